This is an optimization exercise on Yosys and OpenROAD, whose aim is small area and a short achievable clock period, not a production implementation. In this exercise RTL edits were held to simulation tests only and were not proved equivalent to the original. Order is by start time. A run may have started before the one above it ended, and the first run may already hold edits. The series may have gaps, and a smaller design here may also do less where the tests do not look. Power is estimated from default activity; no workload was simulated.

===== flow/run.sh =====
#!/bin/bash
# synth_recipe.tcl (not shown) runs the flow's synth.tcl, then flattens the netlist and writes it again
# the make line also repeats each setting of config.mk as NAME=value (left out here)
make -C /OpenROAD-flow-scripts/flow DESIGN_CONFIG=/design/flow/config.mk WORK_HOME=/design/flow/orfs CLKGATE_MAP_FILE= SYNTH_SCRIPT=/design/flow/synth_recipe.tcl finish

===== flow/config.mk =====
export PLATFORM = sky130hd
export DESIGN_NAME = arm
export DESIGN_NICKNAME = arm
export VERILOG_FILES = /design/flow/design.v
export SDC_FILE = /design/flow/constraint.sdc
export NUM_CORES = 4
export LEC_CHECK = 0
export CAP_MARGIN = 20
export CORE_MARGIN = 2
export CORE_UTILIZATION = 30
export SETUP_SLACK_MARGIN = 1.0
export SLEW_MARGIN = 20

===== flow/constraint.sdc =====
create_clock -name core_clock -period 20.0 [get_ports {clk}]
set_input_delay 4.0000 -clock core_clock [delete_from_list [all_inputs] [get_ports {clk}]]
set_output_delay 4.0000 -clock core_clock [all_outputs]
set_load 0.01 [all_outputs]

===== flow/design.v =====
module adder #(parameter WIDTH = 8)
				(input logic [WIDTH-1:0] a, b,
				output logic [WIDTH-1:0] y);
	assign y = a + b;
endmodule
module mux #(parameter WIDTH = 8) (
	input logic [WIDTH-1:0] d0,d1,
	input logic s,
	output logic [WIDTH-1:0] y);
assign y = s ? d1 : d0;
endmodule
module flopr #(parameter WIDTH = 8)
				(input logic clk, reset,
				input logic [WIDTH-1:0] d,
				output logic [WIDTH-1:0] q);
	always_ff @(posedge clk, posedge reset)
		if (reset) q <= 0;
		else q <= d;
endmodule
module flopenr #(parameter WIDTH = 8)
			(input logic clk, reset, en,
			input logic [WIDTH-1:0] d,
			output logic [WIDTH-1:0] q);
	always_ff @(posedge clk, posedge reset)
		if (reset) q <= 0;
		else if (en) q <= d;
endmodule
module extend(input logic [23:0] Instr,
				input logic [1:0] ImmSrc,
				output logic [31:0] ExtImm);
	always_comb
		case(ImmSrc)
		2'b00: ExtImm = {24'b0, Instr[7:0]};
		2'b01: ExtImm = {20'b0, Instr[11:0]};
		2'b10: ExtImm = {{6{Instr[23]}}, Instr[23:0], 2'b00};
		2'b11: ExtImm = { 24'b0, Instr[11:8] , Instr[3:0]};
		default: ExtImm = 32'bx;  
	endcase
endmodule
module shifter (input logic[31:0] a,
		input logic[2:0] opcode,
		input logic carryIn,
		input logic[4:0] shift,
		output logic[31:0] a_out,
		output logic carryOut);
always @* begin
carryOut = carryIn;  
case(opcode)
	3'h0: a_out = a << shift;
	3'h1: begin
			if (shift == 5'b00000) a_out = 32'h00000000;
			else a_out = a >> shift;
		  end
	3'h3: a_out = (a >> shift) | (a << (32-shift));
	3'h2: begin
		if (shift == 5'b00000) a_out = 32'h00000000;
		else
		begin
			if (a[31]) 
				a_out = (a >> shift) | (32'hFFFFFFFF << ~shift);
			else 
				a_out = a >> shift;
		end
	end
	3'h4: begin
		a_out[31] = carryIn;
		a_out[30:0] = a[31:1];
		carryOut = a[0];
	end
	default a_out = a;
endcase
end
endmodule
module alu (input logic [31:0] a, b,
	input logic carry,
	input logic [3:0] opcode,
	output logic [31:0] c,
	output logic [3:0] flags);
logic [31:0] temp;
always @* begin
flags[0] = 1'b0;
flags[1] = 1'b0;
case(opcode)
	4'h0: begin
		temp = a & b;	
		flags[0] = 1'b0;
		flags[1] = 1'b0;
	end
	4'h1: begin
		temp = a ^ b;
		flags[0] = 1'b0;
		flags[1] = 1'b0;
	end
	4'h2: begin
		{flags[1],temp} = (a + (~b)) + 1;
		flags[0] = (~a[31] & b[31] & temp[31]) | (a[31] & ~b[31] & ~temp[31]);
	end
	4'h3: begin
		{flags[1],temp} = ((~a) + b) + 1;
		flags[0] = (a[31] & ~b[31] & temp[31]) | (~a[31] & b[31] & ~temp[31]);
	end
	4'h4: begin
		{flags[1],temp} = a + b;
		flags[0] = (a[31] & b[31] & ~temp[31]) | (~a[31] & ~b[31] & temp[31]);
	end
	4'h5: begin
		{flags[1],temp} = a + b + carry;
		flags[0] = (a[31] & b[31] & ~temp[31]) | (~a[31] & ~b[31] & temp[31]);
	end
	4'h6: begin
		{flags[1],temp} = (a + (~b) + carry);
		flags[0] = (~a[31] & b[31] & temp[31]) | (a[31] & ~b[31] & ~temp[31]);
	end
	4'h7: begin
		{flags[1], temp} = ((~a) + b + carry);
		flags[0] = (a[31] & ~b[31] & temp[31]) | (~a[31] & b[31] & ~temp[31]);
	end
	4'h8: begin
		temp = a & b;	
		flags[0] = 1'b0;
		flags[1] = 1'b0;
	end
	4'h9: begin
		temp = a ^ b;	
		flags[0] = 1'b0;
		flags[1] = 1'b0;
	end
	4'hA: begin
		{flags[1],temp} = (a + (~b)) + 1;
		flags[0] = (~a[31] & b[31] & temp[31]) | (a[31] & ~b[31] & ~temp[31]);
	end
	4'hB: begin
		{flags[1],temp} = a + b;
		flags[0] = (a[31] & b[31] & ~temp[31]) | (~a[31] & ~b[31] & temp[31]);
	end
	4'hC: begin
		temp = a | b;
		flags[0] = 1'b0;
		flags[1] = 1'b0;
	end
	4'hD: begin  
		temp = b;
		flags[0] = 1'b0;
		flags[1] = 1'b0;
	end	
	4'hE: begin 
		temp = a & (~b);
		flags[0] = 1'b0;
		flags[1] = 1'b0;
	end	
	4'hF: begin  
		 temp = ~b;
		 flags[0] = 1'b0;
	end	
	default
		temp = 32'h00000000;
endcase
if(temp == 0)
	flags[2] = 1'b1;
else
	flags[2] = 1'b0;
flags[3] = temp[31];
end
assign c = temp;
endmodule
module regfile(input logic clk, 
		input logic we3, 
		input logic [3:0] ra1, ra2,
		input logic[3:0] ra3,
		input logic [3:0] wa3, 
		input logic [31:0] wd3, r15, 
		output logic [31:0] rd1, rd2, rd3);
	logic [31:0] rf[14:0];
	always_ff @(posedge clk) 
		if (we3 && wa3 != 4'b1111) rf[wa3] <= wd3;
	assign rd1 = (ra1 == 4'b1111) ? r15 : rf[ra1]; 
	assign rd2 = (ra2 == 4'b1111) ? r15 : rf[ra2]; 
	assign rd3 = (ra3 == 4'b1111) ? r15 : rf[ra3]; 
endmodule
module byte_enabler(input logic [1:0] ALUResult,
                 input logic [1:0] enableSelect,
                 output logic [3:0] be);
always_comb
    case(enableSelect)
		2'h0:
		begin
			case(ALUResult)
				2'b00: be = 4'b0001;
      			2'b01: be = 4'b0010;
				2'b10: be = 4'b0100;
				2'b11: be = 4'b1000;
			endcase
		end
		2'h1:
		begin
			case(ALUResult[1])
				1'b0: be = 4'b0011;
      			1'b1: be = 4'b1100;
			endcase
		end
		default: be = 4'b1111;
	endcase
endmodule
module memextend(input logic [31:0] data,
                 input logic [2:0] memSelect, 
                 input logic [3:0] be,
                 output logic [31:0] dataOut);
always_comb begin
    dataOut = data;
    case(memSelect[1:0])
		2'h0:begin
      			if(memSelect[2]) begin
              if(be[0]) dataOut = {{24{data[7]}}, data[7:0]};
      				else if(be[1]) dataOut = {{24{data[15]}}, data[15:8]};
      				else if(be[2]) dataOut = {{24{data[23]}}, data[23:16]};
              else if(be[3]) dataOut = {{24{data[31]}}, data[31:24]};
      	end
      			else begin
              if(be[0]) dataOut = {24'b0, data[7:0]};
              else if(be[1]) dataOut = {24'b0, data[15:8]};
              else if(be[2]) dataOut = {24'b0, data[23:16]};
              else if(be[3]) dataOut = {24'b0, data[31:24]};
            end
      end
		2'h1:begin
      			if(memSelect[2]) begin
              if(be[1:0]) dataOut = {{16{data[15]}}, data[15:0]};
              else if(be[3:2]) dataOut = {{16{data[31]}}, data[31:16]};
      	end
      			else begin
              if(be[1:0]) dataOut = {16'b0, data[15:0]};
              else if(be[3:2]) dataOut = {16'b0, data[31:16]};
            end 
      end
		default:begin
      	dataOut = data[31:0];
    			end
	endcase
    end
endmodule
module write_data_aligner(input logic [31:0] d,
                 input logic [1:0] enableSelect,
				 input logic [3:0] byteEnable,
                 output logic [31:0] aligned);
always_comb
    case(enableSelect)
		2'h0:
		begin
			case(byteEnable)
				4'b0001: aligned = d;
				4'b0010: aligned = d << 8;
				4'b0100: aligned = d << 16;
				4'b1000: aligned = d << 24;
				default: aligned = d;
			endcase
		end
		2'h1:
		begin
			case(byteEnable)
				4'b0011: aligned = d;
				4'b1100: aligned = d << 16;
				default: aligned = d;
			endcase
		end
		default: aligned = d;
	endcase
endmodule
module decoder(input logic [1:0] Op, 
	input logic [5:0] Funct, 
	input logic [3:0] Rd,
	input logic [11:4] Instr,
	output logic [3:0] FlagW,  
	output logic PCS, RegW, MemW, 
	output logic MemtoReg, ALUSrc,
	output logic linkSelect,
	output logic [1:0] ImmSrc, RegSrc,
	output logic [3:0] ALUControl,
	output logic [2:0] shiftOp,
	output logic registerShift,
	output logic [2:0] memSelect);
	logic [10:0] controls; 
	logic Branch, ALUOp;
	logic [1:0] enableSelect;
	logic loadSigned;
	assign registerShift = Instr[4] & ~Instr[7];
	logic RegWMask; 
	logic temp_RegW;
	always_comb 
	begin
	shiftOp = 3'h5;  
	RegWMask = 1'b1;  
	loadSigned = 1'b0;  
	enableSelect = 2'h2;  
	casex(Op)
		2'b00: begin
			if (Funct[4] & ~Funct[3]) RegWMask = 1'b0;
			if (Funct[5]) begin  
				controls = 11'b00001010010; 
				shiftOp  =  3'h3;
			end
			else begin
				if (Instr[7] & Instr[4]) begin  
					if(Instr[5]) begin  
						loadSigned = Instr[6];
						enableSelect = 2'h1;
						if(Funct[0]) controls = 11'b00111110000; 
						else controls = 11'b10111101000;  
					end
					else begin  
						loadSigned = 1'b1;
						enableSelect = 2'h0;
						controls = 11'b00111110000;
					end
				end
				else begin  
					controls = 11'b00000010010;
					if ( (Instr[11:7] == 5'b0000) && (Instr[4] == 1'b0) && (Instr[6:5] == 2'b11)) shiftOp = 3'h4;
					else shiftOp = {1'b0,Instr[6:5]};
				end
			end
		end
		2'b01: 
			if(Funct[2]) begin
				if(Funct[0]) begin
					enableSelect = 2'h0;
					controls = 11'b00011110000;
				end
				else begin
					enableSelect = 2'h0;
					controls = 11'b10011101000;
				end 
			end
			else begin
				if(Funct[0]) begin
					enableSelect = 2'h2;
					controls = 11'b00011110000;
                  		end
		                else begin
					enableSelect = 2'h2;
					controls = 11'b10011101000;
				end
			end
			2'b10: begin
				if(Funct[4]) controls = 11'b01101010101;  
				else controls = 11'b01101000100;  
			end		
			default: controls = 11'b0; 
	endcase
	end
	assign memSelect = {loadSigned,enableSelect};
	assign {RegSrc, ImmSrc, ALUSrc, MemtoReg, 
		temp_RegW, MemW, Branch, ALUOp, linkSelect} = controls;
	assign RegW = temp_RegW & RegWMask;
	always_comb 
	if (ALUOp) begin  
	 	ALUControl = Funct[4:1];
		FlagW[0] = 1'b0;
		FlagW[3] = Funct[0];
		FlagW[2] = Funct[0];
		FlagW[1] = Funct[0];
		case(Funct[4:1]) 
			4'hA: FlagW = 4'b1111; 			
			4'hB: FlagW = 4'b1111; 			
			4'h9: FlagW[3:1] = 3'b111;
			4'h8: FlagW[3:1] = 3'b111; 			
		endcase
	end	
	else begin 
		ALUControl = 4'h4;  
		FlagW = 4'b0000;  
	end
	assign PCS = ((Rd == 4'b1111) & RegW) | Branch; 
endmodule
module cond_logic(input  logic       clk, reset,
				 input  logic [3:0] Cond,
				 input  logic [3:0] ALUFlags,
				 input  logic [3:0] FlagW,
				 input  logic       PCS, RegW, MemW,
				 output logic       PCSrc, RegWrite, 
									MemWrite,
				 output logic       storedCarry);
	logic [3:0] Flags;
	logic       CondEx;
	flopenr #(1)negFlag(clk, reset, FlagW[3],
						 ALUFlags[3], Flags[3]);
	flopenr #(1)zerFlag(clk, reset, FlagW[2],
						 ALUFlags[2], Flags[2]);
	flopenr #(1)carFlag(clk, reset, FlagW[1],
						 ALUFlags[1], Flags[1]);
	flopenr #(1)ovrFlag(clk, reset, FlagW[0],
						 ALUFlags[0], Flags[0]);						 
	condcheck cc(Cond, Flags, CondEx);
	assign RegWrite  = RegW  & CondEx;
	assign MemWrite  = MemW  & CondEx;
	assign PCSrc     = PCS   & CondEx;
	assign storedCarry = Flags[1];
endmodule
module condcheck(input  logic [3:0]  Cond,
				 input  logic [3:0]  Flags,
				 output logic        CondEx);
	logic neg, zero, carry, overflow, ge;
	assign {neg, zero, carry, overflow} = Flags;
	assign ge =(neg == overflow);
	always_comb
		case(Cond)
		4'b0000: CondEx = zero;                
		4'b0001: CondEx = ~zero;               
		4'b0010: CondEx = carry;               
		4'b0011: CondEx = ~carry;              
		4'b0100: CondEx = neg;             	   
		4'b0101: CondEx = ~neg;                
		4'b0110: CondEx = overflow;            
		4'b0111: CondEx = ~overflow;           
		4'b1000: CondEx = carry & ~zero;       
		4'b1001: CondEx = ~(carry & ~zero);    
		4'b1010: CondEx = ge;                  
		4'b1011: CondEx = ~ge;             	   
		4'b1100: CondEx = ~zero & ge;          
		4'b1101: CondEx = ~(~zero & ge);       
		4'b1110: CondEx = 1'b1;                
		default: CondEx = 1'b0;                
	endcase
endmodule
module controller(	input logic clk, reset,
					input logic [31:4] Instr,
					input logic [3:0] ALUFlags,
					output logic [1:0] RegSrc,
					output logic RegWrite,
					output logic [1:0] ImmSrc,
					output logic ALUSrc,
					output logic linkSelect,
					output logic [3:0] ALUControl,
					output logic MemWrite, MemtoReg,
					output logic PCSrc,
					output logic storedCarry,
					output logic [2:0] shiftOp,
					output logic registerShift,
					output logic [2:0] memSelect);
logic [3:0] FlagW;
logic PCS, RegW, MemW;
decoder decoder(.Op(Instr[27:26]), .Funct(Instr[25:20]), .Rd(Instr[15:12]), 
			.Instr(Instr[11:4]), .FlagW(FlagW), .PCS(PCS), .RegW(RegW), .MemW(MemW),
			.MemtoReg(MemtoReg), .ALUSrc(ALUSrc), .linkSelect(linkSelect),
			.ImmSrc(ImmSrc), .RegSrc(RegSrc), .ALUControl(ALUControl),
			.shiftOp(shiftOp), .registerShift(registerShift), .memSelect(memSelect));
cond_logic cond_logic(clk, reset, Instr[31:28], ALUFlags,
			FlagW, PCS, RegW, MemW,
			PCSrc, RegWrite, MemWrite, storedCarry);
endmodule
module datapath(input logic clk, reset, 
		input logic  [1:0] RegSrc, 
		input logic  RegWrite, 
		input logic  [1:0] ImmSrc, 
		input logic  ALUSrc, 
		input logic  linkSelect,
		input logic  [3:0] ALUControl, 
		input logic  MemtoReg, 
		input logic  PCSrc, 
		output logic [3:0] ALUFlags, 
		output logic [31:0] PC, 
		input logic  [31:0] Instr, 
		output logic [31:0] ALUResult, WriteData, 
		input logic  [31:0] ReadData,
		input logic  storedCarry,
		input logic [2:0] shiftOp,
		input logic registerShift,
		input logic [2:0] memSelect,
		output logic [3:0] byteEnable);
	logic [31:0] PCNext, PCPlus4, PCPlus8; 
	logic [31:0] ExtImm, SrcA, SrcB, Result, BLResult; 
	logic [3:0] RA1, RA2, BLAmuxOut;
	logic [31:0] RD3;
	logic [4:0] shiftAmt;
	logic [31:0] shiftOut;
	logic shiftCarry;
	logic[4:0] regShiftMuxOut;
	logic [3:0] be;
	logic [31:0] ExtReadData;
	logic [31:0] rd2Data;
	mux #(5) regShiftMux(.d0(Instr[11:7]), .d1(RD3[4:0]),  .s(registerShift) , .y(regShiftMuxOut)); 
	mux #(5) immShiftMux(.d0(regShiftMuxOut), .d1({Instr[11:8],1'b0}), .s(Instr[25]), .y(shiftAmt)); 
	shifter shifter(.a(SrcB), .opcode(shiftOp), .carryIn(storedCarry), .shift( shiftAmt) , .a_out(shiftOut), .carryOut(shiftCarry));
	mux #(32) pcmux(.d0(PCPlus4), .d1(Result), .s(PCSrc), .y(PCNext)); 
	flopr #(32) pcreg(.clk(clk), .reset(reset), .d(PCNext), .q(PC)); 
	adder #(32) pcadd1(.a(PC), .b(32'b100), .y(PCPlus4)); 
	adder #(32) pcadd2(.a(PCPlus4), .b(32'b100), .y(PCPlus8));
	mux #(4) ra1mux(.d0(Instr[19:16]), .d1(4'b1111), .s(RegSrc[0]), .y(RA1)); 
	mux #(4) ra2mux(.d0(Instr[3:0]), .d1(Instr[15:12]), .s(RegSrc[1]), .y(RA2)); 
	regfile rf(.clk(clk), .we3(RegWrite), .ra1(RA1), .ra2(RA2), .ra3(Instr[11:8]), 
		.wa3(BLAmuxOut), .wd3(BLResult), .r15(PCPlus8), 
		.rd1(SrcA), .rd2(rd2Data), .rd3(RD3)); 
	mux #(32) resmux(.d0(ALUResult), .d1(ExtReadData), .s(MemtoReg), .y(Result)); 
	mux #(32) bldmux(.d0(Result), .d1(PCPlus4), .s(linkSelect), .y(BLResult));  
	mux #(4) blamux(.d0(Instr[15:12]), .d1(4'b1110), .s(linkSelect), .y(BLAmuxOut));  
 	extend ext(.Instr(Instr[23:0]), .ImmSrc(ImmSrc), .ExtImm(ExtImm));
	mux #(32) srcbmux(.d0(rd2Data), .d1(ExtImm), .s(ALUSrc), .y(SrcB)); 
    alu alu(.a(SrcA), .b(shiftOut), .carry(storedCarry), .opcode(ALUControl), .c(ALUResult), .flags(ALUFlags)); 
	byte_enabler byte_enabler(.ALUResult(ALUResult[1:0]), .enableSelect(memSelect[1:0]), .be(be));
	memextend memextend(.data(ReadData), .memSelect(memSelect), .be(be), .dataOut(ExtReadData));
	write_data_aligner write_data_aligner(.d(rd2Data), .enableSelect(memSelect[1:0]), .byteEnable(be), .aligned(WriteData));
	assign byteEnable = be;
endmodule
module arm( 
	input logic clk, reset, 
	output logic [31:0] PC, 
	input logic [31:0] Instr, 
	output logic MemWrite, 
	output logic [31:0] ALUResult, 
	output logic [31:0] WriteData, 
	input logic [31:0] ReadData ,
	output logic [3:0] byteEnable);
logic [3:0] ALUFlags, ALUControl; 
logic RegWrite, linkSelect, ALUSrc, MemtoReg, PCSrc, storedCarry, registerShift; 
logic [1:0] RegSrc, ImmSrc;
logic [2:0] shiftOp,memSelect;
controller c(clk, reset, Instr[31:4], ALUFlags, RegSrc, RegWrite, ImmSrc, ALUSrc, linkSelect,
			ALUControl, MemWrite, MemtoReg, PCSrc, storedCarry,shiftOp, registerShift, memSelect); 
datapath dp(clk, reset, RegSrc, RegWrite, ImmSrc, ALUSrc, linkSelect, ALUControl, MemtoReg, 
			PCSrc, ALUFlags, PC, Instr, ALUResult, WriteData, ReadData,storedCarry,
			shiftOp, registerShift, memSelect, byteEnable); 
endmodule

==> impl_results.md, run 1 <==
- Status: no timing/DRC/antenna violations
- Initial DRC Count: 9744
- Worst-Margin Slew: 1.25 ns
- Die W: 416 um
- Most frequent cells in the layout: buf_4 (981), nand2_1 (657), edfxtp_1 (480), nor2_1 (459), a21oi_1 (437)
- Crit-path max FO: 15
- Core Region: 169000 um2
- Initial Utilization: 30.2%
- Leakage: 0.0236 uW
- Crit Path Class: primary input to output pin
- Hold Crit Class: register to register
- Gr ovfl total: 0
- Hold violation count in the final report: 0
- FF-to-FF Start: dp.pcreg.q[3]$_DFF_PP0_
- GR peak layer: met2
- EDFF count, synth: 480
- Area of the mapped netlist: 51000 um2
- CP Capture Type: output pin
- Die Y: 416 um
- Via/cell ratio: 6.71
- CTS clk-pin slew, worst paths: 0.07 ns
- Synth top area share: 28.3%
- Max-cap viol count: 0
- Grt met1 use: 51.7%
- Initial antenna violation count: 27
- IO Port Bufs: 166
- Die area: 173000 um2
- Final-report setup violation count: 0
- Max_slew headroom: 15.8%
- Root Buffer: clkbuf_16
- Post-Synth Adder-Cell Area: 3.72%
- Top FF cell, synth: edfxtp_1
- Final worst path period share: 94.2%
- Crit path launch type: primary input
- Area Growth Syn to Fin: 26.1%
- Slowest cell on the critical path: clkdlybuf4s50_1
- Cell taking the most area after synthesis: edfxtp_1
- Post-Syn Nets: 6480
- Clock tree buffer depth: 3
- Nets@finish: 7236
- Vias in the first global route: 57354
- Placed Instance Area: 61500 um2
- Hold path startpoint: c.cond_logic.negFlag.q$_DFFE_PP0P_
- Io pins: 167
- Routed wire length: 369000 um
- Clk_skew: 0.0484 ns
- Power Dens Cells: 123 nW/um2
- Fmax: 53.1 MHz
- H-tree level count: 2
- First-pass GRT wire length: 495000 um
- Antenna-violating nets left: 0
- Global Route Usage Sum: 40.7%
- Seq cells post-synth: 516
- Post-synth ARST share: 6.98%
- Final core utilization: 38.0%
- Worst reg-to-reg setup slack: 6.73 ns
- Slew Viols, Final: 0
- Reg2reg end: dp.rf.rf[0][30]$_DFFE_PP_
- Design Area, Final: 64300 um2
- FF-to-FF path depth: 39
- Compound-Gate Fraction of Synth Area: 28.7%
- Post-synth cell types: 118
- Hold path depth: 2
- Seq/Total Area, Yosys: 30.0%
- Vias: 62262
- CP peak stage delay: 1.28 ns
- GP Congestion: 1.07
- Avg Cell Area, Syn: 8.14 um2
- Number of clock sinks: 516
- Synthesis Warnings: 11
- Later-pin clock latency in the skew report: 0.66 ns
- Xor-xnor portion of the synthesized cell area: 3.43%
- Top post-synthesis cells by area: edfxtp_1 (28%), nand2_1 (4.9%), a21oi_1 (4.4%)
- Largest net degree at the start of global routing: 77
- Grt met2 use: 60.1%
- Fill count: 17337
- Largest family of logic cells by synthesized area: compound AO/OA/AOI/OAI gates
- Inst Count DP: 9149
- Row count: 151
- Drt first pass iters: 6
- Final worst path period need: 18.84 ns
- Worst EP arrival: 14.84 ns
- Critical path buffers and inverters: 9
- Top Family by Delay on Critical Path: compound AO/OA/AOI/OAI gates
- Hold Path Sink: c.cond_logic.negFlag.q$_DFFE_PP0P_
- Cell mode on critical path: buf_4
- Layout cells sized above 1: 21.6%
- GR Util met3: 9.50%
- Setup TNS: 0 ns
- Simple-gate share of the synthesized area: 21.5%
- RSZ-0062 raised after global routing: yes
- Critical path required time: 16.00 ns
- DRC Markers: 0
- Num CTS Buffers: 49
- Non-filler cells, final: 9284
- Syn Inst Count: 6264
- Most common cell after layout, fill and taps aside: buf_4
- Drt wl/cell: 39.7 um
- Post-detail-place hpwl: 282000 um
- Post-synthesis mux area share: 7.57%
- Peak supply drop: 0.0000771 V
- CTS tree: done
[worst min-delay path: stages, from the launching register on]
cell and delay (ns):
dfrtp_1 0.39, nand2_1 0.06, o21ai_0 0.06
[synthesized netlist by cell type, types with 68 or more instances]
library cell	n
o211ai_1	94
a31oi_1	137
o22ai_1	95
inv_1	170
nand4_1	81
ha_1	147
mux2_2	109
nand3_1	258
nor3_1	192
xnor2_1	146
a21oi_1	448
clkbuf_1	351
nor4_1	91
mux2i_1	200
o221ai_1	69
nand2_1	659
o21ai_0	423
a211oi_1	143
a221oi_1	68
nor2b_1	86
edfxtp_1	480
nor2_1	493
[logic make-up after synthesis]
| logic type | count (synthesis) |
|---|---|
| simple gates | 2246 |
| compound gates | 2162 |
| buf+inv | 653 |
| flops | 516 |
| mux | 337 |
| xor+xnor | 200 |
| fa+ha+maj | 150 |
[final cells by class]
cell class	instances	area, um2	share of cell area, %
Antenna cell	6	15.0	0.0234
Clock inverter	37	383	0.596
Timing Repair Buffer	1172	9460	14.7
Clock buffer	54	1240	1.94
Sequential cell	516	15300	23.8
Tap cell	2218	2780	4.32
Multi-Input combinational cell	5098	34400	53.5
Inverter	183	687	1.07
[metrics by stage]
| stage | worst slack (ns) | hold WS (ns) | total power, uW |
|---|---|---|---|
| after global routing | 0.942 | 0.576 | 8050 |
| after global placement | -0.525 | 0.515 | 6620 |
| after CTS | 0.883 | 0.552 | 7600 |
| after detailed placement | -0.259 | 0.534 | 6590 |
| final | 1.16 | 0.545 | 7880 |
| after floorplan | 1.89 | 0.467 | 3790 |
[how the worst max path moves through the flow]
stage          slack, ns  startpoint       endpoint  cells past startpoint
2_1_floorplan       1.89    Instr[9]  ALUResult[26]                     40
3_3_place_gp       -0.53   Instr[26]  ALUResult[30]                     39
3_5_place_dp       -0.26   Instr[26]  ALUResult[30]                     40
4_1_cts             0.88   Instr[27]  ALUResult[30]                     41
5_1_grt             0.94   Instr[27]  ALUResult[30]                     42
6_report            1.16    Instr[2]  ALUResult[30]                     35
[routing by layer]
metal  vias up  part of all wire [%]
met3      1151                    11
met1     30764                    38
met2      4667                    41
met4        20                   9.4
met5         -                 0.038
li1      25660                     -
[what timing repair did]
item,CTS,global route
resized for setup,48,121
hold buffers,0,0
pin swaps,5,25
cloned,1,2
setup buffers,2,31
endpoints found under the hold margin,0,0
setup endpoints to repair,23,30
[registers in the layout (all words and copies together), names as in the netlist]
register                flops
c.cond_logic.carFlag.q      1
c.cond_logic.negFlag.q      1
c.cond_logic.ovrFlag.q      1
c.cond_logic.zerFlag.q      1
dp.pcreg.q                 32
dp.rf.rf                  480
[where the power goes]
part	internal (uW)	total, uW	switching [uW]
Clock	533	984	450
Combinational	1890	5390	3500
Sequential	1400	1500	105
Total	3820	7880	4050
==> run 2, diff against run 1 <==
==> flow/design.v (replaced) <==
module arm(
	input  logic        clk, reset,
	output logic [31:0] PC,
	input  logic [31:0] Instr,
	output logic        MemWrite,
	output logic [31:0] ALUResult,
	output logic [31:0] WriteData,
	input  logic [31:0] ReadData,
	output logic [3:0]  byteEnable);
	logic [1:0] op;
	logic       isMH, isDP, isLS, isB, dpImm, dpReg;
	logic       mask, RegW, MemW, MemtoReg, link, PCS;
	logic [1:0] enSel;      
	logic       loadSigned;
	logic       fN, fZ, fC, fV;    
	assign op    = Instr[27:26];
	assign isMH  = (op == 2'b00) & ~Instr[25] & Instr[7] & Instr[4];
	assign isDP  = (op == 2'b00) & ~isMH;
	assign isLS  = (op == 2'b01);
	assign isB   = (op == 2'b10);
	assign dpImm = (op == 2'b00) & Instr[25];
	assign dpReg = isDP & ~Instr[25];
	assign mask  = ~(Instr[24] & ~Instr[23]);
	assign RegW = (isDP & mask)
	            | (isMH & mask & (~Instr[5] | Instr[20]))
	            | (isLS & Instr[20])
	            | (isB & Instr[24]);
	assign MemW = (isMH & Instr[5] & ~Instr[20]) | (isLS & ~Instr[20]);
	assign MemtoReg = (isMH & (~Instr[5] | Instr[20])) | (isLS & Instr[20]);
	assign link = isB & Instr[24];
	assign PCS  = isB | (RegW & (Instr[15:12] == 4'b1111));
	assign enSel = isMH ? {1'b0, Instr[5]} : (isLS & Instr[22]) ? 2'b00 : 2'b10;
	assign loadSigned = isMH & (~Instr[5] | Instr[6]);
	assign fN = isDP & (Instr[20] | (Instr[24:23] == 2'b10));
	assign fZ = fN;
	assign fC = fN;
	assign fV = isDP & (Instr[24:22] == 3'b101);
	logic flagN, flagZ, flagC, flagV;
	logic aluN, aluZ, aluC, aluV;
	logic CondEx;
	always_ff @(posedge clk, posedge reset)
		if (reset) begin
			flagN <= 1'b0; flagZ <= 1'b0; flagC <= 1'b0; flagV <= 1'b0;
		end else begin
			if (fN) flagN <= aluN;
			if (fZ) flagZ <= aluZ;
			if (fC) flagC <= aluC;
			if (fV) flagV <= aluV;
		end
	always_comb
		case (Instr[31:28])
		4'b0000: CondEx = flagZ;
		4'b0001: CondEx = ~flagZ;
		4'b0010: CondEx = flagC;
		4'b0011: CondEx = ~flagC;
		4'b0100: CondEx = flagN;
		4'b0101: CondEx = ~flagN;
		4'b0110: CondEx = flagV;
		4'b0111: CondEx = ~flagV;
		4'b1000: CondEx = flagC & ~flagZ;
		4'b1001: CondEx = ~(flagC & ~flagZ);
		4'b1010: CondEx = (flagN == flagV);
		4'b1011: CondEx = (flagN != flagV);
		4'b1100: CondEx = ~flagZ & (flagN == flagV);
		4'b1101: CondEx = ~(~flagZ & (flagN == flagV));
		4'b1110: CondEx = 1'b1;
		default: CondEx = 1'b0;
		endcase
	logic RegWrite, PCSrc;
	assign RegWrite = RegW & CondEx;
	assign MemWrite = MemW & CondEx;
	assign PCSrc    = PCS & CondEx;
	logic [31:3] pcInc;
	logic [31:0] PCPlus4, PCPlus8, PCNext, Result;
	always_comb
		for (int i = 3; i < 32; i++) pcInc[i] = PC[i] ^ (&(PC[31:3] | ~((29'd1 << (i - 3)) - 29'd1)));
	assign PCPlus4 = PC[2] ? {pcInc, 1'b0, PC[1:0]} : {PC[31:3], 1'b1, PC[1:0]};
	assign PCPlus8 = {pcInc, PC[2:0]};
	assign PCNext  = PCSrc ? Result : PCPlus4;
	always_ff @(posedge clk, posedge reset)
		if (reset) PC <= 32'b0;
		else       PC <= PCNext;
	logic [31:0] rf [0:14];
	logic [3:0]  wa;
	logic [31:0] wd;
	assign wa = link ? 4'd14 : Instr[15:12];
	assign wd = link ? PCPlus4 : Result;
	always_ff @(posedge clk)
		if (RegWrite && wa != 4'b1111) rf[wa] <= wd;
	logic [15:0] decN, decD, decM, decS, sel1, sel2;
	logic [31:0] rd1, rd2;
	logic [4:0]  rd3;
	always_comb begin
		decN = 16'b0; decN[Instr[19:16]] = 1'b1;
		decD = 16'b0; decD[Instr[15:12]] = 1'b1;
		decM = 16'b0; decM[Instr[3:0]]   = 1'b1;
		decS = 16'b0; decS[Instr[11:8]]  = 1'b1;
	end
	assign sel1 = isB ? 16'h8000 : decN;
	assign sel2 = MemW ? decD : decM;
	always_comb begin
		rd1 = {32{sel1[15]}} & PCPlus8;
		rd2 = {32{sel2[15]}} & PCPlus8;
		rd3 = {5{decS[15]}} & PCPlus8[4:0];
		for (int i = 0; i < 15; i++) begin
			rd1 = rd1 | ({32{sel1[i]}} & rf[i]);
			rd2 = rd2 | ({32{sel2[i]}} & rf[i]);
			rd3 = rd3 | ({5{decS[i]}} & rf[i][4:0]);
		end
	end
	logic        useImm;
	logic [31:0] imm, shIn, rot, keep, fill, srcB;
	logic [4:0]  s, amt;
	logic        kLSL, kLSR, kASR, kRRX, sNZ;
	logic [31:0] geS;   
	assign useImm = dpImm | isMH | isLS | isB;
	assign imm = dpImm ? {24'b0, Instr[7:0]} :
	             isB   ? {{6{Instr[23]}}, Instr[23:0], 2'b00} :
	             isLS  ? {20'b0, Instr[11:0]} :
	                     {24'b0, Instr[11:8], Instr[3:0]};
	assign shIn = useImm ? imm : rd2;
	assign s    = dpImm ? {Instr[11:8], 1'b0} : dpReg ? (Instr[4] ? rd3 : Instr[11:7]) : 5'd0;
	assign sNZ  = (s != 5'd0);
	assign kLSL = dpReg & (Instr[6:5] == 2'b00);
	assign kLSR = dpReg & (Instr[6:5] == 2'b01);
	assign kASR = dpReg & (Instr[6:5] == 2'b10);
	assign kRRX = dpReg & (Instr[6:5] == 2'b11) & ~Instr[4] & (Instr[11:7] == 5'd0);
	logic [4:0] negS;
	assign negS = {s[4] ^ (|s[3:0]), s[3] ^ (|s[2:0]), s[2] ^ (|s[1:0]), s[1] ^ s[0], s[0]};
	assign amt = kLSL ? negS : {4'b0, kRRX} | s;
	logic [31:0] r1, r2, r4, r8;
	assign r1  = amt[0] ? {shIn[0],  shIn[31:1]} : shIn;
	assign r2  = amt[1] ? {r1[1:0],  r1[31:2]}   : r1;
	assign r4  = amt[2] ? {r2[3:0],  r2[31:4]}   : r2;
	assign r8  = amt[3] ? {r4[7:0],  r4[31:8]}   : r4;
	assign rot = amt[4] ? {r8[15:0], r8[31:16]}  : r8;
	assign geS = 32'hFFFFFFFF << s;
	always_comb
		for (int j = 0; j < 32; j++) begin
			if (kLSL) keep[j] = geS[j];
			else if (kLSR | kASR) keep[j] = sNZ & geS[31 - j];
			else if (kRRX) keep[j] = (j != 31);
			else keep[j] = 1'b1;
			fill[j] = (kASR & shIn[31] & sNZ & ~geS[31 - j]) | (kRRX & flagC & (j == 31));
		end
	assign srcB = (rot & keep) | fill;
	logic [3:0]  aluOp;
	assign aluOp = isDP ? Instr[24:21] : 4'h4;
	logic        invA, invB, useC, cin, subType, arith;
	logic [31:0] x, y, sum, g, p;
	logic        selG, selP, selY;
	logic        cout;
	assign arith   = (aluOp[3:1] == 3'b001) | (aluOp[3:2] == 2'b01) | (aluOp[3:1] == 3'b101);
	assign invA    = (aluOp == 4'h3) | (aluOp == 4'h7);
	assign invB    = (aluOp == 4'h2) | (aluOp == 4'h6) | (aluOp == 4'hA) | (aluOp == 4'hE) | (aluOp == 4'hF);
	assign subType = arith & (invA | invB);
	assign useC    = (aluOp == 4'h5) | (aluOp == 4'h6) | (aluOp == 4'h7);
	assign cin     = useC ? flagC : (aluOp == 4'h2) | (aluOp == 4'h3) | (aluOp == 4'hA);
	assign x = invA ? ~rd1 : rd1;
	assign g = x & y;
	assign p = x ^ y;
	assign y = invB ? ~srcB : srcB;
	logic [31:0] gk [0:5];
	logic [31:0] pk [0:5];
	logic [32:0] c;
	always_comb begin
		gk[0] = g;
		pk[0] = p;
		gk[0][0] = (x[0] & y[0]) | ((x[0] ^ y[0]) & cin);
		for (int l = 0; l < 5; l++)
			for (int i = 0; i < 32; i++)
				if ((i >> l) & 1) begin
					gk[l+1][i] = gk[l][i] | (pk[l][i] & gk[l][((i >> l) << l) - 1]);
					pk[l+1][i] = pk[l][i] & pk[l][((i >> l) << l) - 1];
				end else begin
					gk[l+1][i] = gk[l][i];
					pk[l+1][i] = pk[l][i];
				end
		c[0] = cin;
		for (int i = 0; i < 32; i++) c[i+1] = gk[5][i];
	end
	assign sum  = pk[0] ^ c[31:0];
	assign cout = c[32];
	assign selG = (aluOp == 4'h0) | (aluOp == 4'h8) | (aluOp == 4'hC) | (aluOp == 4'hE);
	assign selP = (aluOp == 4'h1) | (aluOp == 4'h9) | (aluOp == 4'hC) | arith;
	assign selY = (aluOp == 4'hD) | (aluOp == 4'hF);
	assign ALUResult = ((g & {32{selG}}) | (p & {32{selP}}) | (y & {32{selY}})) ^ (c[31:0] & {32{arith}});
	assign aluN = ALUResult[31];
	assign aluZ = (ALUResult == 32'b0);
	assign aluC = arith & (cout ^ subType);
	assign aluV = (x[31] == y[31]) & (sum[31] != x[31]);
	logic [1:0]  addr;
	logic [31:0] extRead;
	logic [7:0]  rbyte;
	logic [15:0] rhalf;
	assign addr = rd1[1:0] + Instr[1:0];
	always_comb
		case (enSel)
		2'b00:   byteEnable = 4'b0001 << addr;
		2'b01:   byteEnable = addr[1] ? 4'b1100 : 4'b0011;
		default: byteEnable = 4'b1111;
		endcase
	always_comb
		case (enSel)
		2'b00:   WriteData = rd2 << {addr, 3'b000};
		2'b01:   WriteData = rd2 << {addr[1], 4'b0000};
		default: WriteData = rd2;
		endcase
	assign rbyte = ReadData[{addr, 3'b000} +: 8];
	assign rhalf = addr[1] ? ReadData[31:16] : ReadData[15:0];
	always_comb
		case (enSel)
		2'b00:   extRead = {{24{loadSigned & rbyte[7]}}, rbyte};
		2'b01:   extRead = {{16{loadSigned & rhalf[15]}}, rhalf};
		default: extRead = ReadData;
		endcase
	assign Result = MemtoReg ? extRead : ALUResult;
endmodule
==> flow/flow/run.sh (new file) <==
#!/bin/bash
# Standard ORFS layout, except that Yosys's full/half-adder extraction is
# skipped (ADDER_MAP_FILE empty) so ABC maps the adders and XORs itself.
set -euo pipefail
bash standard.sh ADDER_MAP_FILE= finish > make_finish.log 2>&1
==> flow/standard.sh (new file) <==
#!/bin/bash
# synth_recipe.tcl (not shown) runs the flow's synth.tcl, then flattens the netlist and writes it again
# the make line also repeats each setting of config.mk as NAME=value (left out here)
make -C /OpenROAD-flow-scripts/flow DESIGN_CONFIG=/design/flow/config.mk WORK_HOME=/design/flow/orfs CLKGATE_MAP_FILE= SYNTH_SCRIPT=/design/flow/synth_recipe.tcl "${@:-finish}"
--- a/flow/config.mk
+++ b/flow/config.mk
@@ -6,7 +6,9 @@
 export NUM_CORES = 4
 export LEC_CHECK = 0
+export ABC_AREA = 1
 export CAP_MARGIN = 20
 export CORE_MARGIN = 2
-export CORE_UTILIZATION = 30
-export SETUP_SLACK_MARGIN = 1.0
+export CORE_UTILIZATION = 45
+export GPL_TIMING_DRIVEN = 0
+export SETUP_SLACK_MARGIN = 5.0
 export SLEW_MARGIN = 20
removed: flow/run.sh
==> run 2 against run 1 <==
Critical path type unchanged. First-iteration DRC count down 24%. Flip-flop and latch count unchanged. Still clean on timing, DRC and antenna. Critical endpoint is now ALUResult[31]. Largest power group unchanged. Hold slack gained 0.029 ns. Sequential power about the same. Die area fell by 54%. Clock power rose by 4%. Register-to-register slack better by 5.3 ns. Clock skew decreased by 0.020 ns. Clock-buffer cell count rose by 12. Total power fell by 43%. Setup slack improved by 3.6 ns.
==> impl_results.md, run 2 <==
- Final worst path period share: 76.4%
- Routed wire length: 201000 um
- H-tree level count: 2
- First-pass GRT wire length: 271000 um
- Power Dens Cells: 109 nW/um2
- Flop pwr share: 33.1%
- CP Launch Point: Instr[16]
- Layout cells sized above 1: 10.2%
- Most frequent cells in the layout: nand2_1 (1270), nand3_1 (695), edfxtp_1 (480), inv_1 (360), nor2_1 (325)
- Io pins: 167
- GP Congestion: 1.07
- Cell mode on critical path: nand2_1
- Design Area, Final: 41100 um2
- Seq cells post-synth: 516
- Fmax: 65.5 MHz
- Initial antenna violation count: 16
- Final-report setup violation count: 0
- Num CTS Buffers: 53
- Row count: 101
- Simple-gate share of the synthesized area: 33.4%
- Largest net degree at the start of global routing: 26
- Vias: 39584
- Antenna-violating nets left: 0
- CTS tree: done
- Drt first pass iters: 8
- Final worst path period need: 15.28 ns
- Non-filler cells, final: 5915
- Clock share of power: 22.9%
- Met1 wire length: 69700 um
- Xor-xnor portion of the synthesized cell area: 1.44%
- Internal power: 2510 uW
- Area of the mapped netlist: 34700 um2
- Post-synth cell types: 65
- Crit path launch type: primary input
- Peak supply drop: 0.0000837 V
- Initial DRC Count: 7382
- EDFF count, synth: 480
- Critical path required time: 16.00 ns
- Clock tree buffer depth: 3
- IO Port Bufs: 164
- Post-detail-place hpwl: 152000 um
- Die Y: 282 um
- Clk_skew: 0.0282 ns
- Die W: 282 um
- Synthesis Warnings: 3
- FF-to-FF Start: PC[3]$_DFF_PP0_
- Seq/Total Area, Yosys: 44.2%
- Post-Syn Nets: 4609
- Most flop-heavy register: rf
- Top post-synthesis cells by area: edfxtp_1 (42%), nand2_1 (14%), nand3_1 (10%)
- Slew Viols, Final: 0
- Gr ovfl total: 0
- Core Region: 76100 um2
- Post-Synth Adder-Cell Area: 0%
- Synth top area share: 41.6%
- Most common cell after layout, fill and taps aside: nand2_1
- Setup TNS: 0 ns
- Inst Count DP: 5792
- Syn Inst Count: 4543
- Post-synth ARST share: 6.98%
- Top FF cell, synth: edfxtp_1
- Sw frac: 43.7%
- Compound-Gate Fraction of Synth Area: 13.3%
- Leakage: 0.0167 uW
- Max reg flops: 480
- Vias in the first global route: 35217
- Status: no timing/DRC/antenna violations
- Hold violation count in the final report: 0
- Initial Utilization: 45.6%
- Crit Path Class: primary input to output pin
- Drt wl/cell: 34.0 um
- Cell taking the most area after synthesis: edfxtp_1
- Root Buffer: clkbuf_16
- Biggest regs: rf x480, PC x32
- Crit-path max FO: 10
- Combinational share of power: 44.0%
- Number of clock sinks: 516
- DR WL met3: 31400 um
- Global Route Usage Sum: 49.5%
- CP peak stage delay: 0.65 ns
- Max_slew headroom: 11.4%
- CTS clk-pin slew, worst paths: 0.06 ns
- Top Metal Used: met5
- Hold Crit Class: register to register
- DR WL met2: 79600 um
- Later-pin clock latency in the skew report: 0.64 ns
- Die area: 79300 um2
- NetSw: 1950 uW
- Via/cell ratio: 6.69
- Largest family of logic cells by synthesized area: simple AND/OR/NAND/NOR gates
- Nets@finish: 4903
- Hold path startpoint: flagZ$_DFFE_PP0P_
- CP Capture Type: output pin
- RSZ-0062 raised after global routing: yes
- Max-cap viol count: 0
- Top-count cell post-synth: nand2_1
- Worst EP arrival: 11.28 ns
- Avg Cell Area, Syn: 7.63 um2
- Post-cts hold buffer count: 0
- Slowest cell on the critical path: a2111oi_0
- Worst-Margin Slew: 1.32 ns
- Post-synthesis mux area share: 0%
- Area Growth Syn to Fin: 18.5%
- DRC Markers: 0
- Placed Instance Area: 38800 um2
- Synth cell count leaders: nand2_1 (1272), nand3_1 (708), edfxtp_1 (480)
-- run 2: changes by cell type in the layout (fill, tap and decap cells not counted), moves of 130 or more --
cell     delta
buf_4     -927
a31oi_1   -130
ha_1      -142
xnor2_1   -140
inv_1     +192
mux2i_1   -190
nand2_1   +613
nor2_1    -134
o21ai_0   -197
nand3_1   +438
nor3_1    -160
a21oi_1   -348
-- run 2: final cells by class --
cell class                      instances  area [um2]
Buffer                                226        1170
Antenna cell                            6        15.0
Inverter                              418        1600
Timing Repair Buffer                  239        2770
Fill cell                            7349       35000
Sequential cell                       516       15300
Clock buffer                           66        1460
Tap cell                             1030        1290
Multi-Input combinational cell       3383       17100
Clock inverter                         31         299
-- run 2: per-layer routing --
| metal | track usage (%) | up-vias |
|---|---|---|
| li1 | - | 16512 |
| met1 | 60.9 | 18374 |
| met2 | 69.5 | 3707 |
| met3 | 19.2 | 979 |
| met4 | 38.1 | 12 |
| met5 | 1.34 | - |
-- run 2: cells by family (layout without fill, tap and decap cells) --
kind of cell	count (synthesis)	in the layout
AOI/OAI and AO/OA	716	716
xor gates and xnor gates	56	56
buffers and inverters	644	980
DFF	516	516
other	0	6
and+or+nand+nor	2611	2611
-- run 2: timing repair --
| action | in CTS | in global routing |
|---|---|---|
| gates resized for setup | 24 | 108 |
| pin swaps | 3 | 8 |
| endpoints found under the setup margin | 18 | 33 |
| buffers inserted | 7 | 11 |
| endpoints found under the hold margin | 0 | 0 |
-- run 2: worst max-delay path: cells and delay by family --
family	cells	cell delay (ns)
AND/OR/NAND/NOR	17	2.83
buffers and inverters	9	2.59
AO/OA/AOI/OAI	3	1.42
XOR/XNOR	1	0.41
-- run 2: path summary, 6_finish.rpt --
check / endpoint / slack (ns) / cells after the start
min in group asynchronous: PC[17]$_DFF_PP0_ / 3.63 / 2
max in group asynchronous: PC[0]$_DFFE_PP0P_ / 15.90 / 3
max reg2reg: rf[0][30]$_DFFE_PP_ / 12.02 / 33
min reg2reg: flagZ$_DFFE_PP0P_ / 0.57 / 2
min: flagZ$_DFFE_PP0P_ / 0.57 / 2
max: ALUResult[31] / 4.72 / 30
-- run 2: power by group through the flow --
stage	Combinational (uW)	Sequential, uW	Clock (uW)
6_report	1960	1470	1020
5_1_grt	2020	1470	1050
4_1_cts	1830	1470	1020
3_5_place_dp	1820	1490	0
3_3_place_gp	1750	1510	0
2_1_floorplan	905	1470	0
-- run 2: through the flow --
step	hold WS, ns	setup slack (ns)	util [%]	total power (uW)
finish	0.574	4.72	54.0	4460
global placement	0.537	3.77	49.4	3250
CTS	0.564	5.00	53.4	4320
detailed placement	0.548	4.37	50.9	3310
global route	0.606	4.64	53.9	4550
floorplan	0.492	8.47	-	2370
==> run 3, diff against run 2 <==
==> flow/flow/run.sh (replaced) <==
#!/bin/bash
# Standard ORFS layout with two changes:
#  - Yosys's full/half-adder extraction is skipped (ADDER_MAP_FILE empty), so
#    ABC maps the adders and XORs itself;
#  - every port still gets a buffer, but a plain buf_2 instead of the delay
#    cell buffer_ports picks on its own.
set -euo pipefail
bash standard.sh ADDER_MAP_FILE= "BUFFER_PORTS_ARGS=-buffer_cell sky130_fd_sc_hd__buf_2" finish > make_finish.log 2>&1
--- a/flow/config.mk
+++ b/flow/config.mk
@@ -7,5 +7,5 @@
 export LEC_CHECK = 0
 export ABC_AREA = 1
-export CAP_MARGIN = 20
+export CAP_MARGIN = 30
 export CORE_MARGIN = 2
 export CORE_UTILIZATION = 45
==> run 3 against run 2 <==
Fmax grew 2.2%. Sequential power hardly changed. Combinational power fell by 4%. Sequential share of layout area grew 0.78 points. Clock skew increased by 0.032 ns. Utilization decreased by 1.1 points. Critical path depth grew 8. Via count increased by 0.71%. Highest routed layer unchanged. Design area decreased by 2.1%. First-iteration DRC count increased by 4.2%. Clock power increased by 7%.
==> impl_results.md, run 3 <==
- Synth cell count leaders: nand2_1 (1272), nand3_1 (708), edfxtp_1 (480)
- RSZ-0062 raised after global routing: no
- Area of the mapped netlist: 34700 um2
- CTS clk-pin slew, worst paths: 0.06 ns
- Flop pwr share: 33.2%
- Slowest cell on the critical path: nor2_1
- Combinational share of power: 42.3%
- Final worst path period need: 14.94 ns
- Global Route Usage Sum: 49.8%
- Routed wire length: 201000 um
- Max reg flops: 480
- GR Util met3: 20.5%
- Vias: 39867
- Crit-path max FO: 10
- Fill count: 7452
- PnR worst setup slack: 5.06 ns
- Most flop-heavy register: rf
- Layout cells sized above 1: 12.8%
- Die Y: 282 um
- Clk_skew: 0.0600 ns
- Area Growth Syn to Fin: 16.0%
- Row count: 101
- Max-cap viol count: 0
- Internal power: 2470 uW
- FF-to-FF Start: PC[3]$_DFF_PP0_
- Top post-synthesis cells by area: edfxtp_1 (42%), nand2_1 (14%), nand3_1 (10%)
- Leakage: 0.0167 uW
- Top-count cell post-synth: nand2_1
- GR peak layer: met2
- Root Buffer: clkbuf_16
- Synthesis Warnings: 3
- Largest net degree at the start of global routing: 28
- Worst EP arrival: 10.94 ns
- Crit Path Class: primary input to output pin
- Power Dens Cells: 110 nW/um2
- Syn Inst Count: 4543
- Initial DRC Count: 7694
- Critical path required time: 16.00 ns
- FF-to-FF path depth: 35
- Post-detail-place hpwl: 152000 um
- Most frequent cells in the layout: nand2_1 (1272), nand3_1 (703), edfxtp_1 (480), inv_1 (360), nor2_1 (332)
- Vias in the first global route: 35693
- Avg Cell Area, Syn: 7.63 um2
- Worst hold slack: 0.563 ns
- Final-report setup violation count: 0
- NetSw: 1960 uW
- CP Launch Point: Instr[27]
- CP peak stage delay: 0.70 ns
- Register area: 15300 um2
- Hold Crit Class: register to register
- H-tree level count: 2
- Worst-Margin Slew: 1.16 ns
- Top FF cell, synth: edfxtp_1
- Nets@finish: 4915
- Cell mode on critical path: nand2_1
- GP Congestion: 1.07
- EDFF count, synth: 480
- Io pins: 167
- DRC Markers: 0
- Setup TNS: 0 ns
- IO Port Bufs: 164
- Tot Pwr: 4430 uW
- Worst reg-to-reg setup slack: 12.16 ns
- Initial Utilization: 45.6%
- Num CTS Buffers: 52
- Inst Count DP: 5813
- Post-synth cell types: 65
- Seq/Total Area, Yosys: 44.2%
- Biggest regs: rf x480, PC x32
- First-pass GRT wire length: 274000 um
- CTS tree: done
- Grt met2 use: 69.6%
- Pre-CTS setup slack: 5.27 ns
- Most common cell after layout, fill and taps aside: nand2_1
- Peak supply drop: 0.0000904 V
- Worst setup path endpoint: ALUResult[31]
- Crit path launch type: primary input
- Post-synth ARST share: 6.98%
- Antenna-violating nets left: 0
- Status: no timing/DRC/antenna violations
- Die W: 282 um
- Cell taking the most area after synthesis: edfxtp_1
- Final worst path period share: 74.7%
- Initial antenna violation count: 15
- Core Region: 76100 um2
- Max_slew headroom: 22.6%
- Number of clock sinks: 516
- Hold violation count in the final report: 0
- Post-Syn Nets: 4609
- Post-cts hold buffer count: 0
- Gr ovfl total: 0
- Fmax: 66.9 MHz
- Synth top area share: 41.6%
- Slew Viols, Final: 0
- Clock share of power: 24.5%
- Die area: 79300 um2
- Multi-input gate area: 17000 um2
- Sw frac: 44.2%
- CP Capture Type: output pin
- Drt wl/cell: 33.8 um
- Grt met1 use: 61.0%
- Later-pin clock latency in the skew report: 0.65 ns
- Drt first pass iters: 12
- Clock tree buffer depth: 3
- Reg2reg end: rf[13][31]$_DFFE_PP_
- Non-filler cells, final: 5936
- Via/cell ratio: 6.72
- Seq cells post-synth: 516
==> run 3: cell counts after synthesis <==
Identical to the previous run, type by type.
==> run 3: power groups by stage <==
| stage | Combinational, uW | Clock (uW) | Sequential, uW |
|---|---|---|---|
| after CTS | 1740 | 1070 | 1460 |
| after detailed placement | 1740 | 0 | 1490 |
| after floorplan | 905 | 0 | 1470 |
| after global placement | 1650 | 0 | 1500 |
| after global routing | 1940 | 1110 | 1470 |
| final | 1880 | 1090 | 1470 |
==> run 3: kinds of logic (layout without fill, tap and decap cells) <==
family          Yosys count  in the layout  synth area share (%)
xor+xnor                 56             56                  1.44
other cells               0             13                     0
compound gates          716            716                  13.3
flops                   516            516                  44.2
buf+inv                 644            994                  7.63
simple gates           2611           2611                  33.4
==> run 3: per-stage QoR <==
stage / util (%) / instance area, um2
global route: 52.8 / 40200
global placement: 48.3 / 36800
floorplan: - / 34700
finish: 52.9 / 40200
CTS: 52.5 / 40000
detailed placement: 50.1 / 38100
==> run 3: area by class of cell <==
type	count	area share, %
diodes	13	0.0809
clock inverters	41	1.33
clock buffers	57	3.28
plain buffers	226	2.70
well taps	1030	3.21
repair buffers	252	5.19
multi-input cells	3383	42.2
flip-flops and latches	516	38.1
inverters	418	3.95
==> run 3: worst min path at each step <==
stage / startpoint / to / cells past startpoint
after global routing: flagZ$_DFFE_PP0P_ / flagZ$_DFFE_PP0P_ / 2
after detailed placement: flagZ$_DFFE_PP0P_ / flagZ$_DFFE_PP0P_ / 2
final: flagZ$_DFFE_PP0P_ / flagZ$_DFFE_PP0P_ / 2
after floorplan: flagZ$_DFFE_PP0P_ / flagZ$_DFFE_PP0P_ / 2
after global placement: flagZ$_DFFE_PP0P_ / flagZ$_DFFE_PP0P_ / 2
after CTS: flagZ$_DFFE_PP0P_ / flagZ$_DFFE_PP0P_ / 2
==> run 3: timing repair <==
item,4_1_cts,5_1_grt
setup buffers,0,4
resized for setup,0,18
endpoints found under the setup margin,0,18
==> run 3: worst max-delay path: cells and delay by family <==
family                 cells  cell delay [ns]
AND/OR/NAND/NOR           29             5.51
buffers and inverters      9             1.37
==> run 3: per-layer routing <==
layer | share of wire (%) | vias up
li1 | - | 16534
met1 | 35 | 18574
met2 | 39 | 3769
met3 | 16 | 980
met4 | 9.7 | 10
met5 | 0.15 | -
==> run 4, diff against run 3 <==
--- a/flow/design.v
+++ b/flow/design.v
@@ -110,5 +110,5 @@
 	end
 	logic        useImm;
-	logic [31:0] imm, shIn, rot, keep, fill, srcB;
+	logic [31:0] imm, shIn, rot, srcB;
 	logic [4:0]  s, amt;
 	logic        kLSL, kLSR, kASR, kRRX, sNZ;
@@ -136,13 +136,15 @@
 	assign rot = amt[4] ? {r8[15:0], r8[31:16]}  : r8;
 	assign geS = 32'hFFFFFFFF << s;
-	always_comb
-		for (int j = 0; j < 32; j++) begin
-			if (kLSL) keep[j] = geS[j];
-			else if (kLSR | kASR) keep[j] = sNZ & geS[31 - j];
-			else if (kRRX) keep[j] = (j != 31);
-			else keep[j] = 1'b1;
-			fill[j] = (kASR & shIn[31] & sNZ & ~geS[31 - j]) | (kRRX & flagC & (j == 31));
-		end
-	assign srcB = (rot & keep) | fill;
+	logic        kR, kRz, fb;
+	logic [31:0] kill;
+	assign kR  = kLSR | kASR;
+	assign kRz = kR & ~sNZ;
+	assign fb  = kASR & shIn[31] & sNZ;
+	always_comb
+		for (int j = 0; j < 32; j++)
+			kill[j] = (kLSL & ~geS[j]) | (kR & ~geS[31 - j]) | kRz | ((j == 31) & kRRX);
+	always_comb
+		for (int j = 0; j < 32; j++)
+			srcB[j] = kill[j] ? ((j == 31) ? (fb | (kRRX & flagC)) : fb) : rot[j];
 	logic [3:0]  aluOp;
 	assign aluOp = isDP ? Instr[24:21] : 4'h4;
==> flow/flow/run.sh (replaced) <==
#!/bin/bash
# Standard ORFS layout with these changes:
#  - Yosys's full/half-adder extraction is skipped (ADDER_MAP_FILE empty), so
#    ABC maps the adders and XORs itself;
#  - ABC maps with flow/abc_map.script (via flow/my_synth.tcl, which then runs
#    the standard flow's own synthesis script unchanged);
#  - every port still gets a buffer, but a plain buf_2 instead of the delay
#    cell buffer_ports picks on its own.
set -euo pipefail
export MY_ABC_SCRIPT=$PWD/flow/abc_map.script
export FLOW_SYNTH_TCL=$PWD/synth_recipe.tcl
bash standard.sh ADDER_MAP_FILE= SYNTH_SCRIPT=$PWD/flow/my_synth.tcl \
  "BUFFER_PORTS_ARGS=-buffer_cell sky130_fd_sc_hd__buf_2" finish > make_finish.log 2>&1
==> flow/flow/abc_map.script (new file) <==
strash
&get -n
&dch -f
&nf
&put
buffer -c
topo
stime -c
upsize -c
dnsize -c
==> flow/flow/my_synth.tcl (new file) <==
# The standard flow's synthesis script unchanged, except that ABC's combinational
# mapping uses flow/abc_map.script instead of ORFS's abc_speed/abc_area.
proc abc {args} {
  set i [lsearch -exact $args -script]
  if {$i >= 0} { lset args [expr {$i + 1}] $::env(MY_ABC_SCRIPT) }
  yosys abc {*}$args
}
source $::env(FLOW_SYNTH_TCL)
==> run 4 against run 3 <==
Critical path type unchanged. Clock-buffer cell count shrank 2. Utilization grew 2.4 points. Still clean. First-iteration DRC count is 5.0% higher. Largest power group unchanged. Critical path depth is 15 lower. Highest routed layer unchanged.
==> impl_results.md, run 4 <==
- Status: no timing/DRC/antenna violations
- Crit Path Class: primary input to output pin
- Critical path required time: 16.00 ns
- Via/cell ratio: 7.55
- Post-Syn Nets: 3139
- Seq cells post-synth: 516
- RSZ-0062 raised after global routing: no
- Antenna-violating nets left: 0
- DRC Markers: 0
- Most frequent cells in the layout: edfxtp_1 (480), nand2_1 (282), nor2_1 (202), buf_2 (177), a21oi_1 (175)
- Biggest regs: rf x480, PC x32
- Initial antenna violation count: 6
- First-pass GRT wire length: 240000 um
- Final worst path period share: 75.2%
- Final worst path period need: 15.04 ns
- Post-synth ARST share: 6.98%
- Final-report setup violation count: 0
- Clock tree buffer depth: 3
- Drt wl/cell: 39.8 um
- CTS tree: done
- Avg Cell Area, Syn: 10.3 um2
- Synth top area share: 45.4%
- Cell taking the most area after synthesis: edfxtp_1
- Xor-xnor portion of the synthesized cell area: 5.04%
- Routed wire length: 176000 um
- Top-count cell post-synth: edfxtp_1
- Die area: 72700 um2
- Initial Utilization: 45.4%
- Worst-Margin Slew: 1.16 ns
- Top post-synthesis cells by area: edfxtp_1 (45%), a222oi_1 (5.0%), a22oi_1 (3.8%)
- Die Y: 270 um
- Placed Instance Area: 35200 um2
- Fmax: 66.5 MHz
- Crit path cell chain: buf_2 -> nor3_1 -> xnor2_1 -> nand2_1 -> nor2_1 -> clkbuf_1 -> buf_1 -> clkbuf_1 -> a222oi_1 -> and4_1 -> nand2_1 -> a21oi_1 -> xnor2_1 -> xor2_2 -> nand2_1 -> nor3_4 -> nand3_1 -> a21oi_2 -> o21bai_1 -> nor2_1 -> xor2_2 -> buf_4 -> buf_2
- Post-synth cell types: 94
- Cell mode on critical path: nand2_1
- Largest net degree at the start of global routing: 31
- Most common cell after layout, fill and taps aside: edfxtp_1
- Synthesis Warnings: 3
- Most flop-heavy register: rf
- Nets@finish: 3516
- Clk_skew: 0.0292 ns
- Worst EP arrival: 11.04 ns
- Design Area, Final: 38600 um2
- Global Route Usage Sum: 46.6%
- Initial DRC Count: 8078
- Core Region: 69900 um2
- Row count: 97
- H-tree level count: 2
- IO Port Bufs: 152
- Vias: 33466
- Post-detail-place hpwl: 133000 um
- Syn Inst Count: 3073
- Seq/Total Area, Yosys: 48.2%
- Max reg flops: 480
- Largest family of logic cells by synthesized area: compound AO/OA/AOI/OAI gates
- Hold violation count in the final report: 0
- Layout cells sized above 1: 21.4%
- GP Congestion: 1.07
- Top FF cell, synth: edfxtp_1
- Peak supply drop: 0.0000936 V
- EDFF count, synth: 480
- Post-synthesis mux area share: 2.00%
- Drt first pass iters: 14
- Leakage: 0.0132 uW
- Die W: 270 um
- CP peak stage delay: 0.89 ns
- Number of clock sinks: 516
- Hold Crit Class: register to register
- Max_slew headroom: 22.2%
- Vias in the first global route: 31163
- Power Dens Cells: 127 nW/um2
- Root Buffer: clkbuf_16
- Io pins: 167
- Slowest cell on the critical path: clkbuf_1
- Synth cell count leaders: edfxtp_1 (480), nand2_1 (293), nor2_1 (226)
- Crit-path max FO: 10
- Area of the mapped netlist: 31800 um2
- Area Growth Syn to Fin: 21.7%
- Num CTS Buffers: 50
- Slew Viols, Final: 0
- CTS clk-pin slew, worst paths: 0.06 ns
- Compound-Gate Fraction of Synth Area: 27.0%
- Max-cap viol count: 0
- Crit path launch type: primary input
- Gr ovfl total: 0
- Setup TNS: 0 ns
- CP Capture Type: output pin
- Later-pin clock latency in the skew report: 0.63 ns
- Simple-gate share of the synthesized area: 14.1%
- Post-Synth Adder-Cell Area: 0.0315%
## run 4: stage by stage
| stage | setup slack (ns) | std cells | power (uW) | hold WS (ns) | utilization [%] |
|---|---|---|---|---|---|
| floorplan | 6.57 | 3073 | 2640 | 0.477 | - |
| global route | 4.88 | 4428 | 4980 | 0.614 | 55.3 |
| CTS | 4.91 | 4389 | 4700 | 0.580 | 54.1 |
| detailed placement | 3.20 | 4255 | 3650 | 0.565 | 50.3 |
| global placement | 2.76 | 4165 | 3530 | 0.556 | 48.2 |
| finish | 4.96 | 4433 | 4910 | 0.581 | 55.3 |
## run 4: logic make-up (layout without fill, tap and decap cells)
family          after synthesis  after routing
compound gates             1159           1159
simple gates                900            900
flops                       516            516
buf+inv                     278            693
xor+xnor                    164            164
mux                          55             55
fa+ha+maj                     1              1
other cells                   0              5
## run 4: final timing paths
| path | cells after the start | slack (ns) | from | end |
|---|---|---|---|---|
| setup / recovery | 23 | 4.96 | Instr[16] | ALUResult[31] |
| hold / removal | 1 | 0.58 | flagN$_DFFE_PP0P_ | flagN$_DFFE_PP0P_ |
| setup reg to reg | 29 | 10.45 | PC[3]$_DFF_PP0_ | rf[6][14]$_DFFE_PP_ |
| hold reg to reg | 1 | 0.58 | flagN$_DFFE_PP0P_ | flagN$_DFFE_PP0P_ |
| max in group asynchronous | 3 | 16.27 | reset | PC[1]$_DFFE_PP0P_ |
| min in group asynchronous | 2 | 3.28 | reset | PC[21]$_DFF_PP0_ |
## run 4: area by class of cell
type / instances / area [um2]
diodes: 5 / 12.5
plain buffers: 246 / 1320
clock buffers: 55 / 1270
clock inverters: 35 / 438
fillers: 6037 / 31300
inverters: 32 / 120
multi-input cells: 2279 / 16300
flip-flops and latches: 516 / 15300
well taps: 940 / 1180
repair buffers: 325 / 2690
## run 4: worst max-delay path: cells and delay by family
kind / cells / cell delay [ns]
buffers and inverters: 6 / 2.62
AND/OR/NAND/NOR: 9 / 2.40
XOR/XNOR: 4 / 1.26
AO/OA/AOI/OAI: 4 / 0.74
## run 4: layer usage
layer	part of all wire, %	global-route usage, %	vias to the layer above	wire length [um]
met5	0.11	0.987	-	186
met4	9.3	33.5	6	16300
met3	16	18.1	896	28200
met2	40	67.0	3407	71300
met1	34	57.0	15955	60200
li1	-	-	13202	-
## run 4: report_power, final
group / leakage, uW / switching [uW] / internal [uW]
sequential: 0.00472 / 87.4 / 1490
clock: 0.000798 / 437 / 566
combinational: 0.00771 / 1640 / 689
total: 0.0132 / 2170 / 2740
## run 4: what timing repair did
| action | CTS | global route |
|---|---|---|
| pin swaps | 24 | 34 |
| setup buffers | 44 | 25 |
| hold buffers | 0 | 0 |
| setup endpoints to repair | 29 | 26 |
| gates resized for setup | 147 | 172 |
==> run 5, diff against run 4 <==
==> flow/flow/run.sh (replaced) <==
#!/bin/bash
# Standard ORFS layout with these changes:
#  - Yosys's full/half-adder extraction is skipped (ADDER_MAP_FILE empty), so
#    ABC maps the adders and XORs itself;
#  - every port still gets a buffer, but a plain buf_2 instead of the delay
#    cell buffer_ports picks on its own;
set -euo pipefail
bash standard.sh ADDER_MAP_FILE= SETUP_SLACK_MARGIN=6.5 \
  "BUFFER_PORTS_ARGS=-buffer_cell sky130_fd_sc_hd__buf_2" finish > make_finish.log 2>&1
removed: flow/flow/abc_map.script
removed: flow/flow/my_synth.tcl
==> run 5 against run 4 <==
Clock skew fell by 0.0021 ns. Non-clock buffer count fell by 48. Sequential power fell by 7%. Global-route usage rose by 1.2 points. First-iteration DRC count fell by 17%. Flip-flop and latch count did not move. Synthesized cell count rose by 50%. Setup slack improved by 1.5 ns. Critical path type unchanged. Largest cell class unchanged.
==> impl_results.md, run 5 <==
- Leakage: 0.0177 uW
- Seq cells post-synth: 516
- Power Dens Cells: 106 nW/um2
- Post-cts hold buffer count: 0
- Critical path required time: 16.00 ns
- Most frequent cells in the layout: nand2_1 (1303), nand3_1 (692), edfxtp_1 (480), inv_1 (399), nor2_1 (271)
- GR peak layer: met2
- CTS tree: done
- Initial antenna violation count: 13
- Die area: 80000 um2
- Row count: 102
- CTS clk-pin slew, worst paths: 0.06 ns
- Worst-Margin Slew: 1.12 ns
- Max reg flops: 480
- CP Capture Type: output pin
- FF-to-FF path depth: 37
- Seq/Total Area, Yosys: 43.7%
- Clock tree buffer depth: 3
- Final-report setup violation count: 0
- Most flop-heavy register: rf
- Drt wl/cell: 32.9 um
- Synthesis Warnings: 3
- Initial DRC Count: 6716
- Grt met2 use: 70.0%
- Vias: 39659
- Post-Syn Nets: 4668
- Worst EP arrival: 9.51 ns
- Top post-synthesis cells by area: edfxtp_1 (41%), nand2_1 (14%), nand3_1 (11%)
- Layout cells sized above 1: 17.2%
- Grt met1 use: 58.2%
- Drt first pass iters: 7
- Synth cell count leaders: nand2_1 (1342), nand3_1 (745), edfxtp_1 (480)
- Number of clock sinks: 516
- Synth top area share: 41.2%
- Setup TNS: 0 ns
- Core Region: 77200 um2
- Routed wire length: 199000 um
- Io pins: 167
- Vias in the first global route: 35842
- H-tree level count: 2
- Crit path launch type: primary input
- Fill count: 7443
- Initial Utilization: 45.3%
- Worst hold slack: 0.568 ns
- Post-synth cell types: 70
- Num CTS Buffers: 54
- Slew Viols, Final: 0
- First-pass GRT wire length: 271000 um
- Hold Crit Class: register to register
- Pre-CTS setup slack: 4.75 ns
- Root Buffer: clkbuf_16
- Post-detail-place hpwl: 151000 um
- Crit-path max FO: 10
- GP Congestion: 1.04
- Gr ovfl total: 0
- IO Port Bufs: 164
- Antenna-violating nets left: 0
- Max_slew headroom: 25.0%
- Hold path depth: 2
- Later-pin clock latency in the skew report: 0.64 ns
- DRC Markers: 0
- Largest net degree at the start of global routing: 26
- Crit Path Class: primary input to output pin
- Top-count cell post-synth: nand2_1
- Via/cell ratio: 6.55
- Biggest regs: rf x480, PC x32
- Clk_skew: 0.0271 ns
- Die W: 283 um
- Hold violation count in the final report: 0
- Fmax: 74.0 MHz
- Status: no timing/DRC/antenna violations
- Syn Inst Count: 4602
- Area of the mapped netlist: 35000 um2
- Post-synth ARST share: 6.98%
- PnR worst setup slack: 6.49 ns
- Final worst path period need: 13.51 ns
- Avg Cell Area, Syn: 7.61 um2
- GR Util met3: 16.3%
- Die Y: 283 um
- Area Growth Syn to Fin: 20.6%
- Global Route Usage Sum: 47.9%
- Top FF cell, synth: edfxtp_1
- RSZ-0062 raised after global routing: yes
- EDFF count, synth: 480
- Nets@finish: 5029
- Most common cell after layout, fill and taps aside: nand2_1
- Cell taking the most area after synthesis: edfxtp_1
- Final worst path period share: 67.6%
- Peak supply drop: 0.0000903 V
- Max-cap viol count: 0
-- run 5: area by class of cell --
type	count	area, um2	share of cell area [%]
antenna	6	15.0	0.0356
buffer	218	1320	3.12
clock buffer	67	1440	3.42
clock inverter	31	285	0.676
inverter	442	1690	4.01
multi-input combinational	3426	18200	43.1
sequential	516	15300	36.3
tap	1040	1300	3.08
timing repair buffer	305	2640	6.26
-- run 5: per-layer routing --
layer,up-vias,part of all wire [%]
li1,16755,-
met1,18576,35
met2,3427,41
met3,893,15
met4,8,9.4
met5,-,0.080
-- run 5: path summary, 6_finish.rpt --
check | startpoint | endpoint | slack, ns
hold reg to reg | flagZ$_DFFE_PP0P_ | flagZ$_DFFE_PP0P_ | 0.57
setup / recovery | Instr[18] | WriteData[25] | 6.49
hold / removal | flagZ$_DFFE_PP0P_ | flagZ$_DFFE_PP0P_ | 0.57
setup reg to reg | PC[3]$_DFF_PP0_ | rf[5][30]$_DFFE_PP_ | 12.98
max in group asynchronous | reset | PC[0]$_DFFE_PP0P_ | 16.18
min in group asynchronous | reset | PC[26]$_DFF_PP0_ | 3.32
-- run 5: metrics by stage --
stage                     instances  power, uW  instance area, um2  util, %
after CTS                      6012       4300               41100     53.2
after detailed placement       5884       3270               38600     50.0
after floorplan                4602       2410               35000        -
after global placement         5806       3200               37100     48.1
final                          6051       4490               42200     54.7
after global routing           6045       4590               42200     54.7
-- run 5: logic make-up (layout without fill, tap and decap cells) --
group,after synthesis,after routing,synth area share (%)
flops,516,516,43.7
compound gates,692,692,12.8
other cells,0,6,0
xor+xnor,46,46,1.17
simple gates,2686,2686,34.4
mux,2,2,0.0572
buf+inv,660,1063,7.88
-- run 5: where the power goes --
group / total (uW) / internal, uW / switching, uW
combinational: 1990 / 517 / 1470
sequential: 1470 / 1400 / 73.8
clock: 1020 / 573 / 452
total: 4490 / 2490 / 2000
-- run 5: worst max-delay path, stage by stage --
cell	delay (ns)
buf_2	0.17
inv_1	0.13
nand2_1	0.15
nor2_1	0.05
inv_1	0.07
nand2_2	0.11
nand3_2	0.31
clkinv_2	0.39
a22oi_1	0.27
nand2_1	0.08
a2111oi_0	0.49
buf_1	0.25
nand2_1	0.27
inv_1	0.15
nor2_1	0.07
inv_1	0.08
nand2_1	0.09
nor2_1	0.54
clkinv_1	0.43
clkbuf_1	0.30
o21ai_0	0.47
nand2_1	0.09
o21ai_0	0.14
a2bb2oi_2	0.18
buf_2	0.21
-- run 5: timing repair --
action | 4_1_cts | 5_1_grt
buffers inserted | 30 | 30
pin swaps | 21 | 43
setup endpoints to repair | 60 | 34
gates resized for setup | 115 | 229
==> run 6, diff against run 5 <==
--- a/flow/config.mk
+++ b/flow/config.mk
@@ -10,4 +10,5 @@
 export CORE_MARGIN = 2
 export CORE_UTILIZATION = 45
+export CTS_BUF_LIST = sky130_fd_sc_hd__clkbuf_8
 export GPL_TIMING_DRIVEN = 0
 export SETUP_SLACK_MARGIN = 5.0
==> run 6 against run 5 <==
Wire length grew 0.70%. Via count rose by 0.84%. Global-route usage grew 0.21 points. Clock-buffer cell count increased by 20. Critical path type unchanged. Largest power group unchanged. Synthesized cell count unchanged. Sequential power barely moved.
==> impl_results.md, run 6 <==
- GP Congestion: 1.04
- Initial Utilization: 45.3%
- Crit Path Class: primary input to output pin
- Avg Cell Area, Syn: 7.61 um2
- Power Dens Cells: 104 nW/um2
- Setup TNS: 0 ns
- CP Capture Type: output pin
- Top post-synthesis cells by area: edfxtp_1 (41%), nand2_1 (14%), nand3_1 (11%)
- Worst-Margin Slew: 1.14 ns
- Die Y: 283 um
- First-pass GRT wire length: 272000 um
- Post-synth cell types: 70
- Post-cts hold buffer count: 0
- Slew Viols, Final: 0
- FF-to-FF Start: PC[3]$_DFF_PP0_
- Post-Synth Adder-Cell Area: 0%
- Tot Pwr: 4400 uW
- Final-report setup violation count: 0
- Clock tree buffer depth: 3
- Reg2reg end: rf[4][30]$_DFFE_PP_
- Hold Path Sink: flagZ$_DFFE_PP0P_
- Hold path startpoint: flagZ$_DFFE_PP0P_
- Fmax: 74.3 MHz
- Leakage: 0.0178 uW
- Initial antenna violation count: 15
- PnR worst setup slack: 6.54 ns
- Critical path required time: 16.00 ns
- DRC Markers: 0
- Hold violation count in the final report: 0
- Post-Syn Nets: 4668
- Nets@finish: 5059
- Global Route Usage Sum: 48.1%
- Die area: 80000 um2
- Fill count: 7510
- Io pins: 167
- Synth cell count leaders: nand2_1 (1342), nand3_1 (745), edfxtp_1 (480)
- Crit-path max FO: 10
- Core Region: 77200 um2
- Worst EP arrival: 9.46 ns
- Routed wire length: 200000 um
- Post-synthesis mux area share: 0.0572%
- Simple-gate share of the synthesized area: 34.4%
- Root Buffer: clkbuf_8
- CTS tree: done
- H-tree level count: 3
- Most frequent cells in the layout: nand2_1 (1303), nand3_1 (695), edfxtp_1 (480), inv_1 (425), nor2_1 (267)
- Max-cap viol count: 0
- EDFF count, synth: 480
- Most common cell after layout, fill and taps aside: nand2_1
- Final core utilization: 54.5%
- Largest family of logic cells by synthesized area: simple AND/OR/NAND/NOR gates
- CP peak stage delay: 0.65 ns
- Post-detail-place hpwl: 151000 um
- Crit path launch type: primary input
- Xor-xnor portion of the synthesized cell area: 1.17%
- Vias in the first global route: 36005
- Final worst path period share: 67.3%
- Num CTS Buffers: 85
- Max_slew headroom: 24.2%
- Hold Crit Class: register to register
- Gr ovfl total: 0
- Worst reg-to-reg setup slack: 12.88 ns
- Via/cell ratio: 6.54
- Area Growth Syn to Fin: 20.3%
- Slowest cell on the critical path: o31ai_1
- Synth top area share: 41.2%
- Clk_skew: 0.0568 ns
- Status: no timing/DRC/antenna violations
- Seq/Total Area, Yosys: 43.7%
- Synthesis Warnings: 3
- RSZ-0062 raised after global routing: yes
- Seq cells post-synth: 516
- Die W: 283 um
- Row count: 102
- FF-to-FF path depth: 35
- Area of the mapped netlist: 35000 um2
- CTS clk-pin slew, worst paths: 0.05 ns
- Largest net degree at the start of global routing: 26
- Most flop-heavy register: rf
- Top FF cell, synth: edfxtp_1
- Syn Inst Count: 4602
- Later-pin clock latency in the skew report: 0.75 ns
- Antenna-violating nets left: 0
- Biggest regs: rf x480, PC x32
- Hold path depth: 2
- Compound-Gate Fraction of Synth Area: 12.8%
- IO Port Bufs: 164
- Vias: 39993
- Layout cells sized above 1: 18.0%
- Cell taking the most area after synthesis: edfxtp_1
- Drt wl/cell: 32.8 um
- Top-count cell post-synth: nand2_1
- Initial DRC Count: 6778
- Post-synth ARST share: 6.98%
- Peak supply drop: 0.0000589 V
- Drt first pass iters: 7
- Number of clock sinks: 516
- Final worst path period need: 13.46 ns
- Pre-CTS setup slack: 4.75 ns
- Max reg flops: 480
==> run 6: layout make-up <==
type	instances	area (um2)	share of cell area, %
multi-input cells	3426	18200	43.2
inverters	442	1700	4.04
clock buffers	87	1200	2.84
diodes	8	20.0	0.0475
plain buffers	218	1370	3.24
clock inverters	70	415	0.987
well taps	1040	1300	3.09
flip-flops and latches	516	15300	36.4
repair buffers	304	2600	6.17
==> run 6: kinds of logic after synthesis <==
logic type                count (synthesis)
muxes                                     2
AOI/OAI and AO/OA                       692
xor gates and xnor gates                 46
buffers and inverters                   660
and+or+nand+nor                        2686
DFF                                     516
==> run 6: power breakdown <==
group,internal [uW],leakage [uW],switching [uW]
clock network,450,0.000937,482
registers,1400,0.00476,74.1
logic,512,0.0122,1480
total,2360,0.0178,2030
==> run 6: repair_timing <==
| action | CTS | global route |
|---|---|---|
| cloned | 0 | 0 |
| setup buffers | 27 | 33 |
| setup endpoints to repair | 61 | 34 |
| resized for setup | 107 | 264 |
| pin swaps | 20 | 39 |
| hold endpoints to repair | 0 | 0 |
==> run 6: metal layers <==
layer / part of all wire [%] / global-route usage [%]
met4: 9.5 / 37.7
met3: 15 / 16.5
met5: 0.086 / 0.714
met2: 41 / 69.9
met1: 34 / 58.2
==> run 6: worst max path at each step <==
stage / startpoint / to / slack [ns] / cells past startpoint
after floorplan: Instr[11] / ALUResult[31] / 8.38 / 34
after global placement: Instr[27] / ALUResult[31] / 4.35 / 26
after detailed placement: Instr[27] / WriteData[25] / 4.75 / 21
after CTS: Instr[4] / ALUResult[31] / 6.50 / 37
after global routing: Instr[8] / ALUResult[31] / 6.30 / 36
final: Instr[4] / ALUResult[31] / 6.54 / 28
==> run 6: worst max-delay path, delay by kind of cell <==
kind / cells / cell delay (ns)
xor+xnor: 1 / 0.36
simple gates: 15 / 2.45
buf+inv: 10 / 1.79
compound gates: 2 / 0.82
==> run 6: metrics by stage <==
step / area [um2] / hold slack (ns) / instances
after floorplan: 35000 / 0.493 / 4602
after global placement: 37100 / 0.544 / 5806
after detailed placement: 38600 / 0.543 / 5884
after CTS: 40900 / 0.558 / 6068
after global routing: 42100 / 0.617 / 6104
final: 42100 / 0.559 / 6111
==> run 7, diff against run 6 <==
--- a/flow/config.mk
+++ b/flow/config.mk
@@ -10,6 +10,6 @@
 export CORE_MARGIN = 2
 export CORE_UTILIZATION = 45
-export CTS_BUF_LIST = sky130_fd_sc_hd__clkbuf_8
 export GPL_TIMING_DRIVEN = 0
+export PLACE_DENSITY = 0.75
 export SETUP_SLACK_MARGIN = 5.0
 export SLEW_MARGIN = 20
==> run 7 against run 6 <==
Still clean on timing, DRC and antenna. Clock-buffer cell count fell by 28. Largest power group unchanged. Non-clock buffer count rose by 18. First-iteration DRC count rose by 0.50%. Sequential share of layout area fell by 0.13 points. Area after synthesis did not move. Setup slack got worse by 0.0037 ns. Total power rose by 1.4%. Critical path depth did not move. Critical path type unchanged. Hold slack improved by 0.0096 ns. Fmax barely moved. Flip-flop and latch count did not move. Largest cell class unchanged. Wire length fell by 2.9%.
==> impl_results.md, run 7 <==
- Status: no timing/DRC/antenna violations
- Most frequent cells in the layout: nand2_1 (1298), nand3_1 (679), edfxtp_1 (480), inv_1 (398), nor2_1 (271)
- Crit-path max FO: 10
- Final worst path period need: 13.46 ns
- Sw frac: 44.7%
- Post-Syn Nets: 4668
- RSZ-0062 raised after global routing: yes
- Xor-xnor portion of the synthesized cell area: 1.17%
- Most common cell after layout, fill and taps aside: nand2_1
- Worst EP arrival: 9.46 ns
- Initial Utilization: 45.3%
- Power Dens Cells: 106 nW/um2
- Hold violation count in the final report: 0
- Routed wire length: 195000 um
- Final core utilization: 54.7%
- Initial antenna violation count: 15
- Peak supply drop: 0.0000942 V
- Design Area, Final: 42300 um2
- Largest net degree at the start of global routing: 28
- Post-detail-place hpwl: 148000 um
- Slew Viols, Final: 0
- Avg Cell Area, Syn: 7.61 um2
- Fill count: 7311
- Biggest regs: rf x480, PC x32
- Top post-synthesis cells by area: edfxtp_1 (41%), nand2_1 (14%), nand3_1 (11%)
- Synth top area share: 41.2%
- Area of the mapped netlist: 35000 um2
- Antenna-violating nets left: 0
- Clock tree buffer depth: 3
- Seq cells post-synth: 516
- Final-report setup violation count: 0
- EDFF count, synth: 480
- Die area: 80000 um2
- Io pins: 167
- Post-synthesis mux area share: 0.0572%
- Num CTS Buffers: 50
- Worst hold slack: 0.569 ns
- Slowest cell on the critical path: buf_1
- CP Capture Type: output pin
- CTS clk-pin slew, worst paths: 0.06 ns
- Vias in the first global route: 35927
- Post-synth ARST share: 6.98%
- Later-pin clock latency in the skew report: 0.65 ns
- Final worst path period share: 67.3%
- Vias: 40150
- Simple-gate share of the synthesized area: 34.4%
- Post-Synth Adder-Cell Area: 0%
- Die W: 283 um
- Core Region: 77200 um2
- Post-cts hold buffer count: 0
- Fmax: 74.3 MHz
- First-pass GRT wire length: 265000 um
- Synthesis Warnings: 3
- Crit path launch type: primary input
- Cell mode on critical path: nand2_1
- Max-cap viol count: 0
- DRC Markers: 0
- Cell taking the most area after synthesis: edfxtp_1
- PnR worst setup slack: 6.54 ns
- Layout cells sized above 1: 17.5%
- Clk_skew: 0.0393 ns
- Combinational share of power: 44.7%
- Global Route Usage Sum: 46.6%
- Critical path required time: 16.00 ns
- Row count: 102
- Drt first pass iters: 10
- CTS tree: done
- Area Growth Syn to Fin: 20.7%
- Initial DRC Count: 6812
- NetSw: 1990 uW
- Gr ovfl total: 0
- Max reg flops: 480
- IO Port Bufs: 164
- Clock share of power: 22.2%
- Max_slew headroom: 22.3%
- Setup TNS: 0 ns
- Hold Crit Class: register to register
- Flop pwr share: 33.1%
- Post-synth cell types: 70
- Placed Instance Area: 38600 um2
- GP Congestion: 1.09
- CP peak stage delay: 0.73 ns
- Largest family of logic cells by synthesized area: simple AND/OR/NAND/NOR gates
- Number of clock sinks: 516
- Root Buffer: clkbuf_16
- Worst-Margin Slew: 1.15 ns
- Seq/Total Area, Yosys: 43.7%
- Synth cell count leaders: nand2_1 (1342), nand3_1 (745), edfxtp_1 (480)
- Nets@finish: 5043
- Top FF cell, synth: edfxtp_1
- Via/cell ratio: 6.62
- Crit Path Class: primary input to output pin
- Top-count cell post-synth: nand2_1
- Most flop-heavy register: rf
- Internal power: 2470 uW
- Drt wl/cell: 32.1 um
- Pre-CTS setup slack: 4.99 ns
- Die Y: 283 um
- H-tree level count: 2
- Syn Inst Count: 4602
- Compound-Gate Fraction of Synth Area: 12.8%
- Leakage: 0.0178 uW
run 7: kinds of logic after synthesis:
kind of cell	after synthesis
compound gates	692
buf+inv	660
flops	516
simple gates	2686
xor+xnor	46
mux	2
run 7: power groups by stage:
stage / clock [uW] / combinational (uW) / sequential [uW]
after floorplan: 0 / 933 / 1480
after global placement: 0 / 1670 / 1510
after detailed placement: 0 / 1760 / 1490
after CTS: 978 / 1790 / 1470
after global routing: 1020 / 2060 / 1470
final: 991 / 1990 / 1470
run 7: stage by stage:
step,std cells,total power (uW)
after floorplan,4602,2410
after global placement,5806,3180
after detailed placement,5887,3250
after CTS,6004,4230
after global routing,6059,4550
final,6066,4460
run 7: cell type report:
cell class | count | area [um2] | share of cell area, %
clock inverters | 34 | 378 | 0.894
repair buffers | 322 | 2780 | 6.59
diodes | 8 | 20.0 | 0.0474
flip-flops and latches | 516 | 15300 | 36.2
well taps | 1040 | 1300 | 3.08
inverters | 442 | 1710 | 4.04
plain buffers | 218 | 1340 | 3.17
multi-input cells | 3427 | 18100 | 42.9
clock buffers | 59 | 1280 | 3.04
run 7: timing repair:
action / in CTS / in global routing
buffers inserted: 23 / 48
pin swaps: 17 / 53
gates cloned: 1 / 0
gates resized for setup: 84 / 278
endpoints found under the setup margin: 54 / 39
run 7: worst paths after layout:
check	end	depth (start not counted)	slack, ns	startpoint
setup / recovery	ALUResult[31]	28	6.54	Instr[16]
hold / removal	flagZ$_DFFE_PP0P_	2	0.57	flagZ$_DFFE_PP0P_
setup reg to reg	rf[8][24]$_DFFE_PP_	35	12.70	PC[3]$_DFF_PP0_
hold reg to reg	flagZ$_DFFE_PP0P_	2	0.57	flagZ$_DFFE_PP0P_
max in group asynchronous	PC[0]$_DFFE_PP0P_	3	16.21	reset
min in group asynchronous	PC[24]$_DFF_PP0_	2	3.29	reset
run 7: worst max-delay path, delay by kind of cell:
family,cells,cell delay [ns]
AOI/OAI and AO/OA,4,0.88
xor gates and xnor gates,1,0.36
buffers and inverters,9,2.30
and+or+nand+nor,14,1.90
run 7: metal layers:
metal | vias to the layer above | share of wire [%] | global-route usage (%)
met5 | - | 0.10 | 0.774
met4 | 24 | 10 | 36.5
met3 | 1067 | 16 | 19.2
met2 | 3712 | 40 | 66.7
met1 | 18551 | 33 | 55.1
li1 | 16796 | - | -
==> run 8, diff against run 7 <==
--- a/flow/flow/run.sh
+++ b/flow/flow/run.sh
@@ -6,4 +6,4 @@
 #    cell buffer_ports picks on its own;
 set -euo pipefail
-bash standard.sh ADDER_MAP_FILE= SETUP_SLACK_MARGIN=6.5 \
+bash standard.sh ADDER_MAP_FILE= SETUP_SLACK_MARGIN=6.0 \
   "BUFFER_PORTS_ARGS=-buffer_cell sky130_fd_sc_hd__buf_2" finish > make_finish.log 2>&1
--- a/flow/config.mk
+++ b/flow/config.mk
@@ -10,6 +10,6 @@
 export CORE_MARGIN = 2
 export CORE_UTILIZATION = 45
+export CTS_BUF_LIST = sky130_fd_sc_hd__clkbuf_8
 export GPL_TIMING_DRIVEN = 0
-export PLACE_DENSITY = 0.75
 export SETUP_SLACK_MARGIN = 5.0
 export SLEW_MARGIN = 20
==> run 8 against run 7 <==
Combinational power fell by 3%. Critical path depth did not move. Total power fell by 2.9%. Clock power fell by 6.2%. Critical path type unchanged. Setup slack got worse by 0.61 ns. Sequential power barely moved. Non-clock buffer count fell by 52. Highest routed layer unchanged. Still clean. Clock-buffer cell count rose by 28.
==> impl_results.md, run 8 <==
- Synth cell count leaders: nand2_1 (1342), nand3_1 (745), edfxtp_1 (480)
- First-pass GRT wire length: 271000 um
- Cell mode on critical path: nand2_1
- Vias in the first global route: 35782
- Placed Instance Area: 38600 um2
- CTS tree: done
- IO Port Bufs: 164
- Antenna-violating nets left: 0
- Cell taking the most area after synthesis: edfxtp_1
- Syn Inst Count: 4602
- Pre-CTS setup slack: 4.75 ns
- Most frequent cells in the layout: nand2_1 (1333), nand3_1 (730), edfxtp_1 (480), inv_1 (429), nor2_1 (284)
- Post-synth ARST share: 6.98%
- Layout cells sized above 1: 14.9%
- Top FF cell, synth: edfxtp_1
- Max_slew headroom: 24.1%
- Max reg flops: 480
- Via/cell ratio: 6.52
- Seq cells post-synth: 516
- Post-cts hold buffer count: 0
- EDFF count, synth: 480
- Critical path buffers and inverters: 12
- PnR worst setup slack: 5.93 ns
- Setup TNS: 0 ns
- Routed wire length: 199000 um
- Critical path required time: 16.00 ns
- Top Family by Delay on Critical Path: buffers and inverters
- Crit path launch type: primary input
- Post-synth cell types: 70
- Largest net degree at the start of global routing: 26
- Final worst path period need: 14.07 ns
- Gr ovfl total: 0
- Peak supply drop: 0.0000575 V
- Drt wl/cell: 32.7 um
- Row count: 102
- GP Congestion: 1.04
- Most common cell after layout, fill and taps aside: nand2_1
- Area of the mapped netlist: 35000 um2
- Area Growth Syn to Fin: 17.0%
- Top post-synthesis cells by area: edfxtp_1 (41%), nand2_1 (14%), nand3_1 (11%)
- Final worst path period share: 70.4%
- Worst EP arrival: 10.07 ns
- Num CTS Buffers: 85
- Hold violation count in the final report: 0
- Worst hold slack: 0.572 ns
- Vias: 39627
- Root Buffer: clkbuf_8
- Initial antenna violation count: 15
- DRC Markers: 0
- Drt first pass iters: 7
- Avg Cell Area, Syn: 7.61 um2
- Seq/Total Area, Yosys: 43.7%
- Final-report setup violation count: 0
- Clk_skew: 0.0595 ns
- Die W: 283 um
- Die area: 80000 um2
- Leakage: 0.0174 uW
- Synth top area share: 41.2%
- Io pins: 167
- H-tree level count: 3
- Initial Utilization: 45.3%
- Worst-Margin Slew: 1.14 ns
- Initial DRC Count: 6635
- Crit Path Class: primary input to output pin
- Slowest cell on the critical path: a2111oi_2
- Biggest regs: rf x480, PC x32
- Number of clock sinks: 516
- CP peak stage delay: 0.81 ns
- Global Route Usage Sum: 47.9%
- Die Y: 283 um
- Later-pin clock latency in the skew report: 0.74 ns
- Clock tree buffer depth: 3
- CP Capture Type: output pin
- RSZ-0062 raised after global routing: yes
- Post-detail-place hpwl: 151000 um
- Hold Crit Class: register to register
- Fmax: 71.1 MHz
- Crit-path max FO: 10
- Final core utilization: 53.0%
- Power Dens Cells: 106 nW/um2
- Most flop-heavy register: rf
- Top-count cell post-synth: nand2_1
- Post-Syn Nets: 4668
- CTS clk-pin slew, worst paths: 0.05 ns
- Nets@finish: 5025
- Status: no timing/DRC/antenna violations
- Design Area, Final: 40900 um2
- Slew Viols, Final: 0
- Max-cap viol count: 0
- Synthesis Warnings: 3
- Core Region: 77200 um2
==> run 8: worst paths after layout <==
check	from	end	slack, ns	depth (start not counted)
setup / recovery	Instr[27]	ALUResult[31]	5.93	28
hold / removal	flagZ$_DFFE_PP0P_	flagZ$_DFFE_PP0P_	0.57	2
setup reg to reg	PC[3]$_DFF_PP0_	rf[4][30]$_DFFE_PP_	12.61	34
hold reg to reg	flagZ$_DFFE_PP0P_	flagZ$_DFFE_PP0P_	0.57	2
max in group asynchronous	reset	PC[2]$_DFF_PP0_	16.24	3
min in group asynchronous	reset	PC[29]$_DFF_PP0_	3.22	2
==> run 8: cell families after synthesis <==
logic type | synth area share [%]
AO/OA/AOI/OAI | 12.8
XOR/XNOR | 1.17
buffers and inverters | 7.88
flip-flops | 43.7
multiplexers | 0.0572
AND/OR/NAND/NOR | 34.4
==> run 8: cell type report <==
| cell class | instances | area, um2 |
|---|---|---|
| Fill cell | 7617 | 36300 |
| Multi-Input combinational cell | 3426 | 17500 |
| Sequential cell | 516 | 15300 |
| Timing Repair Buffer | 270 | 2350 |
| Inverter | 442 | 1680 |
| Tap cell | 1040 | 1300 |
| Clock buffer | 87 | 1200 |
| Buffer | 218 | 1150 |
| Clock inverter | 70 | 415 |
| Antenna cell | 9 | 22.5 |
==> run 8: worst reg2reg max path: cells and delay by family (launching register included) <==
| kind | cells | cell delay, ns |
|---|---|---|
| and+or+nand+nor | 27 | 4.72 |
| AOI/OAI and AO/OA | 4 | 1.22 |
| buffers and inverters | 3 | 0.62 |
| DFF | 1 | 0.69 |
==> run 8: report_power, final <==
part / total, uW / leakage [uW] / internal [uW] / switching [uW]
Clock: 930 / 0.000937 / 450 / 480
Combinational: 1930 / 0.0117 / 482 / 1450
Sequential: 1470 / 0.00476 / 1400 / 74.4
Total: 4330 / 0.0174 / 2330 / 2000
==> run 8: repair_timing <==
action	4_1_cts	5_1_grt
setup buffers	5	17
gates resized for setup	25	97
pin swaps	4	15
endpoints found under the setup margin	52	26
gates cloned	0	0
==> run 8: routing by layer <==
metal  up-vias  global-route usage (%)  share of wire, %
met5         -                   0.298             0.092
met4        12                    35.8               9.3
met1     18517                    58.2                35
met3       916                    16.7                15
li1      16752                       -                 -
met2      3430                    70.3                41
==> run 8: through the flow <==
| stage | power (uW) | instances |
|---|---|---|
| floorplan | 2410 | 4602 |
| global placement | 3200 | 5806 |
| detailed placement | 3270 | 5884 |
| CTS | 4180 | 6046 |
| global route | 4440 | 6070 |
| finish | 4330 | 6078 |
==> run 9, diff against run 8 <==
--- a/flow/flow/run.sh
+++ b/flow/flow/run.sh
@@ -6,4 +6,4 @@
 #    cell buffer_ports picks on its own;
 set -euo pipefail
-bash standard.sh ADDER_MAP_FILE= SETUP_SLACK_MARGIN=6.0 \
+bash standard.sh ADDER_MAP_FILE= SETUP_SLACK_MARGIN=6.5 \
   "BUFFER_PORTS_ARGS=-buffer_cell sky130_fd_sc_hd__buf_2" finish > make_finish.log 2>&1
--- a/flow/config.mk
+++ b/flow/config.mk
@@ -9,5 +9,5 @@
 export CAP_MARGIN = 30
 export CORE_MARGIN = 2
-export CORE_UTILIZATION = 45
+export CORE_UTILIZATION = 52
 export CTS_BUF_LIST = sky130_fd_sc_hd__clkbuf_8
 export GPL_TIMING_DRIVEN = 0
==> run 9 against run 8 <==
Still clean on timing, DRC and antenna. Area after synthesis unchanged. Via count increased by 3.0%. Combinational power increased by 3%. Total power decreased by 0.40%. Hold slack about the same. Global-route usage increased by 5.3 points. Final cell count decreased by 2.2%. Register-to-register slack improved by 0.09 ns. Setup slack improved by 0.42 ns. Critical path depth decreased by 3. Sequential power about the same. Die area decreased by 13%. Largest cell class unchanged. Largest power group unchanged.
==> impl_results.md, run 9 <==
- Status: no timing/DRC/antenna violations
- Peak supply drop: 0.0000894 V
- Most flop-heavy register: rf
- FF-to-FF path depth: 35
- Non-filler cells, final: 5945
- Setup TNS: 0 ns
- Max reg flops: 480
- Area Growth Syn to Fin: 19.5%
- Placed Instance Area: 38200 um2
- Initial DRC Count: 7714
- Worst reg-to-reg setup slack: 12.70 ns
- Leakage: 0.0178 uW
- Post-Syn Nets: 4668
- Drt first pass iters: 9
- Worst EP arrival: 9.65 ns
- Gr ovfl total: 0
- Final worst path period share: 68.3%
- Hold path startpoint: flagZ$_DFFE_PP0P_
- Worst-Margin Slew: 1.14 ns
- Vias in the first global route: 36031
- Hold violation count in the final report: 0
- Drt wl/cell: 32.3 um
- Core Region: 66900 um2
- Crit Path Class: primary input to output pin
- Top FF cell, synth: edfxtp_1
- Nets@finish: 5064
- Reg2reg end: rf[14][15]$_DFFE_PP_
- H-tree level count: 3
- Most common cell after layout, fill and taps aside: nand2_1
- Via/cell ratio: 6.87
- Clk_skew: 0.0564 ns
- Antenna-violating nets left: 0
- Seq cells post-synth: 516
- Critical path required time: 16.00 ns
- Post-detail-place hpwl: 143000 um
- Top post-synthesis cells by area: edfxtp_1 (41%), nand2_1 (14%), nand3_1 (11%)
- Max_slew headroom: 24.1%
- FF-to-FF Start: PC[3]$_DFF_PP0_
- Initial Utilization: 52.3%
- Vias: 40823
- Global Route Usage Sum: 53.2%
- RSZ-0062 raised after global routing: yes
- Die area: 69400 um2
- Top-count cell post-synth: nand2_1
- CP Capture Type: output pin
- Avg Cell Area, Syn: 7.61 um2
- GP Congestion: 1.07
- Fmax: 73.3 MHz
- Synth top area share: 41.2%
- EDFF count, synth: 480
- Post-synth ARST share: 6.98%
- Area of the mapped netlist: 35000 um2
- Die W: 263 um
- First-pass GRT wire length: 260000 um
- Final worst path period need: 13.65 ns
- Later-pin clock latency in the skew report: 0.75 ns
- Slew Viols, Final: 0
- Largest net degree at the start of global routing: 24
- Power Dens Cells: 103 nW/um2
- Die Y: 263 um
- Seq/Total Area, Yosys: 43.7%
- Io pins: 167
- Row count: 95
- Final-report setup violation count: 0
- Crit path launch type: primary input
- Tot Pwr: 4310 uW
- Routed wire length: 192000 um
- Initial antenna violation count: 24
- Synth cell count leaders: nand2_1 (1342), nand3_1 (745), edfxtp_1 (480)
- Number of clock sinks: 516
- Design Area, Final: 41800 um2
- Inst Count DP: 5708
- CTS tree: done
- Hold path depth: 2
- Post-synth cell types: 70
- Hold Path Sink: flagZ$_DFFE_PP0P_
- Clock tree buffer depth: 3
- Crit-path max FO: 10
- IO Port Bufs: 164
- Layout cells sized above 1: 18.3%
- Max-cap viol count: 0
- Hold Crit Class: register to register
- Syn Inst Count: 4602
- Most frequent cells in the layout: nand2_1 (1297), nand3_1 (672), edfxtp_1 (480), inv_1 (425), nor2_1 (267)
- Biggest regs: rf x480, PC x32
- DRC Markers: 0
- Synthesis Warnings: 3
- Fill count: 6011
- CTS clk-pin slew, worst paths: 0.06 ns
- Num CTS Buffers: 80
- Root Buffer: clkbuf_8
- Cell taking the most area after synthesis: edfxtp_1
==> run 9: cell types whose count changed in the layout (fill, tap and decap cells not counted), moves of 10 or more <==
cell	delta
nand2_1	-36
buf_2	-11
nand3_2	+49
nand3_1	-58
nor2_2	+10
nor2_1	-17
buf_4	+52
clkbuf_1	-14
nand2_2	+30
clkbuf_2	+16
==> run 9: worst max path at each step <==
stage | start | to | slack, ns | cells past startpoint
2_1_floorplan | Instr[11] | ALUResult[31] | 8.38 | 34
3_3_place_gp | Instr[27] | ALUResult[31] | 4.52 | 24
3_5_place_dp | Instr[27] | ALUResult[31] | 5.26 | 26
4_1_cts | Instr[8] | ALUResult[31] | 6.38 | 38
5_1_grt | Instr[4] | ALUResult[31] | 6.32 | 41
6_report | Instr[18] | WriteData[23] | 6.35 | 25
==> run 9: per-stage QoR <==
step	hold WS [ns]	util, %	setup slack (ns)
3_3_place_gp	0.545	55.2	4.52
5_1_grt	0.620	62.5	6.32
2_1_floorplan	0.493	-	8.38
3_5_place_dp	0.556	57.2	5.26
6_report	0.572	62.5	6.35
4_1_cts	0.568	60.1	6.38
==> run 9: layout make-up <==
cell class / count / area (um2) / share of cell area, %
inverter: 442 / 1720 / 4.10
multi-input combinational: 3426 / 18200 / 43.6
tap: 873 / 1090 / 2.61
antenna: 14 / 35.0 / 0.0837
buffer: 218 / 1350 / 3.22
clock inverter: 60 / 317 / 0.757
timing repair buffer: 314 / 2670 / 6.37
sequential: 516 / 15300 / 36.6
clock buffer: 82 / 1130 / 2.70
==> run 9: power by group <==
group,internal (uW),switching [uW]
registers,1400,75.3
clock network,398,453
logic,526,1460
total,2320,1990
==> run 9: cells by family after synthesis <==
kind of cell | after synthesis | synth area share, %
compound gates | 692 | 12.8
xor+xnor | 46 | 1.17
buf+inv | 660 | 7.88
flops | 516 | 43.7
mux | 2 | 0.0572
simple gates | 2686 | 34.4
==> run 9: layer usage <==
layer / up-vias / track usage [%] / routed length, um
met4: 20 / 44.0 / 19900
met5: - / 0.693 / 192
li1: 16838 / - / -
met3: 1223 / 22.6 / 32200
met1: 18645 / 63.0 / 63000
met2: 4097 / 74.7 / 76600
==> run 9: timing repair <==
action | 4_1_cts | 5_1_grt
gates cloned | 0 | 0
hold buffers | 0 | 0
setup endpoints to repair | 58 | 40
setup buffers | 21 | 55
resized for setup | 97 | 301
pin swaps | 13 | 62
==> run 9: critical path, stage by stage <==
cell and delay (ns):
buf_2 0.16, inv_1 0.13, nand2_1 0.14, nor2_1 0.05, inv_1 0.07, nand2_1 0.18, nand3_2 0.35, clkinv_2 0.36
a22oi_1 0.27, nand2_1 0.07, a2111oi_0 0.43, nand2_1 0.46, inv_1 0.18, nor2_1 0.07, inv_1 0.08, nand2_1 0.05
nand2_1 0.07, clkbuf_1 0.40, nor2_1 0.22, inv_1 0.18, nand2_1 0.16, nor2_1 0.33, clkbuf_2 0.36, a2bb2oi_1 0.60
buf_2 0.25
==> run 10, diff against run 9 <==
--- a/flow/config.mk
+++ b/flow/config.mk
@@ -9,6 +9,8 @@
 export CAP_MARGIN = 30
 export CORE_MARGIN = 2
-export CORE_UTILIZATION = 52
-export CTS_BUF_LIST = sky130_fd_sc_hd__clkbuf_8
+export CORE_UTILIZATION = 45
+export CTS_BUF_LIST = sky130_fd_sc_hd__clkbuf_16
+export CTS_CLUSTER_DIAMETER = 60
+export CTS_CLUSTER_SIZE = 14
 export GPL_TIMING_DRIVEN = 0
 export SETUP_SLACK_MARGIN = 5.0
==> run 10 against run 9 <==
Register-to-register slack improved by 0.21 ns. Setup slack improved by 0.13 ns. Sequential share of layout area rose by 0.093 points. Area after synthesis did not move. Fmax rose by 0.98%.
==> impl_results.md, run 10 <==
- FF-to-FF path depth: 35
- Num CTS Buffers: 45
- Hold violation count in the final report: 0
- Post-detail-place hpwl: 151000 um
- Worst-Margin Slew: 1.09 ns
- Drt wl/cell: 33.0 um
- Max-cap viol count: 0
- FF-to-FF Start: PC[3]$_DFF_PP0_
- Initial Utilization: 45.3%
- Final worst path period need: 13.52 ns
- Syn Inst Count: 4602
- Worst EP arrival: 9.52 ns
- Hold path startpoint: flagZ$_DFFE_PP0P_
- Design Area, Final: 41700 um2
- Status: no timing/DRC/antenna violations
- Antenna-violating nets left: 0
- Top post-synthesis cells by area: edfxtp_1 (41%), nand2_1 (14%), nand3_1 (11%)
- CP peak stage delay: 0.57 ns
- Global Route Usage Sum: 47.8%
- Largest net degree at the start of global routing: 26
- Final worst path period share: 67.6%
- CTS tree: done
- Top-count cell post-synth: nand2_1
- Initial antenna violation count: 13
- Synthesis Warnings: 3
- Vias in the first global route: 35613
- Row count: 102
- First-pass GRT wire length: 271000 um
- Top FF cell, synth: edfxtp_1
- Hold Crit Class: register to register
- Final-report setup violation count: 0
- Hold path depth: 2
- Vias: 39384
- Root Buffer: clkbuf_16
- Cell mode on critical path: nand2_1
- Biggest regs: rf x480, PC x32
- Cell taking the most area after synthesis: edfxtp_1
- Seq cells post-synth: 516
- CTS clk-pin slew, worst paths: 0.07 ns
- Core Region: 77200 um2
- Fmax: 74.0 MHz
- Most common cell after layout, fill and taps aside: nand2_1
- Slew Viols, Final: 0
- Initial DRC Count: 6525
- CP Capture Type: output pin
- Synth top area share: 41.2%
- Crit path launch type: primary input
- Later-pin clock latency in the skew report: 0.63 ns
- Post-cts hold buffer count: 0
- Post-Syn Nets: 4668
- Nets@finish: 5012
- Multi-input gate area: 18200 um2
- Die Y: 283 um
- Post-synth ARST share: 6.98%
- Avg Cell Area, Syn: 7.61 um2
- Area of the mapped netlist: 35000 um2
- Clock tree buffer depth: 3
- Crit Path Class: primary input to output pin
- Clk_skew: 0.0501 ns
- Synth cell count leaders: nand2_1 (1342), nand3_1 (745), edfxtp_1 (480)
- RSZ-0062 raised after global routing: yes
- Most frequent cells in the layout: nand2_1 (1299), nand3_1 (687), edfxtp_1 (480), inv_1 (402), nor2_1 (271)
- Critical path buffers and inverters: 11
- Register area: 15300 um2
- DRC Markers: 0
- Max_slew headroom: 27.0%
- GP Congestion: 1.04
- Routed wire length: 198000 um
- Setup TNS: 0 ns
- Gr ovfl total: 0
- Fill count: 7485
- Die area: 80000 um2
- Reg2reg end: rf[5][30]$_DFFE_PP_
- Seq/Total Area, Yosys: 43.7%
- H-tree level count: 2
- Hold Path Sink: flagZ$_DFFE_PP0P_
- IO Port Bufs: 164
- Placed Instance Area: 38600 um2
- Number of clock sinks: 516
- Layout cells sized above 1: 17.2%
- Worst reg-to-reg setup slack: 12.91 ns
- EDFF count, synth: 480
- Leakage: 0.0175 uW
- Power Dens Cells: 103 nW/um2
- Most flop-heavy register: rf
- Slowest cell on the critical path: clkinv_1
- Die W: 283 um
- Post-synth cell types: 70
- Peak supply drop: 0.0000900 V
- Top Family by Delay on Critical Path: buffers and inverters
- Crit-path max FO: 10
- Critical path required time: 16.00 ns
- Drt first pass iters: 6
- Io pins: 167
- Via/cell ratio: 6.56
- Max reg flops: 480
- Area Growth Syn to Fin: 19.2%
==> run 10: cell counts after synthesis <==
Identical to the previous run, type by type.
==> run 10: logic make-up after synthesis <==
| family | after synthesis | synth area share [%] |
|---|---|---|
| XOR/XNOR | 46 | 1.17 |
| buffers and inverters | 660 | 7.88 |
| AO/OA/AOI/OAI | 692 | 12.8 |
| flip-flops | 516 | 43.7 |
| multiplexers | 2 | 0.0572 |
| AND/OR/NAND/NOR | 2686 | 34.4 |
==> run 10: repair_timing <==
| action | in CTS | in global routing |
|---|---|---|
| gates resized for setup | 118 | 245 |
| buffers inserted | 28 | 24 |
| endpoints found under the setup margin | 61 | 34 |
| pin swaps | 21 | 40 |
==> run 10: tightest hold or removal path: cells and delay by family (launching register included) <==
family | cells | cell delay [ns]
flops | 1 | 0.40
simple gates | 2 | 0.13
==> run 10: stage by stage <==
step / total power (uW) / hold slack [ns] / std cells / setup slack, ns / utilization (%)
2_1_floorplan: 2410 / 0.493 / 4602 / 8.38 / -
3_3_place_gp: 3200 / 0.544 / 5806 / 4.35 / 48.1
3_5_place_dp: 3270 / 0.543 / 5884 / 4.75 / 50.0
4_1_cts: 4130 / 0.560 / 5973 / 6.50 / 52.6
5_1_grt: 4410 / 0.619 / 6000 / 6.35 / 54.0
6_report: 4310 / 0.560 / 6006 / 6.48 / 54.0
==> run 10: cell type report <==
cell class              instances  share of cell area, %
flip-flops and latches        516                   36.7
repair buffers                297                   6.07
diodes                          6                 0.0360
plain buffers                 218                   3.24
multi-input cells            3426                   43.6
inverters                     442                   4.06
clock buffers                  47                   2.82
well taps                    1040                   3.12
clock inverters                14                  0.318
==> run 10: worst max-delay path by stage <==
stage                    from            end  cells after the start
floorplan           Instr[11]  ALUResult[31]                     34
global placement    Instr[27]  ALUResult[31]                     26
detailed placement  Instr[27]  WriteData[25]                     21
CTS                  Instr[4]  ALUResult[31]                     38
global route         Instr[8]  ALUResult[31]                     38
finish              Instr[18]  ALUResult[31]                     29
==> run 10: per-layer routing <==
metal  share of wire (%)  vias up  global-route usage (%)
met1                  35    18448                    58.1
met5               0.075        -                       0
met3                  14      915                    16.4
met2                  41     3319                    69.9
met4                 9.7       12                    35.9
li1                    -    16690                       -
==> run 10: power by group <==
part	internal [uW]	total (uW)	switching [uW]
combinational	512	1980	1470
sequential	1400	1470	74.3
clock	435	854	419
==> run 11, diff against run 10 <==
--- a/flow/design.v
+++ b/flow/design.v
@@ -91,22 +91,24 @@
 	logic [31:0] rd1, rd2;
 	logic [4:0]  rd3;
-	always_comb begin
-		decN = 16'b0; decN[Instr[19:16]] = 1'b1;
-		decD = 16'b0; decD[Instr[15:12]] = 1'b1;
-		decM = 16'b0; decM[Instr[3:0]]   = 1'b1;
-		decS = 16'b0; decS[Instr[11:8]]  = 1'b1;
-	end
+	assign decN = 16'b1 << Instr[19:16];
+	assign decD = 16'b1 << Instr[15:12];
+	assign decM = 16'b1 << Instr[3:0];
+	assign decS = 16'b1 << Instr[11:8];
 	assign sel1 = isB ? 16'h8000 : decN;
 	assign sel2 = MemW ? decD : decM;
-	always_comb begin
-		rd1 = {32{sel1[15]}} & PCPlus8;
-		rd2 = {32{sel2[15]}} & PCPlus8;
-		rd3 = {5{decS[15]}} & PCPlus8[4:0];
-		for (int i = 0; i < 15; i++) begin
-			rd1 = rd1 | ({32{sel1[i]}} & rf[i]);
-			rd2 = rd2 | ({32{sel2[i]}} & rf[i]);
-			rd3 = rd3 | ({5{decS[i]}} & rf[i][4:0]);
-		end
+	logic [15:0][31:0] rfw;
+	for (genvar i = 0; i < 15; i++) begin : g_rfw
+		assign rfw[i] = rf[i];
 	end
+	assign rfw[15] = PCPlus8;
+	function automatic [31:0] rsel(input logic [15:0] sel, input logic [15:0][31:0] w);
+		rsel = 32'b0;
+		for (int i = 0; i < 16; i++) rsel = rsel | ({32{sel[i]}} & w[i]);
+	endfunction
+	logic [31:0] rd3w;
+	assign rd1  = rsel(sel1, rfw);
+	assign rd2  = rsel(sel2, rfw);
+	assign rd3w = rsel(decS, rfw);
+	assign rd3  = rd3w[4:0];
 	logic        useImm;
 	logic [31:0] imm, shIn, rot, srcB;
@@ -163,24 +165,49 @@
 	assign p = x ^ y;
 	assign y = invB ? ~srcB : srcB;
-	logic [31:0] gk [0:5];
-	logic [31:0] pk [0:5];
+	logic [31:0] g0, g1, g2, g3, g4, g5, p1, p2, p3, p4;
 	logic [32:0] c;
-	always_comb begin
-		gk[0] = g;
-		pk[0] = p;
-		gk[0][0] = (x[0] & y[0]) | ((x[0] ^ y[0]) & cin);
-		for (int l = 0; l < 5; l++)
-			for (int i = 0; i < 32; i++)
-				if ((i >> l) & 1) begin
-					gk[l+1][i] = gk[l][i] | (pk[l][i] & gk[l][((i >> l) << l) - 1]);
-					pk[l+1][i] = pk[l][i] & pk[l][((i >> l) << l) - 1];
-				end else begin
-					gk[l+1][i] = gk[l][i];
-					pk[l+1][i] = pk[l][i];
-				end
-		c[0] = cin;
-		for (int i = 0; i < 32; i++) c[i+1] = gk[5][i];
+	assign g0 = {g[31:1], g[0] | (p[0] & cin)};
+	for (genvar i = 0; i < 32; i++) begin : g_sk
+		localparam int J1 = ((i >> 0) << 0) - 1;
+		localparam int J2 = ((i >> 1) << 1) - 1;
+		localparam int J3 = ((i >> 2) << 2) - 1;
+		localparam int J4 = ((i >> 3) << 3) - 1;
+		localparam int J5 = ((i >> 4) << 4) - 1;
+		if ((i >> 0) & 1) begin : l1
+			assign g1[i] = g0[i] | (p[i] & g0[J1]);
+			assign p1[i] = p[i] & p[J1];
+		end else begin : l1n
+			assign g1[i] = g0[i];
+			assign p1[i] = p[i];
+		end
+		if ((i >> 1) & 1) begin : l2
+			assign g2[i] = g1[i] | (p1[i] & g1[J2]);
+			assign p2[i] = p1[i] & p1[J2];
+		end else begin : l2n
+			assign g2[i] = g1[i];
+			assign p2[i] = p1[i];
+		end
+		if ((i >> 2) & 1) begin : l3
+			assign g3[i] = g2[i] | (p2[i] & g2[J3]);
+			assign p3[i] = p2[i] & p2[J3];
+		end else begin : l3n
+			assign g3[i] = g2[i];
+			assign p3[i] = p2[i];
+		end
+		if ((i >> 3) & 1) begin : l4
+			assign g4[i] = g3[i] | (p3[i] & g3[J4]);
+			assign p4[i] = p3[i] & p3[J4];
+		end else begin : l4n
+			assign g4[i] = g3[i];
+			assign p4[i] = p3[i];
+		end
+		if ((i >> 4) & 1) begin : l5
+			assign g5[i] = g4[i] | (p4[i] & g4[J5]);
+		end else begin : l5n
+			assign g5[i] = g4[i];
+		end
 	end
-	assign sum  = pk[0] ^ c[31:0];
+	assign c = {g5, cin};
+	assign sum  = p ^ c[31:0];
 	assign cout = c[32];
 	assign selG = (aluOp == 4'h0) | (aluOp == 4'h8) | (aluOp == 4'hC) | (aluOp == 4'hE);
==> run 11 against run 10 <==
Still clean. Clock skew shrank 0.0087 ns. Area after synthesis is 2.0% higher. Clock-buffer cell count rose by 6. Clock power rose by 13%. Setup slack lost 0.12 ns. Via count increased by 11%. Global-route usage rose by 5.7 points. Total power increased by 3.3%. First-iteration DRC count increased by 44%. Final cell count increased by 2.5%. Hold slack got worse by 0.024 ns. Critical path type unchanged.
==> impl_results.md, run 11 <==
- Initial Utilization: 45.3%
- Setup TNS: 0 ns
- Syn Inst Count: 4668
- Io pins: 167
- Most flop-heavy register: rf
- Area Growth Syn to Fin: 21.8%
- Gr ovfl total: 0
- Number of clock sinks: 516
- Die W: 286 um
- Synthesis Warnings: 1
- Hold path startpoint: flagZ$_DFFE_PP0P_
- Reg2reg end: rf[10][10]$_DFFE_PP_
- Crit-path max FO: 10
- Die Y: 286 um
- Initial antenna violation count: 21
- Design Area, Final: 43500 um2
- Post-synth cell types: 67
- Fmax: 73.3 MHz
- First-pass GRT wire length: 303000 um
- Max-cap viol count: 0
- Hold path depth: 2
- Root Buffer: clkbuf_16
- Peak supply drop: 0.000103 V
- Seq cells post-synth: 516
- H-tree level count: 2
- Cell taking the most area after synthesis: edfxtp_1
- Die area: 81600 um2
- RSZ-0062 raised after global routing: yes
- Worst EP arrival: 9.64 ns
- Slew Viols, Final: 0
- Leakage: 0.0179 uW
- Synth cell count leaders: nand2_1 (1171), nand3_1 (558), edfxtp_1 (480)
- Initial DRC Count: 9389
- Worst reg-to-reg setup slack: 12.28 ns
- Drt first pass iters: 9
- Drt wl/cell: 36.7 um
- Hold Path Sink: flagZ$_DFFE_PP0P_
- Max reg flops: 480
- Hold violation count in the final report: 0
- Top post-synthesis cells by area: edfxtp_1 (40%), nand2_1 (12%), nand3_1 (7.8%)
- Status: no timing/DRC/antenna violations
- Post-cts hold buffer count: 0
- Placed Instance Area: 39500 um2
- Crit Path Class: primary input to output pin
- Max_slew headroom: 27.3%
- Hold Crit Class: register to register
- FF-to-FF Start: PC[3]$_DFF_PP0_
- Register area: 15300 um2
- Seq/Total Area, Yosys: 42.9%
- Worst-Margin Slew: 1.09 ns
- Row count: 103
- Fill count: 7420
- DRC Markers: 0
- Final-report setup violation count: 0
- Crit path launch type: primary input
- Post-synth ARST share: 6.98%
- Nets@finish: 5119
- Multi-input gate area: 18900 um2
- IO Port Bufs: 163
- Clock tree buffer depth: 3
- Area of the mapped netlist: 35700 um2
- Top Family by Delay on Critical Path: buffers and inverters
- Vias in the first global route: 38411
- GP Congestion: 1.13
- Most frequent cells in the layout: nand2_1 (1145), nand3_1 (485), edfxtp_1 (480), nand4_1 (403), inv_1 (380)
- Avg Cell Area, Syn: 7.65 um2
- Top FF cell, synth: edfxtp_1
- CTS tree: done
- CP peak stage delay: 0.50 ns
- Post-Syn Nets: 4734
- Post-detail-place hpwl: 170000 um
- Later-pin clock latency in the skew report: 0.66 ns
- Slowest cell on the critical path: clkbuf_1
- Largest net degree at the start of global routing: 23
- Global Route Usage Sum: 53.5%
- FF-to-FF path depth: 32
- Synth top area share: 40.4%
- Final worst path period need: 13.64 ns
- CP Capture Type: output pin
- Inst Count DP: 5963
- Layout cells sized above 1: 18.8%
- CTS clk-pin slew, worst paths: 0.05 ns
- Final worst path period share: 68.2%
- Biggest regs: rf x480, PC x32
- Top-count cell post-synth: nand2_1
- Core Region: 78700 um2
- Routed wire length: 226000 um
- Num CTS Buffers: 52
- Critical path buffers and inverters: 10
- Most common cell after layout, fill and taps aside: nand2_1
- Via/cell ratio: 7.08
- Power Dens Cells: 102 nW/um2
- Critical path required time: 16.00 ns
- Non-filler cells, final: 6157
- Clk_skew: 0.0415 ns
- Antenna-violating nets left: 0
- Vias: 43598
- EDFF count, synth: 480
run 11: cell type report:
cell class | instances | share of cell area [%]
Clock inverter | 33 | 0.616
Tap cell | 1050 | 3.02
Buffer | 279 | 3.80
Antenna cell | 22 | 0.127
Multi-Input combinational cell | 3450 | 43.4
Sequential cell | 516 | 35.2
Timing Repair Buffer | 331 | 7.00
Clock buffer | 53 | 3.05
Inverter | 423 | 3.74
run 11: report_power, final:
group          switching, uW  total (uW)  internal, uW
combinational           1510        2030           515
clock                    476         967           491
sequential              67.0        1460          1390
run 11: worst max-delay path by stage:
stage,to,slack (ns),depth (start not counted),from
2_1_floorplan,ALUResult[31],8.50,34,Instr[11]
3_3_place_gp,ALUResult[30],4.67,28,Instr[27]
3_5_place_dp,WriteData[28],5.59,21,Instr[27]
4_1_cts,WriteData[28],6.50,21,Instr[27]
5_1_grt,ALUResult[14],6.40,40,Instr[4]
6_report,ALUResult[31],6.36,25,Instr[27]
run 11: cells by family after synthesis:
| logic type | count (synthesis) | share of synthesized area (%) |
|---|---|---|
| and+or+nand+nor | 2664 | 34.3 |
| AOI/OAI and AO/OA | 719 | 12.8 |
| buffers and inverters | 702 | 8.27 |
| DFF | 516 | 42.9 |
| xor gates and xnor gates | 67 | 1.69 |
run 11: layer usage:
layer	share of wire, %	GRT usage, %
met1	33	61.1
met2	40	75.9
met3	16	24.8
met4	12	44.4
met5	0.063	0.988
run 11: tightest hold or removal path, cell delays in order, from the launching register on:
cell,delay (ns)
dfrtp_1,0.39
nand2_1,0.07
nand2_1,0.05
run 11: through the flow:
stage | worst slack [ns] | hold slack [ns] | utilization (%) | power [uW]
5_1_grt | 6.40 | 0.569 | 55.1 | 4500
3_3_place_gp | 4.67 | 0.530 | 48.1 | 3160
6_report | 6.36 | 0.536 | 55.2 | 4450
3_5_place_dp | 5.59 | 0.527 | 50.2 | 3250
2_1_floorplan | 8.50 | 0.491 | - | 2350
4_1_cts | 6.50 | 0.542 | 53.1 | 4210
run 11: timing repair:
action                     in CTS  in global routing
buffers inserted               17                 62
setup endpoints to repair      63                 56
pin swaps                      10                 52
gates resized for setup       153                310

[re-timing with driven ports]
How much do the figures lean on ideal ports? The routed layouts below were timed once more, with nothing changed but the port constraints. Step 1 sets driving cells, clkbuf_16 on the clock port and buf_2 on the other inputs (assumed; they add their load-dependent delay and slew). Step 2 adds t to the input delays and takes it off the output delays; t is the mean of the earliest and latest rising clock arrival at the registers after step 1. Input paths then give back, and output paths get back, about the clock's delay inside the block. Three values: ideal ports, drivers, drivers and shift; two values: the first two.
run | t, ns | setup WS [ns] | worst setup path at the end | worst data-port slew with drivers (ns)
run 1 | 0.696 | 1.162 / 0.980 / 0.980 | input to output | 0.20
run 2 | 0.691 | 4.723 / 4.687 / 4.687 | input to output | 0.09
run 3 | 0.685 | 5.059 / 5.036 / 5.036 | input to output | 0.06
run 4 | 0.681 | 4.958 / 4.921 / 4.921 | input to output | 0.12
run 5 | 0.690 | 6.489 / 6.468 / 6.468 | input to output | 0.05
run 6 | 0.785 | 6.544 / 6.520 / 6.520 | input to output | 0.05
run 7 | 0.692 | 6.541 / 6.519 / 6.519 | input to output | 0.11
run 8 | 0.778 | 5.930 / 5.899 / 5.899 | input to output | 0.05
run 9 | 0.782 | 6.349 / 6.320 / 6.320 | input to output | 0.10
run 10 | 0.662 | 6.482 / 6.460 / 6.460 | input to output | 0.05
run 11 | 0.706 | 6.361 / 6.341 / 6.341 | input to output | 0.11
After both steps setup and hold are still met in every run listed. For run 1, which loses most, drivers alone change the setup slack by -0.182 ns; drivers and shift together by -0.182 ns.
